From an optimization exercise on the open Yosys and OpenROAD flow, aimed at small area; shortcuts taken in it are not production practice. At most, simulation tests tie the RTL to the original design; equivalence was not proved. Order is by start time. A run may have started before the one above it ended, and the first run may already hold edits. The series may have gaps, and a smaller design here may also do less where the tests do not look. Function not checked in runs 1 to 4 and 12: the RTL went through the layout flow alone. No driver is modelled on the clock port, so clocking that relies on it looks cheaper here than on a real chip. Power is estimated from default activity; no workload was simulated.

==> flow/design.v <==
`timescale 1ns / 1ps
`default_nettype none
module dmi_jtag (
    input  logic i_clk,
    input  logic i_tms,
    input  logic i_td,
    output logic o_td
);
    localparam logic [3:0] EXIT2_DR = 4'h0, EXIT1_DR = 4'h1, SHIFT_DR = 4'h2,
        PAUSE_DR = 4'h3, SELECT_IR = 4'h4, UPDATE_DR = 4'h5, CAPTURE_DR = 4'h6,
        SELECT_DR = 4'h7, EXIT2_IR = 4'h8, EXIT1_IR = 4'h9, SHIFT_IR = 4'hA,
        PAUSE_IR = 4'hB, RUN_IDLE = 4'hC, UPDATE_IR = 4'hD, CAPTURE_IR = 4'hE,
        TEST_RESET = 4'hF;
    logic [3:0] state, next_state;
    logic [31:0] sr;       
    logic [40:0] dmi;      
    logic sel_s;           
    logic sel_b;           
    logic err;             
    logic tdo;
    always_comb begin
        case (state)
            TEST_RESET: next_state = i_tms ? TEST_RESET : RUN_IDLE;
            RUN_IDLE:   next_state = i_tms ? SELECT_DR  : RUN_IDLE;
            SELECT_DR:  next_state = i_tms ? SELECT_IR  : CAPTURE_DR;
            CAPTURE_DR: next_state = i_tms ? EXIT1_DR   : SHIFT_DR;
            SHIFT_DR:   next_state = i_tms ? EXIT1_DR   : SHIFT_DR;
            EXIT1_DR:   next_state = i_tms ? UPDATE_DR  : PAUSE_DR;
            PAUSE_DR:   next_state = i_tms ? EXIT2_DR   : PAUSE_DR;
            EXIT2_DR:   next_state = i_tms ? UPDATE_DR  : SHIFT_DR;
            UPDATE_DR:  next_state = i_tms ? SELECT_DR  : RUN_IDLE;
            SELECT_IR:  next_state = i_tms ? TEST_RESET : CAPTURE_IR;
            CAPTURE_IR: next_state = i_tms ? EXIT1_IR   : SHIFT_IR;
            SHIFT_IR:   next_state = i_tms ? EXIT1_IR   : SHIFT_IR;
            EXIT1_IR:   next_state = i_tms ? UPDATE_IR  : PAUSE_IR;
            PAUSE_IR:   next_state = i_tms ? EXIT2_IR   : PAUSE_IR;
            EXIT2_IR:   next_state = i_tms ? UPDATE_IR  : SHIFT_IR;
            default:    next_state = i_tms ? SELECT_DR  : RUN_IDLE;  
        endcase
    end
    always_ff @(posedge i_clk)
        state <= next_state;
    wire tlr   = (state == TEST_RESET);
    wire cap_dr = (state == CAPTURE_DR);
    wire cap_ir = (state == CAPTURE_IR);
    wire sh_dr = (state == SHIFT_DR);
    wire sh_ir = (state == SHIFT_IR);
    wire upd_dr = (state == UPDATE_DR);
    wire upd_ir = (state == UPDATE_IR);
    wire sel_id    = sel_s & sel_b;
    wire sel_dtmcs = sel_s & ~sel_b;
    wire sel_dmi   = ~sel_s & sel_b;
    wire s_sh   = sh_dr | sh_ir;
    wire s_hold = ~(s_sh | cap_dr | cap_ir);
    wire ld_id  = cap_dr & sel_b;                  
    wire [31:0] ld;
    genvar gi;
    generate
        for (gi = 0; gi < 32; gi = gi + 1) begin : g_ld
            if (gi == 0 || gi == 2)
                assign ld[gi] = ld_id | cap_ir;
            else if (gi == 10)
                assign ld[gi] = cap_dr & (sel_b | err);
            else if (gi == 18 || gi == 22 || gi == 23 || gi == 24 || gi == 28)
                assign ld[gi] = cap_dr;
            else
                assign ld[gi] = ld_id;
        end
    endgenerate
    wire [31:0] s_in = {i_td, sr[31:6], sh_ir ? i_td : sr[5], sr[4:1]};
    always_ff @(posedge i_clk)
        sr <= ld | ({32{s_sh}} & s_in) | ({32{s_hold}} & sr);
    wire d_sh   = sh_dr & sel_dmi;
    wire d_hold = ~(tlr | d_sh);
    always_ff @(posedge i_clk)
        dmi <= ({41{d_sh}} & {i_td, dmi[40:1]}) | ({41{d_hold}} & dmi);
    wire ir_id    = (sr[4:0] == 5'h01);
    wire ir_dtmcs = (sr[4:0] == 5'h10);
    wire ir_dmi   = (sr[4:0] == 5'h11);
    always_ff @(negedge i_clk) begin
        if (tlr) begin
            sel_s <= 1'b1;
            sel_b <= 1'b1;
        end else if (upd_ir) begin
            sel_s <= ir_id | ir_dtmcs;
            sel_b <= ir_id | ir_dmi;
        end
    end
    always_ff @(negedge i_clk) begin
        if (tlr)
            err <= 1'b0;
        else if (upd_dr) begin
            if (sel_dtmcs && (sr[15] || sr[14]))
                err <= 1'b0;
            else if (sel_dmi)
                err <= 1'b1;
        end
    end
    always_ff @(negedge i_clk)
        tdo <= ((sh_ir | (sh_dr & sel_s)) & sr[0]) | (sh_dr & sel_dmi & dmi[0]);
    assign o_td = tdo;
endmodule
==> flow/run.sh <==
#!/bin/bash
# synth_recipe.tcl (not shown) runs the flow's synth.tcl, then flattens the netlist and writes it again
# the make line also repeats each setting of config.mk as NAME=value (left out here)
make -C /OpenROAD-flow-scripts/flow DESIGN_CONFIG=/design/flow/config.mk WORK_HOME=/design/flow/orfs CLKGATE_MAP_FILE= SYNTH_SCRIPT=/design/flow/synth_recipe.tcl finish
==> flow/config.mk <==
export PLATFORM = sky130hd
export DESIGN_NAME = dmi_jtag
export DESIGN_NICKNAME = dmi_jtag
export VERILOG_FILES = /design/flow/design.v
export SDC_FILE = /design/flow/constraint.sdc
export NUM_CORES = 4
export LEC_CHECK = 0
export CAP_MARGIN = 20
export CORE_MARGIN = 2
export CORE_UTILIZATION = 40
export SLEW_MARGIN = 20
==> flow/constraint.sdc <==
create_clock -name core_clock -period 8.0 [get_ports {i_clk}]
set_input_delay 1.6000 -clock core_clock [delete_from_list [all_inputs] [get_ports {i_clk}]]
set_output_delay 1.6000 -clock core_clock [all_outputs]
set_load 0.01 [all_outputs]
==> impl_metrics.csv, run 1 <==
group,metric,value,unit
status,outcome,"timing/DRC/antenna clean",
drt,wire_per_inst,11.0,µm
die,die_area,8860,µm²
synth,synthCells,369,
global_routing,grt_usage,0.128,
cells_and_area,areaGrowthSynthToFinish,7.35,%
synth,ys_seq_area_frac,0.499,
placement,hpwlAfterDp,3120,µm
synth,synthesis.area,3250,µm²
cells_and_area,regArea,1620,µm²
clocking,cts-resized-gates,0,
drt,drc,0,
clocking,cts_buffer_depth,2,
synth,ys.flop_type,"dfxtp_1",
clocking,cts_setup_buffers,0,
clocking,htree_levels,3,
min_path,hp-class,"flip-flop to flip-flop",
run,maxCapViolCount,0,
worst_setup_path,criticalPathCategory,"flip-flop to output port",
synth,synth_edf_count,0,
die,initial_core_util,0.416,
placement,gp_congestion,0.688,
synth,avgSynthCellArea,8.81,µm²
timing,maxSlewHeadroom,0.354,
synth,synth_top_area_frac,0.499,
clocking,cts_num_sinks,81,
drt,vias,2248,
worst_setup_path,cpMaxStageDelayCell,"clkdlybuf4s50_1",
power,power_leakage,1.54,nW
timing,hold_viol,0,
timing,skew,36.5,ps
power,power_density,364,nW/µm²
synth,synth-seq-cells,81,
die,die_w,94.1,µm
synth,ys_types,34,
die,core-area,7810,µm²
cells_and_area,finalNonFillerCells,469,
placement,place_ws,1580,ps
global_routing,grt_pass1_wl,9060,µm
die,die_y,94.1,µm
cells_and_area,nFillCells,768,
cells_and_area,finalNetCount,365,
global_routing,grt_max_degree,45,
worst_setup_path,worstPathCellList,"clkdlybuf4s50_1",
cells_and_area,diodes,0,
clocking,root_buffer,"clkbuf_8",
worst_setup_path,cp-end-kind,"output port",
die,pin_count,4,
cells_and_area,multiInputGateArea,1280,µm²
synth,synthArstFlopShare,0,
worst_setup_path,path_buf_inv,1,
power,vdd_drop_max,0.220,mV
timing,fin_ws,1200,ps
synth,synth_area_leader_cell,"dfxtp_1",
synth,yosys-top-cells-area,"dfxtp_1 50%, mux2i_1 13%, nand2_1 6.5%, inv_1 5.2%, a21oi_1 4.6%",
placement,io_buffers,3,
synth,synthesis.nets,372,
cells_and_area,drive_gt1_frac,0.0627,
clocking,clkLatencyLatePin,380,ps
timing,worst_slew_pin_slew,966,ps
worst_setup_path,cpLargestDelayFamily,"buffers and inverters",
clocking,tritoncts,"done",
worst_setup_path,slowest_delay,520,ps
drt,drt_first_pass_iters,4,
timing,rsz0062_at_grt,"no",
clocking,cts_buffers,9,
timing,timing_max_transition_violations_final,0,
clocking,clk_pin_slew,80,ps
drt,wirelength,5160,µm
global_routing,grt_antenna_before_repair,0,
synth,yosysWarnings,1,
clocking,cts_hold_buf,0,
global_routing,grt_overflow_total,0,
timing,setup_tns,0,ps
drt,drt_iter0_drc,153,
worst_setup_path,worstPathArrival,5200,ps
drt,via_per_inst,4.79,
drt,ant_nets,0,
worst_setup_path,critPathMaxFanout,1,
global_routing,first_global_vias,2120,
timing,final-setup-viol-count,0,
die,core.rowCount,32,
placement,dp_cells,450,
worst_setup_path,required,6400,ps
worst_setup_path,worst_setup_path_start_kind,"flip-flop",
-- cell usage after synthesis (2+ instances only) --
cell / n
a211oi_1: 2
clkbuf_1: 2
mux2i_1: 42
nand2b_1: 3
nor2_1: 25
nand3_1: 4
nand2_1: 56
a21oi_1: 30
dfxtp_1: 81
buf_4: 3
o311ai_1: 4
o22ai_1: 2
o21ai_0: 3
inv_1: 45
buf_2: 17
o21ai_1: 28
buf_6: 5
-- registers in the layout, indices dropped and copies added (netlist names) --
name,count
tdo,1
dmi,41
state,4
err,1
sr,32
sel_b,1
sel_s,1
-- kinds of logic after synthesis --
logic type	count (synthesis)	share of synthesized area
AO/OA/AOI/OAI	75	0.130
XOR/XNOR	1	0.00270
buffers and inverters	73	0.106
flip-flops	81	0.499
multiplexers	44	0.136
AND/OR/NAND/NOR	95	0.126
-- power breakdown --
part	leakage, nW	switching [mW]	internal [mW]	total [mW]
combinational	0.740	0.194	0.138	0.333
sequential	0.666	0.0932	0.513	0.606
clock	0.131	0.146	0.186	0.332
total	1.54	0.434	0.837	1.27
-- layer usage --
metal	part of all wire	GRT usage	vias to the layer above
met5	0	0	-
met4	0.022	0.0580	0
met3	0.021	0.0361	9
met2	0.45	0.204	18
met1	0.51	0.162	1038
li1	-	-	1183
-- cell type report --
| cell class | instances | area share |
|---|---|---|
| flip-flops and latches | 81 | 0.465 |
| well taps | 102 | 0.0366 |
| clock inverters | 9 | 0.0265 |
| repair buffers | 6 | 0.0151 |
| clock buffers | 11 | 0.0405 |
| multi-input cells | 215 | 0.368 |
| inverters | 45 | 0.0484 |
-- through the flow --
stage / power, mW / hold WS (ps) / cell area (µm²) / utilization
floorplan: 0.904 / 427 / 3250 / -
global placement: 0.941 / 433 / 3260 / 0.417
detailed placement: 0.954 / 439 / 3260 / 0.417
CTS: 1.28 / 451 / 3490 / 0.447
global route: 1.36 / 469 / 3490 / 0.447
finish: 1.27 / 449 / 3490 / 0.447
-- path summary, 6_finish.rpt --
path | start | end | slack (ps) | cells past startpoint
worst max-delay path | tdo$_DFF_N_ | o_td | 1200 | 1
worst min-delay path | dmi[35]$_DFF_P_ | dmi[34]$_DFF_P_ | 450 | 2
worst max register to register | sel_b$_SDFFE_NP1N_ | dmi[26]$_DFF_P_ | 2130 | 2
worst min register to register | dmi[35]$_DFF_P_ | dmi[34]$_DFF_P_ | 450 | 2
-- cell usage in the layout, fill, tap and decap left out, types with 2 or more instances in the layout --
master / instances
clkdlybuf4s50_1: 3
o311ai_1: 4
nand2_1: 56
a21oi_1: 30
mux2i_1: 42
bufinv_16: 2
buf_4: 3
clkinv_2: 2
nand2b_1: 3
o21ai_0: 3
o21ai_1: 28
a211oi_1: 2
inv_1: 48
dfxtp_1: 81
clkbuf_8: 10
nand3_1: 4
o22ai_1: 2
nor2_1: 25
==> run 2: changes to the inputs <==
--- a/flow/config.mk
+++ b/flow/config.mk
@@ -6,6 +6,10 @@
 export NUM_CORES = 4
 export LEC_CHECK = 0
+export ABC_AREA = 1
 export CAP_MARGIN = 20
 export CORE_MARGIN = 2
 export CORE_UTILIZATION = 40
+export CTS_BUF_LIST = sky130_fd_sc_hd__clkbuf_4
+export CTS_CLUSTER_DIAMETER = 100
+export CTS_CLUSTER_SIZE = 30
 export SLEW_MARGIN = 20
==> run 2 against run 1 <==
Net effect:
- sequential power shrank 7.8%
- setup slack lost 60 ps
- still clean
- count of clock-buffer cells in the layout shrank 2
- power shrank 15%
- synthesized area shrank 5.5%
- register-to-register slack lost 150 ps
- synthesized cell count grew 11%
- critical path type unchanged
- via count grew 7.9%
- sequential share of layout area grew 3.2 points
- routed wire length grew 1.6%
- non-clock buffer count is the same
==> impl_metrics.csv, run 2 <==
group,metric,value,unit
status,outcome,"timing/DRC/antenna clean",
global_routing,grt_antenna_before_repair,0,
die,core-area,7330,µm²
power,p_clk_frac,0.215,
synth,synth_fa_ha_area_frac,0,
min_path,hold_end,"dmi[21]$_DFF_P_",
timing,timing_max_transition_violations_final,0,
worst_setup_path,worstPathArrival,5260,ps
global_routing,grt_overflow_total,0,
power,swShare,0.361,
worst_setup_path,ff2ff_path_depth,6,
timing,setup_tns,0,ps
clocking,cts_num_sinks,81,
drt,drt_iter0_drc,155,
cells_and_area,layout_common_cells,"166 x nand2_1, 81 x dfxtp_1, 79 x nand3_1, 22 x inv_1, 14 x nor2_1",
clocking,cts_hold_buf,0,
global_routing,grt_pass1_wl,9320,µm
power,p_int,0.690,mW
power,power_density,331,nW/µm²
power,power,1.08,mW
cells_and_area,drive_gt1_frac,0.0659,
clocking,cts_buffers,9,
cells_and_area,final_area,3260,µm²
placement,gp_congestion,0.822,
clocking,htree_levels,3,
clocking,clk_pin_slew,120,ps
global_routing,gr-max-usage-layer,"met2",
worst_setup_path,path_buf_inv,1,
synth,ys_types,21,
worst_setup_path,ff2ff_setup_slack,1980,ps
worst_setup_path,reg2reg_to,"dmi[15]$_DFF_P_",
worst_setup_path,criticalPathCategory,"flip-flop to output port",
global_routing,first_global_vias,2175,
die,die_y,91.6,µm
power,p_sw,0.389,mW
synth,synthesis.nets,411,
worst_setup_path,critPathMaxFanout,1,
synth,synth-xor-area-share,0.00285,
drt,wirelength,5240,µm
synth,synthMuxAreaShare,0,
synth,synth.most_common_cell,"nand2_1",
die,die_w,91.6,µm
synth,synth_top_area_frac,0.528,
clocking,clkLatencyLatePin,430,ps
die,pin_count,4,
timing,final-setup-viol-count,0,
placement,io_buffers,3,
worst_setup_path,worst_setup_path_start_kind,"flip-flop",
min_path,worstHoldStart,"dmi[22]$_DFF_P_",
drt,wire_per_inst,10.3,µm
synth,synth_compound_area_frac,0.0285,
clocking,tritoncts,"done",
synth,synth.top_cells.by_count,"166 x nand2_1, 81 x dfxtp_1, 79 x nand3_1",
synth,avgSynthCellArea,7.52,µm²
min_path,hp-class,"flip-flop to flip-flop",
global_routing,grt_usage,0.136,
cells_and_area,largest-register,"dmi",
drt,vias,2426,
timing,rsz0062_at_grt,"no",
synth,yosys-top-cells-area,"dfxtp_1 53%, nand2_1 20%, nand3_1 13%, inv_1 2.3%, nor2_1 1.7%",
synth,synthCells,408,
cells_and_area,diodes,0,
drt,drc,0,
global_routing,use_met3,0.0340,
timing,worst_slew_pin_slew,629,ps
drt,ant_nets,0,
cells_and_area,nFillCells,759,
cells_and_area,top_regs,"dmi x41, sr x32, state x4",
synth,yosysWarnings,1,
worst_setup_path,worstPathCellList,"clkdlybuf4s50_1",
cells_and_area,layout_commonest_cell,"nand2_1",
cells_and_area,finalNetCount,410,
die,die_area,8390,µm²
die,core.rowCount,31,
clocking,cts_buffer_depth,2,
cells_and_area,final_util,0.445,
global_routing,use_met1,0.174,
synth,synth-seq-cells,81,
placement,hpwlAfterDp,3180,µm
timing,maxSlewHeadroom,0.580,
worst_setup_path,required,6400,ps
global_routing,use_met2,0.213,
worst_setup_path,cpMaxStageDelayCell,"clkdlybuf4s50_1",
power,seqPwrFrac,0.518,
synth,synth-simple-area-share,0.374,
timing,whs,456,ps
drt,drt_first_pass_iters,4,
die,initial_core_util,0.419,
synth,synth_top_family_by_area,"simple AND/OR/NAND/NOR gates",
synth,ys_seq_area_frac,0.528,
timing,skew,32.7,ps
placement,dpl_cell_area,3130,µm²
drt,via_per_inst,4.77,
synth,ys.flop_type,"dfxtp_1",
cells_and_area,largest_reg_flops,41,
global_routing,grt_max_degree,44,
run,maxCapViolCount,0,
synth,synth_edf_count,0,
synth,synth_area_leader_cell,"dfxtp_1",
power,p_comb_frac,0.267,
worst_setup_path,slowest_delay,530,ps
worst_setup_path,r2r_start,"sel_b$_SDFFE_NP1N_",
power,power_leakage,1.59,nW
min_path,hold_depth,2,
power,vdd_drop_max,0.195,mV
synth,synthArstFlopShare,0,
timing,hold_viol,0,
synth,synthesis.area,3070,µm²
cells_and_area,areaGrowthSynthToFinish,6.32,%
worst_setup_path,cp-end-kind,"output port",
worst_setup_path,cpLargestDelayFamily,"buffers and inverters",
clocking,cts-resized-gates,0,
clocking,cts_setup_buffers,0,
clocking,root_buffer,"clkbuf_4",
## run 2: changes by cell type after synthesis, moves of 7 or more
cell	previous run	this run
mux2i_1	42	0
inv_1	45	19
nand2_1	56	166
nor2_1	25	14
buf_2	17	10
a21oi_1	30	3
nand3_1	4	79
o21ai_1	28	2
## run 2: cell type report
class                   count  area [µm²]  share of cell area
clock inverters             9        71.3              0.0219
well taps                  99         124              0.0380
clock buffers               9        67.6              0.0207
flip-flops and latches     81        1620               0.497
multi-input cells         283        1240               0.381
repair buffers              6        52.6              0.0161
inverters                  22        82.6              0.0253
## run 2: worst max path at each step
stage                 from  endpoint  depth (start not counted)
2_1_floorplan  tdo$_DFF_N_      o_td                          0
3_3_place_gp   tdo$_DFF_N_      o_td                          1
3_5_place_dp   tdo$_DFF_N_      o_td                          1
4_1_cts        tdo$_DFF_N_      o_td                          1
5_1_grt        tdo$_DFF_N_      o_td                          1
6_report       tdo$_DFF_N_      o_td                          1
## run 2: metal layers
layer  share of wire  vias up  routed length, µm
li1                -     1292                  -
met1            0.52     1103               2750
met2            0.44       24               2290
met3           0.025        7                130
met4           0.015        0                 78
met5               0        -                  0
## run 2: cells by family after synthesis
kind of cell,count (synthesis)
AO/OA/AOI/OAI,15
flip-flops,81
AND/OR/NAND/NOR,267
XOR/XNOR,1
buffers and inverters,44
## run 2: per-stage QoR
| stage | cells | setup WS (ps) |
|---|---|---|
| after detailed placement | 492 | 1580 |
| after global routing | 509 | 1090 |
| after CTS | 509 | 1110 |
| after floorplan | 408 | 2070 |
| final | 509 | 1140 |
| after global placement | 492 | 1580 |
## run 2: power by group through the flow
stage	registers, mW	logic (mW)	clock network [mW]
finish	0.559	0.288	0.232
global route	0.571	0.334	0.257
CTS	0.559	0.293	0.242
detailed placement	0.567	0.291	0.00389
global placement	0.567	0.288	0.00389
floorplan	0.548	0.251	0.00389
==> run 3: changes to the inputs <==
--- a/flow/design.v
+++ b/flow/design.v
@@ -41,9 +41,7 @@
     always_ff @(posedge i_clk)
         state <= next_state;
-    wire tlr   = (state == TEST_RESET);
-    wire cap_dr = (state == CAPTURE_DR);
-    wire cap_ir = (state == CAPTURE_IR);
-    wire sh_dr = (state == SHIFT_DR);
-    wire sh_ir = (state == SHIFT_IR);
+    wire tlr    = (state == TEST_RESET);
+    wire sh_dr  = (state == SHIFT_DR);
+    wire sh_ir  = (state == SHIFT_IR);
     wire upd_dr = (state == UPDATE_DR);
     wire upd_ir = (state == UPDATE_IR);
@@ -51,31 +49,38 @@
     wire sel_dtmcs = sel_s & ~sel_b;
     wire sel_dmi   = ~sel_s & sel_b;
-    wire s_sh   = sh_dr | sh_ir;
-    wire s_hold = ~(s_sh | cap_dr | cap_ir);
-    wire ld_id  = cap_dr & sel_b;                  
-    wire [31:0] ld;
-    genvar gi;
-    generate
-        for (gi = 0; gi < 32; gi = gi + 1) begin : g_ld
-            if (gi == 0 || gi == 2)
-                assign ld[gi] = ld_id | cap_ir;
-            else if (gi == 10)
-                assign ld[gi] = cap_dr & (sel_b | err);
-            else if (gi == 18 || gi == 22 || gi == 23 || gi == 24 || gi == 28)
-                assign ld[gi] = cap_dr;
-            else
-                assign ld[gi] = ld_id;
-        end
-    endgenerate
-    wire [31:0] s_in = {i_td, sr[31:6], sh_ir ? i_td : sr[5], sr[4:1]};
+    wire n_sh_dr  = (next_state == SHIFT_DR);
+    wire n_sh_ir  = (next_state == SHIFT_IR);
+    wire n_cap_dr = (next_state == CAPTURE_DR);
+    wire n_cap_ir = (next_state == CAPTURE_IR);
+    logic s_sh, s_hold, s_inv, ld_ir, ld_dt, ld_err, d_sh, d_hold;
+    always_ff @(posedge i_clk) begin
+        s_sh   <= n_sh_dr | n_sh_ir;
+        s_hold <= ~(n_sh_dr | n_sh_ir | n_cap_dr | n_cap_ir);
+        s_inv  <= n_sh_dr & sel_id;
+        ld_ir  <= n_cap_ir;
+        ld_dt  <= n_cap_dr & sel_dtmcs;
+        ld_err <= n_cap_dr & sel_dtmcs & err;
+        d_sh   <= n_sh_dr & sel_dmi;
+        d_hold <= ~((next_state == TEST_RESET) | (n_sh_dr & sel_dmi));
+    end
+    logic [31:0] ld;
+    always_comb begin
+        ld = '0;
+        ld[27] = ld_ir;
+        ld[29] = ld_ir;
+        ld[10] = ld_err;
+        ld[18] = ld_dt;
+        ld[22] = ld_dt;
+        ld[23] = ld_dt;
+        ld[24] = ld_dt;
+        ld[28] = ld_dt;
+    end
     always_ff @(posedge i_clk)
-        sr <= ld | ({32{s_sh}} & s_in) | ({32{s_hold}} & sr);
-    wire d_sh   = sh_dr & sel_dmi;
-    wire d_hold = ~(tlr | d_sh);
+        sr <= ld | ({32{s_sh}} & {i_td ^ s_inv, sr[31:1]}) | ({32{s_hold}} & sr);
     always_ff @(posedge i_clk)
         dmi <= ({41{d_sh}} & {i_td, dmi[40:1]}) | ({41{d_hold}} & dmi);
-    wire ir_id    = (sr[4:0] == 5'h01);
-    wire ir_dtmcs = (sr[4:0] == 5'h10);
-    wire ir_dmi   = (sr[4:0] == 5'h11);
+    wire ir_id    = (sr[31:27] == 5'h01);
+    wire ir_dtmcs = (sr[31:27] == 5'h10);
+    wire ir_dmi   = (sr[31:27] == 5'h11);
     always_ff @(negedge i_clk) begin
         if (tlr) begin
@@ -98,5 +103,7 @@
     end
     always_ff @(negedge i_clk)
-        tdo <= ((sh_ir | (sh_dr & sel_s)) & sr[0]) | (sh_dr & sel_dmi & dmi[0]);
+        tdo <= (sh_ir & sr[27]) |
+               (sh_dr & sel_s & (sr[0] ^ sel_b)) |
+               (sh_dr & sel_dmi & dmi[0]);
     assign o_td = tdo;
 endmodule
==> flow/config.mk (replaced) <==
export PLATFORM = sky130hd
export DESIGN_NAME = dmi_jtag
export DESIGN_NICKNAME = dmi_jtag
export VERILOG_FILES = /design/flow/design.v
export SDC_FILE = /design/flow/constraint.sdc
export NUM_CORES = 4
export LEC_CHECK = 0
export ABC_AREA = 0
export CAP_MARGIN = 20
export CORE_MARGIN = 2
export CORE_UTILIZATION = 40
export CTS_BUF_LIST = sky130_fd_sc_hd__clkbuf_8
export CTS_CLUSTER_DIAMETER = 500
export CTS_CLUSTER_SIZE = 100
export SLEW_MARGIN = 20
==> run 3 against run 2 <==
Net effect:
- hold slack worse by 36 ps
- sequential share of layout area is 6.2 points higher
- clock skew is 21 ps higher
==> impl_metrics.csv, run 3 <==
group,metric,value,unit
status,outcome,"timing/DRC/antenna clean",
min_path,hold_end,"sr[10]$_DFF_P_",
worst_setup_path,required,6400,ps
placement,dpl_cell_area,2980,µm²
worst_setup_path,worstPathArrival,5220,ps
synth,synth_area_leader_cell,"dfxtp_1",
worst_setup_path,worst_setup_path_start_kind,"flip-flop",
synth,synth.top_cells.by_count,"89 x dfxtp_1, 65 x a22o_1, 21 x clkbuf_1",
worst_setup_path,ff2ff_path_depth,3,
synth,synthesis.nets,247,
cells_and_area,finalNetCount,244,
placement,hpwlAfterDp,2480,µm
worst_setup_path,ff2ff_setup_slack,2580,ps
worst_setup_path,cpLargestDelayFamily,"buffers and inverters",
synth,avgSynthCellArea,11.9,µm²
synth,synth.most_common_cell,"dfxtp_1",
drt,drc,0,
worst_setup_path,critPathMaxFanout,1,
placement,io_buffers,3,
global_routing,first_global_vias,1691,
min_path,hp-class,"flip-flop to flip-flop",
clocking,cts_hold_buf,0,
drt,vias,1826,
worst_setup_path,cpMaxStageDelayCell,"clkdlybuf4s50_1",
cells_and_area,final_area,3190,µm²
drt,drt_first_pass_iters,4,
placement,place_ws,1590,ps
clocking,cts_setup_buffers,0,
power,p_sw,0.330,mW
worst_setup_path,reg2reg_to,"ld_err$_DFF_P_",
synth,yosys-top-cells-area,"dfxtp_1 62%, a22o_1 20%, a221o_1 2.8%, clkbuf_1 2.7%, a21oi_1 1.2%",
cells_and_area,diodes,0,
worst_setup_path,slowest_delay,530,ps
cells_and_area,largest-register,"dmi",
min_path,worstHoldStart,"ld_err$_DFF_P_",
drt,wirelength,4480,µm
placement,gp_congestion,0.683,
global_routing,grt_overflow_total,0,
cells_and_area,layout_common_cells,"89 x dfxtp_1, 65 x a22o_1, 10 x clkbuf_8, 8 x inv_1, 8 x a221o_1",
drt,drt_iter0_drc,137,
cells_and_area,largest_reg_flops,41,
die,initial_core_util,0.406,
drt,via_per_inst,5.29,
global_routing,grt_pass1_wl,7930,µm
timing,setup_tns,0,ps
die,die_y,89.1,µm
die,core-area,7140,µm²
synth,synthArstFlopShare,0,
min_path,hold_depth,1,
global_routing,grt_max_degree,42,
global_routing,grt_antenna_before_repair,0,
synth,synth_top_area_frac,0.616,
power,power_leakage,1.24,nW
clocking,clkLatencyLatePin,390,ps
clocking,cts_buffer_depth,2,
power,seqPwrFrac,0.574,
synth,ys_seq_area_frac,0.616,
clocking,cts_buffers,9,
power,swShare,0.306,
timing,final-setup-viol-count,0,
clocking,tritoncts,"done",
power,p_clk_frac,0.282,
drt,ant_nets,0,
synth,ys.flop_type,"dfxtp_1",
synth,synth-seq-cells,89,
global_routing,grt_usage,0.127,
timing,hold_viol,0,
cells_and_area,finalNonFillerCells,345,
clocking,cts_num_sinks,89,
die,die_area,7930,µm²
run,maxCapViolCount,0,
synth,synthCells,244,
power,vdd_drop_max,0.173,mV
placement,dp_cells,326,
worst_setup_path,criticalPathCategory,"flip-flop to output port",
timing,fin_ws,1180,ps
timing,timing_max_transition_violations_final,0,
timing,maxSlewHeadroom,0.294,
timing,worst_slew_pin_slew,1060,ps
cells_and_area,drive_gt1_frac,0.0854,
die,pin_count,4,
synth,yosysWarnings,1,
worst_setup_path,r2r_start,"sel_s$_SDFFE_NP1N_",
timing,skew,53.4,ps
power,p_comb_frac,0.143,
synth,synth_edf_count,0,
drt,wire_per_inst,13.0,µm
worst_setup_path,path_buf_inv,1,
synth,synthesis.area,2890,µm²
cells_and_area,top_regs,"dmi x41, sr x32, state x4",
synth,ys_types,38,
clocking,cts-resized-gates,0,
power,p_int,0.747,mW
die,core.rowCount,31,
timing,rsz0062_at_grt,"no",
die,die_w,89.1,µm
cells_and_area,areaGrowthSynthToFinish,10.1,%
worst_setup_path,worstPathCellList,"clkdlybuf4s50_1",
worst_setup_path,cp-end-kind,"output port",
clocking,htree_levels,3,
cells_and_area,layout_commonest_cell,"dfxtp_1",
clocking,root_buffer,"clkbuf_8",
power,power_density,338,nW/µm²
clocking,clk_pin_slew,80,ps
==> run 3: how the worst max path moves through the flow <==
stage,start,endpoint,slack [ps],cells after the start
2_1_floorplan,tdo$_DFF_N_,o_td,2070,0
3_3_place_gp,tdo$_DFF_N_,o_td,1580,1
3_5_place_dp,tdo$_DFF_N_,o_td,1590,1
4_1_cts,tdo$_DFF_N_,o_td,1160,1
5_1_grt,tdo$_DFF_N_,o_td,1130,1
6_report,tdo$_DFF_N_,o_td,1180,1
==> run 3: metrics by stage <==
step | power, mW | utilization | hold slack (ps)
2_1_floorplan | 0.745 | - | 400
3_3_place_gp | 0.781 | 0.417 | 412
3_5_place_dp | 0.785 | 0.417 | 412
4_1_cts | 1.09 | 0.446 | 426
5_1_grt | 1.15 | 0.446 | 455
6_report | 1.08 | 0.446 | 420
==> run 3: cell families after synthesis <==
kind of cell	share of synthesized area
buffers and inverters	0.0354
flip-flops	0.616
AND/OR/NAND/NOR	0.0597
XOR/XNOR	0.00605
AO/OA/AOI/OAI	0.283
==> run 3: power groups by stage <==
| stage | clock network [mW] | logic (mW) | registers, mW |
|---|---|---|---|
| finish | 0.304 | 0.154 | 0.618 |
| CTS | 0.315 | 0.156 | 0.617 |
| global placement | 0.00389 | 0.152 | 0.626 |
| detailed placement | 0.00389 | 0.154 | 0.627 |
| global route | 0.333 | 0.179 | 0.635 |
| floorplan | 0.00389 | 0.183 | 0.558 |
==> run 3: per-layer routing <==
layer	vias up	global-route usage	wire, µm
met5	-	0	0
met4	0	0.0692	57
met3	6	0.0332	94
met2	18	0.161	1780
met1	880	0.191	2550
li1	922	-	-
==> run 3: area by class of cell <==
cell class	count	area, µm²
Multi-Input combinational cell	128	1010
Fill cell	685	3950
Timing Repair Buffer	5	45.0
Clock inverter	10	72.6
Clock buffer	10	138
Inverter	4	15.0
Tap cell	99	124
Sequential cell	89	1780
==> run 4: changes to the inputs <==
--- a/flow/design.v
+++ b/flow/design.v
@@ -15,6 +15,5 @@
     logic [31:0] sr;       
     logic [40:0] dmi;      
-    logic sel_s;           
-    logic sel_b;           
+    logic ia, ib;          
     logic err;             
     logic tdo;
@@ -42,25 +41,21 @@
         state <= next_state;
     wire tlr    = (state == TEST_RESET);
+    wire cap_dr = (state == CAPTURE_DR);
+    wire cap_ir = (state == CAPTURE_IR);
     wire sh_dr  = (state == SHIFT_DR);
     wire sh_ir  = (state == SHIFT_IR);
     wire upd_dr = (state == UPDATE_DR);
     wire upd_ir = (state == UPDATE_IR);
-    wire sel_id    = sel_s & sel_b;
-    wire sel_dtmcs = sel_s & ~sel_b;
-    wire sel_dmi   = ~sel_s & sel_b;
-    wire n_sh_dr  = (next_state == SHIFT_DR);
-    wire n_sh_ir  = (next_state == SHIFT_IR);
-    wire n_cap_dr = (next_state == CAPTURE_DR);
-    wire n_cap_ir = (next_state == CAPTURE_IR);
-    logic s_sh, s_hold, s_inv, ld_ir, ld_dt, ld_err, d_sh, d_hold;
-    always_ff @(posedge i_clk) begin
-        s_sh   <= n_sh_dr | n_sh_ir;
-        s_hold <= ~(n_sh_dr | n_sh_ir | n_cap_dr | n_cap_ir);
-        s_inv  <= n_sh_dr & sel_id;
-        ld_ir  <= n_cap_ir;
-        ld_dt  <= n_cap_dr & sel_dtmcs;
-        ld_err <= n_cap_dr & sel_dtmcs & err;
-        d_sh   <= n_sh_dr & sel_dmi;
-        d_hold <= ~((next_state == TEST_RESET) | (n_sh_dr & sel_dmi));
+    wire sel_id    = ia & ~ib;
+    wire sel_dtmcs = ~ia & ib;
+    wire sel_dmi   = ia & ib;
+    logic s_sh, s_hold, ld_ir, ld_dt, d_sh, d_hold;
+    always_ff @(negedge i_clk) begin
+        s_sh   <= sh_dr | sh_ir;
+        s_hold <= ~(sh_dr | sh_ir | cap_dr | cap_ir);
+        ld_ir  <= cap_ir;
+        ld_dt  <= cap_dr & sel_dtmcs;
+        d_sh   <= sh_dr & sel_dmi;
+        d_hold <= ~(tlr | (sh_dr & sel_dmi));
     end
     logic [31:0] ld;
@@ -69,5 +64,5 @@
         ld[27] = ld_ir;
         ld[29] = ld_ir;
-        ld[10] = ld_err;
+        ld[10] = ld_dt & err;
         ld[18] = ld_dt;
         ld[22] = ld_dt;
@@ -76,18 +71,17 @@
         ld[28] = ld_dt;
     end
+    wire s_in = i_td ^ (sel_id & sh_dr);
     always_ff @(posedge i_clk)
-        sr <= ld | ({32{s_sh}} & {i_td ^ s_inv, sr[31:1]}) | ({32{s_hold}} & sr);
+        sr <= ld | ({32{s_sh}} & {s_in, sr[31:1]}) | ({32{s_hold}} & sr);
     always_ff @(posedge i_clk)
         dmi <= ({41{d_sh}} & {i_td, dmi[40:1]}) | ({41{d_hold}} & dmi);
-    wire ir_id    = (sr[31:27] == 5'h01);
-    wire ir_dtmcs = (sr[31:27] == 5'h10);
-    wire ir_dmi   = (sr[31:27] == 5'h11);
+    wire ir_z = ~(sr[28] | sr[29] | sr[30]);
     always_ff @(negedge i_clk) begin
         if (tlr) begin
-            sel_s <= 1'b1;
-            sel_b <= 1'b1;
+            ia <= 1'b1;
+            ib <= 1'b0;
         end else if (upd_ir) begin
-            sel_s <= ir_id | ir_dtmcs;
-            sel_b <= ir_id | ir_dmi;
+            ia <= ir_z & sr[27];
+            ib <= ir_z & sr[31];
         end
     end
@@ -104,5 +98,6 @@
     always_ff @(negedge i_clk)
         tdo <= (sh_ir & sr[27]) |
-               (sh_dr & sel_s & (sr[0] ^ sel_b)) |
+               (sh_dr & sel_id & ~sr[0]) |
+               (sh_dr & sel_dtmcs & sr[0]) |
                (sh_dr & sel_dmi & dmi[0]);
     assign o_td = tdo;
--- a/flow/config.mk
+++ b/flow/config.mk
@@ -11,5 +11,3 @@
 export CORE_UTILIZATION = 40
 export CTS_BUF_LIST = sky130_fd_sc_hd__clkbuf_8
-export CTS_CLUSTER_DIAMETER = 500
-export CTS_CLUSTER_SIZE = 100
 export SLEW_MARGIN = 20
==> run 4 against run 3 <==
Net effect:
- still clean
- non-clock buffer count is 1 higher
- register-to-register slack better by 40 ps
- count of clock-buffer cells in the layout is 1 lower
- utilization is 0.97 points higher
- power is 4.3% lower
- setup slack worse by 10 ps
- global-route usage is 0.29 points lower
- routed wire length is 3.2% lower
- die area is 2.3% lower
- sequential cell count is 2 lower
- final area is 2.2% lower
- final cell count is 2.3% lower
- highest routed layer unchanged
==> impl_metrics.csv, run 4 <==
group,metric,value,unit
worst_setup_path,required,6400,ps
min_path,hp-class,"flip-flop to flip-flop",
worst_setup_path,cp-endpoint,"o_td",
synth,synth-seq-cells,87,
clocking,cts_num_sinks,87,
die,die_w,88.0,µm
placement,gp_congestion,0.758,
timing,worst_slew_pin_slew,1050,ps
power,seqPwrFrac,0.560,
clocking,tritoncts,"done",
clocking,cts_setup_buffers,0,
die,initial_core_util,0.414,
clocking,clk_pin_slew,80,ps
global_routing,first_global_vias,1635,
cells_and_area,finalNetCount,239,
worst_setup_path,startpoint,"tdo$_DFF_N_",
synth,synth_edf_count,0,
timing,hold_viol,0,
drt,drt_first_pass_iters,4,
worst_setup_path,ff2ff_setup_slack,2620,ps
drt,wirelength,4340,µm
drt,vias,1763,
power,power_density,331,nW/µm²
power,p_clk_frac,0.304,
clocking,htree_levels,3,
placement,dpl_cell_area,2880,µm²
die,die_y,88.0,µm
worst_setup_path,cpLargestDelayFamily,"buffers and inverters",
synth,synth.top_cells.by_count,"87 x dfxtp_1, 65 x a22o_1, 17 x clkbuf_1",
clocking,root_buffer,"clkbuf_8",
drt,ant_nets,0,
timing,whs,474,ps
run,maxCapViolCount,0,
die,core.rowCount,30,
worst_setup_path,crit_cells,1,
cells_and_area,final_area,3120,µm²
die,core-area,6830,µm²
synth,yosysWarnings,1,
placement,hpwlAfterDp,2530,µm
clocking,cts_hold_buf,0,
power,swShare,0.313,
synth,synthesis.area,2830,µm²
timing,skew,56.4,ps
worst_setup_path,r2r_start,"s_hold$_DFF_N_",
synth,ys_types,35,
worst_setup_path,worstPathCellList,"clkdlybuf4s50_1",
synth,synth_area_leader_cell,"dfxtp_1",
timing,maxSlewHeadroom,0.301,
synth,yosys-top-cells-area,"dfxtp_1 62%, a22o_1 20%, a221o_1 2.5%, clkbuf_1 2.3%, clkbuf_8 0.97%",
clocking,cts-resized-gates,0,
synth,synthCells,231,
cells_and_area,nFillCells,649,
worst_setup_path,cpMaxStageDelayCell,"clkdlybuf4s50_1",
drt,wire_per_inst,12.9,µm
power,power,1.03,mW
drt,via_per_inst,5.23,
cells_and_area,largest-register,"dmi",
drt,drc,0,
drt,drt_iter0_drc,90,
cells_and_area,diodes,0,
global_routing,grt_pass1_wl,7390,µm
die,pin_count,4,
cells_and_area,multiInputGateArea,951,µm²
clocking,clkLatencyLatePin,400,ps
synth,avgSynthCellArea,12.2,µm²
synth,ys_seq_area_frac,0.616,
power,p_comb_frac,0.136,
power,p_int,0.708,mW
synth,synthArstFlopShare,0,
cells_and_area,drive_gt1_frac,0.0996,
global_routing,grt_overflow_total,0,
synth,synth.most_common_cell,"dfxtp_1",
status,outcome,"timing/DRC/antenna clean",
cells_and_area,areaGrowthSynthToFinish,10.3,%
power,power_leakage,1.25,nW
placement,place_ws,1590,ps
synth,ys.flop_type,"dfxtp_1",
power,p_sw,0.322,mW
synth,synth_top_area_frac,0.616,
worst_setup_path,critPathMaxFanout,1,
power,vdd_drop_max,0.211,mV
placement,dp_cells,311,
worst_setup_path,path_buf_inv,1,
clocking,cts_buffer_depth,2,
worst_setup_path,slowest_delay,530,ps
global_routing,grt_antenna_before_repair,0,
worst_setup_path,ff2ff_path_depth,1,
synth,synthesis.nets,234,
die,die_area,7750,µm²
clocking,cts_buffers,9,
cells_and_area,final_util,0.456,
cells_and_area,layout_commonest_cell,"dfxtp_1",
cells_and_area,layout_common_cells,"87 x dfxtp_1, 65 x a22o_1, 14 x inv_1, 9 x clkbuf_8, 7 x a221o_1",
worst_setup_path,cp-end-kind,"output port",
timing,setup_tns,0,ps
placement,io_buffers,3,
cells_and_area,finalNonFillerCells,337,
cells_and_area,top_regs,"dmi x41, sr x32, state x4",
timing,fin_ws,1170,ps
worst_setup_path,criticalPathCategory,"flip-flop to output port",
timing,rsz0062_at_grt,"no",
worst_setup_path,worstPathArrival,5230,ps
global_routing,grt_usage,0.124,
worst_setup_path,worst_setup_path_start_kind,"flip-flop",
timing,timing_max_transition_violations_final,0,
worst_setup_path,reg2reg_to,"sr[29]$_DFF_P_",
cells_and_area,largest_reg_flops,41,
global_routing,grt_max_degree,42,
cells_and_area,regArea,1740,µm²
timing,final-setup-viol-count,0,
## run 4: cell count changes in the layout (fill, tap and decap cells not counted), sizes merged, moves of 2 or more
cell	before	now
nor3b	0	2
xor2	2	0
o21bai	2	0
a31oi	3	0
inv	9	17
nor3	3	1
nand4b	0	2
mux2	0	2
a21oi	7	4
o22ai	0	2
dfxtp	89	87
## run 4: final cells by class
type	count	area share
repair buffers	6	0.0193
flip-flops and latches	87	0.559
clock inverters	17	0.0333
well taps	96	0.0386
clock buffers	9	0.0398
inverters	4	0.00482
multi-input cells	118	0.305
## run 4: power by group through the flow
stage	combinational, mW	sequential [mW]	clock [mW]
global route	0.160	0.590	0.343
global placement	0.120	0.600	0.00846
finish	0.141	0.577	0.313
CTS	0.121	0.590	0.323
detailed placement	0.121	0.597	0.00846
floorplan	0.181	0.523	0.00846
## run 4: worst min-delay path by stage
stage	from	end	cells after the start
floorplan	sr[10]$_DFF_P_	sr[10]$_DFF_P_	2
global placement	dmi[35]$_DFF_P_	dmi[35]$_DFF_P_	1
detailed placement	dmi[22]$_DFF_P_	dmi[22]$_DFF_P_	1
CTS	dmi[35]$_DFF_P_	dmi[35]$_DFF_P_	1
global route	dmi[33]$_DFF_P_	dmi[33]$_DFF_P_	1
finish	dmi[7]$_DFF_P_	dmi[7]$_DFF_P_	1
## run 4: kinds of logic (layout without fill, tap and decap cells)
group	count (synthesis)	in the layout	synth area share
AOI/OAI and AO/OA	87	87	0.262
DFF	87	87	0.616
muxes	3	3	0.0115
and+or+nand+nor	28	28	0.0629
buffers and inverters	26	36	0.0469
## run 4: routing by layer
layer,up-vias,track usage,share of wire
met5,-,0,0
met4,0,0.0537,0.016
met3,7,0.0537,0.033
met2,24,0.187,0.43
met1,846,0.154,0.52
li1,886,-,-
==> run 5: changes to the inputs <==
--- a/flow/design.v
+++ b/flow/design.v
@@ -50,10 +50,10 @@
     wire sel_dtmcs = ~ia & ib;
     wire sel_dmi   = ia & ib;
-    logic s_sh, s_hold, ld_ir, ld_dt, d_sh, d_hold;
+    logic s_sh, d_sh, d_hold;
+    wire s_hold = ~(state[1] & ~state[0]);    
+    wire ld_ir = cap_ir;
+    wire ld_dt = cap_dr & sel_dtmcs;
     always_ff @(negedge i_clk) begin
         s_sh   <= sh_dr | sh_ir;
-        s_hold <= ~(sh_dr | sh_ir | cap_dr | cap_ir);
-        ld_ir  <= cap_ir;
-        ld_dt  <= cap_dr & sel_dtmcs;
         d_sh   <= sh_dr & sel_dmi;
         d_hold <= ~(tlr | (sh_dr & sel_dmi));
==> run 5 against run 4 <==
Net effect:
- still clean on timing, DRC and antenna
- routed wire length down 3.8%
- power shrank 5.5%
- hold slack better by 0.63 ps
- register-to-register slack got worse by 320 ps
- via count shrank 1.1%
- critical endpoint unchanged
- largest cell class unchanged
- largest power group unchanged
- highest routed layer unchanged
==> impl_metrics.csv, run 5 <==
group,metric,value,unit
worst_setup_path,criticalPathCategory,"flip-flop to output port",
clocking,cts_buffers,9,
status,outcome,"timing/DRC/antenna clean",
timing,skew,41.9,ps
die,die_y,86.7,µm
die,core-area,6720,µm²
placement,dp_cells,298,
clocking,cts-resized-gates,0,
timing,rsz0062_at_grt,"no",
synth,synthArstFlopShare,0,
run,maxCapViolCount,0,
cells_and_area,finalNonFillerCells,320,
cells_and_area,top_regs,"dmi x41, sr x32, state x4",
cells_and_area,largest_reg_flops,41,
power,p_clk_frac,0.304,
timing,hold_viol,0,
worst_setup_path,ff2ff_setup_slack,2300,ps
global_routing,use_met3,0.0619,
worst_setup_path,crit_cells,1,
die,initial_core_util,0.408,
power,vdd_drop_max,0.173,mV
min_path,hp-class,"flip-flop to flip-flop",
drt,vias,1743,
worst_setup_path,slowest_delay,520,ps
synth,yosysWarnings,1,
timing,worst_slew_pin_slew,1030,ps
cells_and_area,drive_gt1_frac,0.100,
clocking,tritoncts,"done",
synth,synth-seq-cells,84,
power,p_comb_frac,0.146,
worst_setup_path,reg2reg_to,"sr[31]$_DFF_P_",
worst_setup_path,worstPathArrival,5210,ps
global_routing,use_met1,0.158,
global_routing,use_met2,0.173,
worst_setup_path,cpLargestDelayFamily,"buffers and inverters",
cells_and_area,layout_commonest_cell,"dfxtp_1",
synth,synthCells,234,
placement,dpl_cell_area,2800,µm²
global_routing,grt_usage,0.123,
synth,synthesis.area,2740,µm²
drt,wire_per_inst,13.0,µm
synth,yosys-top-cells-area,"dfxtp_1 61%, a22o_1 21%, clkbuf_1 2.7%, a221o_1 2.2%, nand2_1 1.6%",
power,p_int,0.668,mW
timing,final-setup-viol-count,0,
die,die_w,86.7,µm
worst_setup_path,startpoint,"tdo$_DFF_N_",
power,seqPwrFrac,0.550,
worst_setup_path,r2r_start,"s_sh$_DFF_N_",
cells_and_area,diodes,0,
drt,drc,0,
cells_and_area,areaGrowthSynthToFinish,10.2,%
timing,timing_max_transition_violations_final,0,
worst_setup_path,cp-end-kind,"output port",
clocking,root_buffer,"clkbuf_8",
cells_and_area,nFillCells,623,
drt,drt_iter0_drc,56,
worst_setup_path,cp-endpoint,"o_td",
cells_and_area,largest-register,"dmi",
timing,setup_tns,0,ps
drt,ant_nets,0,
global_routing,first_global_vias,1640,
timing,maxSlewHeadroom,0.310,
power,power_density,323,nW/µm²
placement,hpwlAfterDp,2360,µm
synth,synth.most_common_cell,"dfxtp_1",
clocking,cts_hold_buf,0,
synth,synth_edf_count,0,
synth,synth.top_cells.by_count,"84 x dfxtp_1, 65 x a22o_1, 20 x clkbuf_1",
worst_setup_path,critPathMaxFanout,1,
clocking,clk_pin_slew,80,ps
clocking,clkLatencyLatePin,390,ps
synth,synth_area_leader_cell,"dfxtp_1",
drt,drt_first_pass_iters,4,
power,power,0.974,mW
clocking,cts_setup_buffers,0,
global_routing,grt_overflow_total,0,
worst_setup_path,required,6400,ps
clocking,cts_num_sinks,84,
synth,ys_seq_area_frac,0.614,
die,pin_count,4,
synth,synthesis.nets,237,
power,p_sw,0.306,mW
global_routing,grt_max_degree,42,
power,swShare,0.314,
die,die_area,7520,µm²
min_path,worstHoldStart,"dmi[10]$_DFF_P_",
global_routing,gr-max-usage-layer,"met2",
drt,via_per_inst,5.45,
placement,gp_congestion,0.737,
synth,ys_types,31,
cells_and_area,finalNetCount,238,
cells_and_area,final_area,3020,µm²
synth,synth_top_area_frac,0.614,
drt,wirelength,4170,µm
die,core.rowCount,30,
power,power_leakage,1.18,nW
synth,ys.flop_type,"dfxtp_1",
synth,avgSynthCellArea,11.7,µm²
worst_setup_path,ff2ff_path_depth,2,
worst_setup_path,worst_setup_path_start_kind,"flip-flop",
worst_setup_path,worstPathCellList,"clkdlybuf4s50_1",
clocking,cts_buffer_depth,2,
global_routing,grt_antenna_before_repair,0,
worst_setup_path,path_buf_inv,1,
cells_and_area,layout_common_cells,"84 x dfxtp_1, 65 x a22o_1, 12 x nand2_1, 11 x clkbuf_8, 10 x inv_1",
placement,io_buffers,3,
global_routing,grt_pass1_wl,7210,µm
clocking,htree_levels,3,
worst_setup_path,cpMaxStageDelayCell,"clkdlybuf4s50_1",
[run 5: worst min-delay path by stage]
stage,to,slack [ps],depth (start not counted)
global placement,dmi[39]$_DFF_P_,450,1
global route,dmi[24]$_DFF_P_,490,1
CTS,dmi[10]$_DFF_P_,480,1
finish,dmi[10]$_DFF_P_,470,1
detailed placement,dmi[27]$_DFF_P_,460,1
floorplan,dmi[0]$_DFF_P_,440,1
[run 5: layout make-up]
cell class / count / area, µm² / area share
flip-flops and latches: 84 / 1680 / 0.557
multi-input cells: 124 / 952 / 0.316
clock buffers: 11 / 151 / 0.0502
well taps: 80 / 100 / 0.0332
clock inverters: 12 / 68.8 / 0.0228
repair buffers: 6 / 52.6 / 0.0174
inverters: 3 / 11.3 / 0.00373
[run 5: cell families (layout without fill, tap and decap cells)]
logic type	count (synthesis)	after routing	share of synthesized area
AND/OR/NAND/NOR	37	37	0.0749
buffers and inverters	26	32	0.0384
flip-flops	84	84	0.614
multiplexers	2	2	0.00822
AO/OA/AOI/OAI	85	85	0.265
[run 5: worst register-to-register path, cell delays in order (launching register included)]
cell and delay [ps]:
dfxtp_1 990, or4b_1 510, nand4_1 110
[run 5: power by group through the flow]
stage	combinational [mW]	sequential (mW)	clock [mW]
2_1_floorplan	0.160	0.498	0.00618
3_3_place_gp	0.141	0.544	0.00618
3_5_place_dp	0.143	0.544	0.00618
4_1_cts	0.144	0.536	0.308
5_1_grt	0.161	0.547	0.327
6_report	0.142	0.536	0.296
[run 5: stage by stage]
stage               hold slack (ps)  worst slack [ps]  utilization
floorplan                       440              2070            -
global placement                454              1590        0.417
detailed placement              455              1590        0.417
CTS                             479              1180        0.449
global route                    489              1150        0.449
finish                          474              1190        0.449
[run 5: routing by layer]
metal,up-vias,routed length (µm),part of all wire
met4,0,75,0.018
met3,6,142,0.034
met5,-,0,0
met1,827,2230,0.53
li1,892,-,-
met2,18,1730,0.41
==> run 6: changes to the inputs <==
==> flow/flow/run.sh (new file) <==
#!/bin/bash
# The standard layout, with two changes to clock tree synthesis: no
# dummy loads, and clock buffers downsized afterwards (flow/post_cts.tcl).
set -euo pipefail
here=$(pwd)
cat >> config.mk <<EOC
export CTS_ARGS = -sink_clustering_enable -repair_clock_nets -dont_use_dummy_load -buf_list sky130_fd_sc_hd__clkbuf_8
export POST_CTS_TCL = $here/flow/post_cts.tcl
EOC
bash standard.sh > standard.log 2>&1
==> flow/flow/post_cts.tcl (new file) <==
set slew_target 0.108
set sizes {sky130_fd_sc_hd__clkbuf_1 sky130_fd_sc_hd__clkbuf_2 sky130_fd_sc_hd__clkbuf_4 sky130_fd_sc_hd__clkbuf_8 sky130_fd_sc_hd__clkbuf_16}

proc worst_clk_slew {} {
  set mx 0.0
  foreach pin [get_pins -hierarchical */CLK] {
    foreach p {slew_max_rise slew_max_fall} {
      set s [get_property $pin $p]
      if { $s > $mx } { set mx $s }
    }
  }
  return $mx
}

estimate_parasitics -placement
puts "clock resize: worst clock pin slew before [worst_clk_slew]"
set bufs {}
foreach inst [get_cells *] {
  set ref [get_property $inst ref_name]
  if { [string match "sky130_fd_sc_hd__clkbuf_*" $ref] } { lappend bufs [get_full_name $inst] }
}
set bufs [lsort -decreasing $bufs]
foreach b $bufs {
  set orig [get_property [get_cells $b] ref_name]
  foreach m $sizes {
    if { $m eq $orig } { break }
    replace_cell [get_cells $b] $m
    estimate_parasitics -placement
    if { [worst_clk_slew] <= $slew_target } {
      break
    }
    replace_cell [get_cells $b] $orig
  }
  puts "clock resize: $b $orig -> [get_property [get_cells $b] ref_name]"
}
estimate_parasitics -placement
puts "clock resize: worst clock pin slew after [worst_clk_slew]"
detailed_placement
estimate_parasitics -placement
==> flow/standard.sh (new file) <==
#!/bin/bash
# synth_recipe.tcl (not shown) runs the flow's synth.tcl, then flattens the netlist and writes it again
# the make line also repeats each setting of config.mk as NAME=value (left out here)
make -C /OpenROAD-flow-scripts/flow DESIGN_CONFIG=/design/flow/config.mk WORK_HOME=/design/flow/orfs CLKGATE_MAP_FILE= SYNTH_SCRIPT=/design/flow/synth_recipe.tcl "${@:-finish}"
--- a/flow/config.mk
+++ b/flow/config.mk
@@ -12,2 +12,4 @@
 export CTS_BUF_LIST = sky130_fd_sc_hd__clkbuf_8
 export SLEW_MARGIN = 20
+export CTS_ARGS = -sink_clustering_enable -repair_clock_nets -dont_use_dummy_load -buf_list sky130_fd_sc_hd__clkbuf_8
+export POST_CTS_TCL = /design/flow/flow/post_cts.tcl
removed: flow/run.sh
==> run 6 against run 5 <==
Net effect:
- largest power group unchanged
- clock power is 35% lower
- register-to-register slack improved by 20 ps
- still clean on timing, DRC and antenna
- clock skew fell by 15 ps
==> impl_metrics.csv, run 6 <==
group,metric,value,unit
status,outcome,"timing/DRC/antenna clean",
global_routing,grt_antenna_before_repair,0,
timing,fin_ws,1090,ps
cells_and_area,largest_reg_flops,41,
synth,yosysWarnings,1,
synth,synthCells,234,
synth,synthesis.nets,237,
worst_setup_path,cpLargestDelayFamily,"buffers and inverters",
placement,gp_congestion,0.737,
worst_setup_path,worstPathArrival,5310,ps
worst_setup_path,path_buf_inv,1,
cells_and_area,areaGrowthSynthToFinish,6.03,%
timing,whs,474,ps
drt,wl_met2,1710,µm
drt,top_layer,"met4",
timing,final-setup-viol-count,0,
clocking,clk_pin_slew,90,ps
worst_setup_path,worstPathCellList,"clkdlybuf4s50_1",
die,die_y,86.7,µm
die,die_area,7520,µm²
die,pin_count,4,
global_routing,grt_overflow_total,0,
synth,synthArstFlopShare,0,
synth,ys_seq_area_frac,0.614,
global_routing,grt_usage,0.120,
placement,place_ws,1590,ps
synth,synth_edf_count,0,
worst_setup_path,cpMaxStageDelayCell,"clkdlybuf4s50_1",
drt,wirelength,4080,µm
synth,synth.most_common_cell,"dfxtp_1",
cells_and_area,finalNetCount,238,
synth,synth_top_area_frac,0.614,
cells_and_area,final_util,0.432,
clocking,clkLatencyLatePin,500,ps
min_path,hp-class,"flip-flop to flip-flop",
worst_setup_path,criticalPathCategory,"flip-flop to output port",
worst_setup_path,worst_setup_path_start_kind,"flip-flop",
worst_setup_path,cp-end-kind,"output port",
power,p_sw,0.273,mW
drt,wire_per_inst,13.0,µm
power,p_int,0.596,mW
run,maxCapViolCount,0,
timing,maxSlewHeadroom,0.287,
cells_and_area,layout_commonest_cell,"dfxtp_1",
synth,avgSynthCellArea,11.7,µm²
power,power_density,299,nW/µm²
synth,synth.top_cells.by_count,"84 x dfxtp_1, 65 x a22o_1, 20 x clkbuf_1",
die,core-area,6720,µm²
timing,timing_max_transition_violations_final,0,
power,p_comb_frac,0.163,
die,die_w,86.7,µm
die,initial_core_util,0.408,
power,swShare,0.314,
synth,ys.flop_type,"dfxtp_1",
drt,drt_first_pass_iters,4,
timing,skew,27.1,ps
worst_setup_path,required,6400,ps
min_path,hold_end,"sr[3]$_DFF_P_",
cells_and_area,diodes,0,
worst_setup_path,slowest_delay,520,ps
drt,wl_met3,170,µm
drt,drt_iter0_drc,64,
die,core.rowCount,30,
timing,rsz0062_at_grt,"no",
power,seqPwrFrac,0.615,
worst_setup_path,ff2ff_path_depth,2,
synth,yosys-top-cells-area,"dfxtp_1 61%, a22o_1 21%, clkbuf_1 2.7%, a221o_1 2.2%, nand2_1 1.6%",
timing,hold_viol,0,
power,power_leakage,1.13,nW
global_routing,grt_max_degree,42,
cells_and_area,top_regs,"dmi x41, sr x32, state x4",
clocking,tritoncts,"done",
clocking,cts_num_sinks,84,
drt,vias,1723,
worst_setup_path,ff2ff_setup_slack,2320,ps
timing,setup_tns,0,ps
drt,wl_met1,2160,µm
timing,worst_slew_pin_slew,1070,ps
synth,synth_area_leader_cell,"dfxtp_1",
cells_and_area,largest-register,"dmi",
min_path,hold_depth,1,
cells_and_area,layout_common_cells,"84 x dfxtp_1, 65 x a22o_1, 12 x nand2_1, 10 x inv_1",
drt,drc,0,
worst_setup_path,reg2reg_to,"sr[31]$_DFF_P_",
worst_setup_path,critPathMaxFanout,1,
placement,io_buffers,3,
drt,via_per_inst,5.50,
cells_and_area,drive_gt1_frac,0.0687,
global_routing,grt_pass1_wl,7040,µm
synth,synthesis.area,2740,µm²
min_path,worstHoldStart,"sr[4]$_DFF_P_",
drt,ant_nets,0,
synth,synth-seq-cells,84,
power,p_clk_frac,0.222,
placement,hpwlAfterDp,2360,µm
power,vdd_drop_max,0.158,mV
synth,ys_types,31,
global_routing,first_global_vias,1593,
worst_setup_path,r2r_start,"s_sh$_DFF_N_",
[run 6: cell counts after synthesis]
Identical to the previous run, type by type.
[run 6: worst max path at each step]
stage / slack [ps] / to / start / cells past startpoint
after floorplan: 2070 / o_td / tdo$_DFF_N_ / 0
after global placement: 1590 / o_td / tdo$_DFF_N_ / 1
after detailed placement: 1590 / o_td / tdo$_DFF_N_ / 1
after global routing: 1000 / o_td / tdo$_DFF_N_ / 1
final: 1090 / o_td / tdo$_DFF_N_ / 1
[run 6: logic make-up after synthesis]
group	Yosys count	synth area share
multiplexers	2	0.00822
buffers and inverters	26	0.0384
flip-flops	84	0.614
AO/OA/AOI/OAI	85	0.265
AND/OR/NAND/NOR	37	0.0749
[run 6: cell type report]
cell class	count	area [µm²]
clock inverters	7	26.3
fillers	625	3810
clock buffers	9	80.1
flip-flops and latches	84	1680
well taps	80	100
inverters	3	11.3
multi-input cells	124	952
repair buffers	6	52.6
[run 6: power by group through the flow]
stage	logic, mW	clock network [mW]	registers (mW)
after global placement	0.141	0.00618	0.544
after global routing	0.161	0.222	0.547
after detailed placement	0.143	0.00618	0.544
after floorplan	0.160	0.00618	0.498
final	0.142	0.193	0.535
[run 6: through the flow]
step / cell area [µm²] / power, mW / instances
2_1_floorplan: 2740 / 0.665 / 234
3_3_place_gp: 2800 / 0.692 / 298
3_5_place_dp: 2800 / 0.693 / 298
5_1_grt: 2900 / 0.929 / 313
6_report: 2900 / 0.869 / 313
[run 6: layer usage]
| metal | track usage | up-vias |
|---|---|---|
| met5 | 0 | - |
| met4 | 0.0455 | 0 |
| met3 | 0.0648 | 4 |
| met2 | 0.164 | 22 |
| met1 | 0.160 | 818 |
| li1 | - | 879 |
==> run 7: changes to the inputs <==
--- a/flow/flow/run.sh
+++ b/flow/flow/run.sh
@@ -7,4 +7,5 @@
 export CTS_ARGS = -sink_clustering_enable -repair_clock_nets -dont_use_dummy_load -buf_list sky130_fd_sc_hd__clkbuf_8
 export POST_CTS_TCL = $here/flow/post_cts.tcl
+export BUFFER_PORTS_ARGS = -buffer_cell sky130_fd_sc_hd__buf_1
 EOC
 bash standard.sh > standard.log 2>&1
--- a/flow/config.mk
+++ b/flow/config.mk
@@ -7,9 +7,10 @@
 export LEC_CHECK = 0
 export ABC_AREA = 0
-export CAP_MARGIN = 20
+export CAP_MARGIN = 0
 export CORE_MARGIN = 2
 export CORE_UTILIZATION = 40
 export CTS_BUF_LIST = sky130_fd_sc_hd__clkbuf_8
-export SLEW_MARGIN = 20
+export SLEW_MARGIN = 0
 export CTS_ARGS = -sink_clustering_enable -repair_clock_nets -dont_use_dummy_load -buf_list sky130_fd_sc_hd__clkbuf_8
 export POST_CTS_TCL = /design/flow/flow/post_cts.tcl
+export BUFFER_PORTS_ARGS = -buffer_cell sky130_fd_sc_hd__buf_1
==> run 7 against run 6 <==
Net effect:
- first-iteration DRC count is 3.1% higher
- routed wire length is 1.3% higher
- via count is 1.2% lower
- setup slack better by 470 ps
- critical path type unchanged
- critical endpoint unchanged
- largest power group unchanged
==> impl_metrics.csv, run 7 <==
group,metric,value,unit
drt,vias,1702,
timing,maxSlewHeadroom,0.288,
die,die_area,7520,µm²
cells_and_area,largest-register,"dmi",
timing,final-setup-viol-count,0,
synth,yosysWarnings,1,
cells_and_area,largest_reg_flops,41,
worst_setup_path,cpLargestDelayFamily,"flip-flops",
power,power_leakage,1.13,nW
timing,rsz0062_at_grt,"no",
min_path,worstHoldStart,"dmi[28]$_DFF_P_",
synth,synth.most_common_cell,"dfxtp_1",
worst_setup_path,critPathMaxFanout,1,
worst_setup_path,slowest_delay,290,ps
worst_setup_path,worst_setup_path_start_kind,"flip-flop",
cells_and_area,diodes,0,
worst_setup_path,worstPathArrival,4850,ps
global_routing,grt_usage,0.120,
worst_setup_path,cpMaxStageDelayCell,"dfxtp_1",
die,die_w,86.7,µm
timing,fin_ws,1550,ps
placement,io_buffers,3,
worst_setup_path,path_buf_inv,1,
global_routing,first_global_vias,1546,
timing,timing_max_transition_violations_final,0,
cells_and_area,top_regs,"dmi x41, sr x32, state x4",
run,maxCapViolCount,0,
clocking,clkLatencyLatePin,420,ps
timing,setup_tns,0,ps
synth,synth_top_area_frac,0.614,
timing,hold_viol,0,
cells_and_area,layout_common_cells,"84 x dfxtp_1, 65 x a22o_1, 12 x nand2_1, 10 x inv_1",
drt,ant_nets,0,
synth,ys_types,31,
global_routing,grt_overflow_total,0,
synth,ys_seq_area_frac,0.614,
cells_and_area,finalNonFillerCells,313,
worst_setup_path,worstPathCellList,"buf_1",
min_path,hold_depth,1,
cells_and_area,drive_gt1_frac,0.0730,
worst_setup_path,ff2ff_setup_slack,2340,ps
min_path,hp-class,"flip-flop to flip-flop",
drt,wire_per_inst,13.2,µm
synth,synth-seq-cells,84,
drt,drt_first_pass_iters,4,
drt,via_per_inst,5.44,
global_routing,grt_pass1_wl,7130,µm
worst_setup_path,reg2reg_to,"sr[31]$_DFF_P_",
global_routing,grt_max_degree,42,
die,die_y,86.7,µm
cells_and_area,areaGrowthSynthToFinish,5.80,%
clocking,cts_num_sinks,84,
placement,dp_cells,298,
die,initial_core_util,0.408,
die,pin_count,4,
clocking,tritoncts,"done",
placement,hpwlAfterDp,2380,µm
drt,drt_iter0_drc,66,
die,core-area,6720,µm²
placement,gp_congestion,0.737,
drt,wirelength,4140,µm
cells_and_area,finalNetCount,238,
synth,ys.flop_type,"dfxtp_1",
global_routing,grt_antenna_before_repair,0,
worst_setup_path,ff2ff_path_depth,2,
status,outcome,"timing/DRC/antenna clean",
timing,skew,34.0,ps
timing,worst_slew_pin_slew,1070,ps
synth,yosys-top-cells-area,"dfxtp_1 61%, a22o_1 21%, clkbuf_1 2.7%, a221o_1 2.2%, nand2_1 1.6%",
power,vdd_drop_max,0.148,mV
synth,synthesis.area,2740,µm²
placement,place_ws,1970,ps
worst_setup_path,cp-end-kind,"output port",
synth,synth_area_leader_cell,"dfxtp_1",
synth,avgSynthCellArea,11.7,µm²
synth,synthCells,234,
min_path,hold_end,"dmi[27]$_DFF_P_",
power,power_density,305,nW/µm²
synth,synthesis.nets,237,
die,core.rowCount,30,
synth,synth.top_cells.by_count,"84 x dfxtp_1, 65 x a22o_1, 20 x clkbuf_1",
clocking,clk_pin_slew,100,ps
synth,synthArstFlopShare,0,
synth,synth_edf_count,0,
cells_and_area,nFillCells,611,
worst_setup_path,r2r_start,"s_sh$_DFF_N_",
worst_setup_path,required,6400,ps
worst_setup_path,criticalPathCategory,"flip-flop to output port",
cells_and_area,layout_commonest_cell,"dfxtp_1",
drt,drc,0,
-- run 7: power breakdown --
group	leakage [nW]	total (mW)	switching [mW]	internal (mW)
Clock	0.0890	0.206	0.128	0.0781
Sequential	0.680	0.536	0.0707	0.466
Combinational	0.359	0.141	0.0776	0.0635
-- run 7: stage by stage --
step | utilization | hold WS, ps | power, mW | cell area (µm²)
floorplan | - | 440 | 0.665 | 2740
global placement | 0.414 | 453 | 0.689 | 2780
detailed placement | 0.414 | 454 | 0.692 | 2780
global route | 0.431 | 481 | 0.941 | 2900
finish | 0.431 | 467 | 0.883 | 2900
-- run 7: kinds of logic (layout without fill, tap and decap cells) --
family | after synthesis | count (layout) | share of synthesized area
buffers and inverters | 26 | 25 | 0.0384
muxes | 2 | 2 | 0.00822
AOI/OAI and AO/OA | 85 | 85 | 0.265
and+or+nand+nor | 37 | 37 | 0.0749
DFF | 84 | 84 | 0.614
-- run 7: layout make-up --
class | count | area, µm² | share of cell area
clock inverters | 7 | 26.3 | 0.00907
clock buffers | 9 | 92.6 | 0.0320
repair buffers | 6 | 33.8 | 0.0117
well taps | 80 | 100 | 0.0345
inverters | 3 | 11.3 | 0.00389
flip-flops and latches | 84 | 1680 | 0.580
multi-input cells | 124 | 952 | 0.329
-- run 7: layer usage --
metal | vias up | wire length, µm | part of all wire | GRT usage
met4 | 0 | 49 | 0.012 | 0.0511
met2 | 14 | 1720 | 0.42 | 0.162
met1 | 806 | 2240 | 0.54 | 0.166
met3 | 5 | 120 | 0.029 | 0.0514
li1 | 877 | - | - | -
met5 | - | 0 | 0 | 0
-- run 7: worst max path at each step --
stage                           start    to  slack [ps]  depth (start not counted)
final                     tdo$_DFF_N_  o_td        1550                          1
after global routing      tdo$_DFF_N_  o_td        1490                          1
after detailed placement  tdo$_DFF_N_  o_td        1970                          1
after global placement    tdo$_DFF_N_  o_td        1970                          1
after floorplan           tdo$_DFF_N_  o_td        2070                          0
==> run 8: changes to the inputs <==
--- a/flow/config.mk
+++ b/flow/config.mk
@@ -7,9 +7,10 @@
 export LEC_CHECK = 0
 export ABC_AREA = 0
-export CAP_MARGIN = 0
+export CAP_MARGIN = 20
 export CORE_MARGIN = 2
-export CORE_UTILIZATION = 40
+export CORE_UTILIZATION = 65
 export CTS_BUF_LIST = sky130_fd_sc_hd__clkbuf_8
-export SLEW_MARGIN = 0
+export PLACE_DENSITY = 0.75
+export SLEW_MARGIN = 20
 export CTS_ARGS = -sink_clustering_enable -repair_clock_nets -dont_use_dummy_load -buf_list sky130_fd_sc_hd__clkbuf_8
 export POST_CTS_TCL = /design/flow/flow/post_cts.tcl
==> run 8 against run 7 <==
Net effect:
- synthesized cell count is the same
- final area down 1.3%
- sequential cell count stayed put
- highest routed layer unchanged
- largest cell class unchanged
- non-clock buffer count is 1 lower
- clock skew grew 55 ps
- still clean on timing, DRC and antenna
- hold slack barely moved
- utilization rose by 28 points
- largest power group unchanged
- setup slack better by 2.3 ps
==> impl_metrics.csv, run 8 <==
group,metric,value,unit
status,outcome,"timing/DRC/antenna clean",
clocking,clkLatencyLatePin,420,ps
clocking,cts_num_sinks,84,
timing,maxSlewHeadroom,0.288,
timing,worst_slew_pin_slew,1070,ps
global_routing,grt_max_degree,42,
timing,rsz0062_at_grt,"no",
placement,hpwlAfterDp,2620,µm
die,die_w,68.9,µm
drt,wirelength,4400,µm
synth,yosysWarnings,1,
timing,timing_max_transition_violations_final,0,
drt,drt_iter0_drc,113,
worst_setup_path,worstPathArrival,4840,ps
cells_and_area,final_area,2860,µm²
cells_and_area,layout_commonest_cell,"dfxtp_1",
worst_setup_path,slowest_delay,290,ps
synth,synth_top_area_frac,0.614,
worst_setup_path,worst_setup_path_start_kind,"flip-flop",
min_path,hold_depth,1,
die,core.rowCount,23,
global_routing,grt_pass1_wl,7030,µm
run,maxCapViolCount,0,
timing,skew,89.2,ps
worst_setup_path,critPathMaxFanout,1,
drt,via_per_inst,6.29,
cells_and_area,finalNetCount,237,
worst_setup_path,crit_cells,1,
min_path,hp-class,"flip-flop to flip-flop",
cells_and_area,multiInputGateArea,952,µm²
cells_and_area,drive_gt1_frac,0.0733,
synth,yosys-top-cells-area,"dfxtp_1 61%, a22o_1 21%, clkbuf_1 2.7%, a221o_1 2.2%, nand2_1 1.6%",
drt,drc,0,
cells_and_area,top_regs,"dmi x41, sr x32, state x4",
drt,drt_first_pass_iters,4,
cells_and_area,areaGrowthSynthToFinish,4.43,%
worst_setup_path,worstPathCellList,"buf_1",
placement,dpl_cell_area,2740,µm²
die,initial_core_util,0.680,
clocking,tritoncts,"done",
die,pin_count,4,
synth,avgSynthCellArea,11.7,µm²
synth,synthArstFlopShare,0,
worst_setup_path,cp-end-kind,"output port",
global_routing,grt_overflow_total,0,
cells_and_area,largest-register,"dmi",
cells_and_area,largest_reg_flops,41,
synth,ys.flop_type,"dfxtp_1",
global_routing,grt_usage,0.209,
power,vdd_drop_max,0.235,mV
clocking,clk_pin_slew,100,ps
synth,synthesis.area,2740,µm²
worst_setup_path,required,6400,ps
cells_and_area,regArea,1680,µm²
synth,ys_seq_area_frac,0.614,
worst_setup_path,cpMaxStageDelayCell,"dfxtp_1",
drt,ant_nets,0,
worst_setup_path,ff2ff_path_depth,2,
power,power_density,313,nW/µm²
synth,synth_area_leader_cell,"dfxtp_1",
global_routing,first_global_vias,1541,
worst_setup_path,cpLargestDelayFamily,"flip-flops",
worst_setup_path,path_buf_inv,1,
synth,synthCells,234,
timing,final-setup-viol-count,0,
placement,gp_congestion,0.902,
placement,io_buffers,3,
synth,synth.most_common_cell,"dfxtp_1",
cells_and_area,nFillCells,290,
synth,ys_types,31,
worst_setup_path,criticalPathCategory,"flip-flop to output port",
die,die_y,68.9,µm
power,power_leakage,1.13,nW
cells_and_area,layout_common_cells,"83 x dfxtp_1, 65 x a22o_1, 12 x nand2_1, 10 x inv_1",
synth,synth.top_cells.by_count,"84 x dfxtp_1, 65 x a22o_1, 20 x clkbuf_1",
die,core-area,4030,µm²
cells_and_area,diodes,0,
synth,synthesis.nets,237,
synth,synth-seq-cells,84,
global_routing,grt_antenna_before_repair,0,
timing,setup_tns,0,ps
die,die_area,4750,µm²
synth,synth_edf_count,0,
drt,wire_per_inst,15.6,µm
drt,vias,1773,
timing,hold_viol,0,
-- run 8: logic make-up (layout without fill, tap and decap cells) --
group | Yosys count | in the layout | synth area share
compound gates | 85 | 85 | 0.265
flops | 84 | 84 | 0.614
simple gates | 37 | 37 | 0.0749
buf+inv | 26 | 24 | 0.0384
mux | 2 | 2 | 0.00822
-- run 8: layout make-up --
cell class | instances | area share
well taps | 50 | 0.0219
clock inverters | 7 | 0.00919
flip-flops and latches | 84 | 0.588
multi-input cells | 124 | 0.333
repair buffers | 5 | 0.00919
inverters | 3 | 0.00394
clock buffers | 9 | 0.0346
-- run 8: final timing paths --
| check | startpoint | to | slack (ps) |
|---|---|---|---|
| worst min register to register | dmi[13]$_DFF_P_ | dmi[12]$_DFF_P_ | 470 |
| worst max register to register | s_sh$_DFF_N_ | sr[31]$_DFF_P_ | 2260 |
| worst max-delay path | tdo$_DFF_N_ | o_td | 1560 |
| worst min-delay path | dmi[13]$_DFF_P_ | dmi[12]$_DFF_P_ | 470 |
-- run 8: report_power, final --
part,total [mW],switching [mW],leakage [nW],internal (mW)
combinational,0.141,0.0774,0.354,0.0636
sequential,0.538,0.0719,0.681,0.466
clock,0.216,0.132,0.0916,0.0841
total,0.895,0.282,1.13,0.613
-- run 8: metrics by stage --
step | total power, mW | hold slack, ps | setup WS (ps) | instances | util
floorplan | 0.665 | 440 | 2070 | 234 | -
global placement | 0.681 | 453 | 1970 | 267 | 0.680
detailed placement | 0.692 | 455 | 1970 | 267 | 0.680
global route | 0.948 | 489 | 1470 | 282 | 0.710
finish | 0.895 | 466 | 1560 | 282 | 0.710
-- run 8: routing by layer --
metal	part of all wire	global-route usage	up-vias
met2	0.44	0.284	34
met3	0.048	0.107	11
met4	0.018	0.103	0
met1	0.49	0.273	851
met5	0	0	-
li1	-	-	877
==> run 9: changes to the inputs <==
--- a/flow/design.v
+++ b/flow/design.v
@@ -7,9 +7,5 @@
     output logic o_td
 );
-    localparam logic [3:0] EXIT2_DR = 4'h0, EXIT1_DR = 4'h1, SHIFT_DR = 4'h2,
-        PAUSE_DR = 4'h3, SELECT_IR = 4'h4, UPDATE_DR = 4'h5, CAPTURE_DR = 4'h6,
-        SELECT_DR = 4'h7, EXIT2_IR = 4'h8, EXIT1_IR = 4'h9, SHIFT_IR = 4'hA,
-        PAUSE_IR = 4'hB, RUN_IDLE = 4'hC, UPDATE_IR = 4'hD, CAPTURE_IR = 4'hE,
-        TEST_RESET = 4'hF;
+    localparam logic [3:0] EXIT2_DR = 4'h0, EXIT1_DR = 4'h1, SHIFT_DR = 4'h2, PAUSE_DR = 4'h3, SELECT_IR = 4'h7, UPDATE_DR = 4'h4, CAPTURE_DR = 4'h6, SELECT_DR = 4'h5, EXIT2_IR = 4'h8, EXIT1_IR = 4'h9, SHIFT_IR = 4'hA, PAUSE_IR = 4'hB, RUN_IDLE = 4'hC, UPDATE_IR = 4'hD, CAPTURE_IR = 4'hE, TEST_RESET = 4'hF;
     logic [3:0] state, next_state;
     logic [31:0] sr;       
@@ -51,5 +47,5 @@
     wire sel_dmi   = ia & ib;
     logic s_sh, d_sh, d_hold;
-    wire s_hold = ~(state[1] & ~state[0]);    
+    wire s_hold = ~(sh_dr | sh_ir | cap_dr | cap_ir);
     wire ld_ir = cap_ir;
     wire ld_dt = cap_dr & sel_dtmcs;
--- a/flow/flow/post_cts.tcl
+++ b/flow/flow/post_cts.tcl
@@ -1,3 +1,3 @@
-set slew_target 0.108
+set slew_target 0.118
 set sizes {sky130_fd_sc_hd__clkbuf_1 sky130_fd_sc_hd__clkbuf_2 sky130_fd_sc_hd__clkbuf_4 sky130_fd_sc_hd__clkbuf_8 sky130_fd_sc_hd__clkbuf_16}
 
--- a/flow/config.mk
+++ b/flow/config.mk
@@ -7,10 +7,9 @@
 export LEC_CHECK = 0
 export ABC_AREA = 0
-export CAP_MARGIN = 20
+export CAP_MARGIN = 0
 export CORE_MARGIN = 2
-export CORE_UTILIZATION = 65
+export CORE_UTILIZATION = 40
 export CTS_BUF_LIST = sky130_fd_sc_hd__clkbuf_8
-export PLACE_DENSITY = 0.75
-export SLEW_MARGIN = 20
+export SLEW_MARGIN = 0
 export CTS_ARGS = -sink_clustering_enable -repair_clock_nets -dont_use_dummy_load -buf_list sky130_fd_sc_hd__clkbuf_8
 export POST_CTS_TCL = /design/flow/flow/post_cts.tcl
==> run 9 against run 8 <==
Net effect:
- critical path depth stayed put
- largest cell class unchanged
- utilization is 27 points lower
- synthesized cell count decreased by 3.0%
- critical endpoint unchanged
- final area grew 0.13%
- synthesized area fell by 1.1%
- final cell count increased by 8.2%
- sequential share of layout area shrank 0.12 points
- critical path type unchanged
- count of clock-buffer cells in the layout stayed put
- highest routed layer unchanged
- largest power group unchanged
- via count shrank 5.8%
==> impl_metrics.csv, run 9 <==
group,metric,value,unit
synth,synthesis.nets,230,
synth,synthCells,227,
global_routing,grt_overflow_total,0,
drt,ant_nets,0,
power,swShare,0.306,
timing,timing_max_transition_violations_final,0,
drt,wl_met2,1740,µm
synth,synth_edf_count,0,
global_routing,grt_antenna_before_repair,0,
die,initial_core_util,0.419,
synth,ys_types,32,
synth,synthArstFlopShare,0,
cells_and_area,diodes,0,
timing,hold_viol,0,
synth,synth.top_cells.by_count,"84 x dfxtp_1, 65 x a22o_1, 14 x clkbuf_1",
cells_and_area,areaGrowthSynthToFinish,5.78,%
worst_setup_path,criticalPathCategory,"flip-flop to output port",
worst_setup_path,worstPathCellList,"buf_1",
power,p_comb_frac,0.151,
cells_and_area,top_regs,"dmi x41, sr x32, state x4",
worst_setup_path,slowest_delay,290,ps
cells_and_area,layout_common_cells,"84 x dfxtp_1, 65 x a22o_1, 10 x inv_1, 9 x nand2_1",
die,pin_count,4,
cells_and_area,final_util,0.443,
power,vdd_drop_max,0.217,mV
die,core-area,6460,µm²
synth,synth.most_common_cell,"dfxtp_1",
die,core.rowCount,29,
die,die_w,86.3,µm
drt,top_layer,"met4",
worst_setup_path,critPathMaxFanout,1,
synth,ys_seq_area_frac,0.621,
worst_setup_path,ff2ff_setup_slack,2440,ps
power,power,0.844,mW
placement,dpl_cell_area,2760,µm²
timing,worst_slew_pin_slew,1060,ps
drt,drt_iter0_drc,50,
cells_and_area,layout_commonest_cell,"dfxtp_1",
clocking,clkLatencyLatePin,390,ps
power,p_clk_frac,0.237,
worst_setup_path,cpMaxStageDelayCell,"dfxtp_1",
cells_and_area,finalNetCount,233,
power,p_int,0.586,mW
placement,io_buffers,3,
synth,ys.flop_type,"dfxtp_1",
die,die_area,7440,µm²
worst_setup_path,worst_setup_path_start_kind,"flip-flop",
cells_and_area,final_area,2860,µm²
global_routing,grt_usage,0.126,
worst_setup_path,cp-end-kind,"output port",
drt,wl_met1,2270,µm
drt,wl_met3,157,µm
global_routing,grt_pass1_wl,7450,µm
worst_setup_path,cpLargestDelayFamily,"flip-flops",
run,maxCapViolCount,0,
drt,via_per_inst,5.48,
global_routing,grt_max_degree,42,
cells_and_area,nFillCells,608,
worst_setup_path,required,6400,ps
timing,maxSlewHeadroom,0.294,
worst_setup_path,worstPathArrival,4800,ps
global_routing,first_global_vias,1642,
placement,dp_cells,290,
worst_setup_path,path_buf_inv,1,
die,die_y,86.3,µm
clocking,cts_num_sinks,84,
power,power_leakage,1.13,nW
synth,avgSynthCellArea,11.9,µm²
power,power_density,295,nW/µm²
clocking,tritoncts,"done",
cells_and_area,largest_reg_flops,41,
status,outcome,"timing/DRC/antenna clean",
synth,yosysWarnings,1,
synth,synth_area_leader_cell,"dfxtp_1",
placement,gp_congestion,0.731,
timing,rsz0062_at_grt,"no",
timing,skew,70.2,ps
synth,synth_top_area_frac,0.621,
cells_and_area,finalNonFillerCells,305,
drt,wire_per_inst,13.7,µm
power,seqPwrFrac,0.613,
min_path,hp-class,"flip-flop to flip-flop",
timing,final-setup-viol-count,0,
cells_and_area,largest-register,"dmi",
synth,yosys-top-cells-area,"dfxtp_1 62%, a22o_1 21%, clkbuf_1 1.9%, a221o_1 1.8%, nand2_1 1.2%",
synth,synthesis.area,2710,µm²
power,p_sw,0.258,mW
drt,wirelength,4190,µm
clocking,clk_pin_slew,110,ps
drt,vias,1671,
drt,drt_first_pass_iters,4,
timing,setup_tns,0,ps
synth,synth-seq-cells,84,
drt,drc,0,
placement,hpwlAfterDp,2420,µm
cells_and_area,drive_gt1_frac,0.0702,
[run 9: cell types whose count changed after synthesis, moves of 2 or more]
| cell | before | now |
|---|---|---|
| a22oi_1 | 1 | 3 |
| and2_1 | 0 | 2 |
| buf_2 | 0 | 6 |
| clkbuf_1 | 20 | 14 |
| nand2_1 | 12 | 9 |
| nand3_1 | 6 | 1 |
| or3_1 | 0 | 2 |
| or4b_1 | 2 | 0 |
[run 9: metal layers]
metal  global-route usage  vias to the layer above
li1                     -                      862
met1                0.162                      790
met2                0.187                       17
met3               0.0571                        2
met4               0.0483                        0
met5                    0                        -
[run 9: cells by family (layout without fill, tap and decap cells)]
group | Yosys count | in the layout | share of synthesized area
compound gates | 91 | 91 | 0.282
flops | 84 | 84 | 0.621
simple gates | 27 | 27 | 0.0568
buf+inv | 24 | 25 | 0.0360
mux | 1 | 1 | 0.00416
[run 9: path summary, 6_finish.rpt]
| kind | from | cells after the start | to |
|---|---|---|---|
| max | tdo$_DFF_N_ | 1 | o_td |
| min | dmi[36]$_DFF_P_ | 1 | dmi[35]$_DFF_P_ |
| max reg2reg | s_sh$_DFF_N_ | 3 | sr[31]$_DFF_P_ |
| min reg2reg | dmi[36]$_DFF_P_ | 1 | dmi[35]$_DFF_P_ |
[run 9: area by class of cell]
cell class / instances / area (µm²) / area share
inverters: 3 / 11.3 / 0.00393
repair buffers: 6 / 33.8 / 0.0118
multi-input cells: 119 / 928 / 0.324
clock buffers: 9 / 86.3 / 0.0301
flip-flops and latches: 84 / 1680 / 0.587
clock inverters: 7 / 26.3 / 0.00917
well taps: 77 / 96.3 / 0.0336
[run 9: through the flow]
| stage | hold slack, ps | setup slack [ps] |
|---|---|---|
| floorplan | 440 | 2070 |
| global placement | 453 | 1970 |
| detailed placement | 456 | 1970 |
| global route | 483 | 1570 |
| finish | 463 | 1600 |
[run 9: power groups by stage]
| stage | logic [mW] | registers (mW) | clock network [mW] |
|---|---|---|---|
| after floorplan | 0.135 | 0.491 | 0.00618 |
| final | 0.127 | 0.517 | 0.200 |
| after global placement | 0.126 | 0.526 | 0.00618 |
| after global routing | 0.147 | 0.527 | 0.229 |
| after detailed placement | 0.128 | 0.525 | 0.00618 |
==> run 10: changes to the inputs <==
--- a/flow/design.v
+++ b/flow/design.v
@@ -67,5 +67,5 @@
         ld[28] = ld_dt;
     end
-    wire s_in = i_td ^ (sel_id & sh_dr);
+    wire s_in = i_td ^ (sel_id & ~state[3]);   
     always_ff @(posedge i_clk)
         sr <= ld | ({32{s_sh}} & {s_in, sr[31:1]}) | ({32{s_hold}} & sr);
--- a/flow/flow/run.sh
+++ b/flow/flow/run.sh
@@ -1,5 +1,10 @@
 #!/bin/bash
-# The standard layout, with two changes to clock tree synthesis: no
-# dummy loads, and clock buffers downsized afterwards (flow/post_cts.tcl).
+# The standard layout (standard.sh) with these changes:
+# - clock tree synthesis inserts no dummy loads;
+# - after it, flow/post_cts.tcl downsizes the clock buffers (keeping clock
+#   pin slews under 118 ps) and the logic cells (keeping timing met and no
+#   slew/cap/fanout violations), see flow/area_recover.tcl;
+# - ports are buffered with buf_1.
+# All tool output goes to standard.log and ORFS's own logs under orfs/logs.
 set -euo pipefail
 here=$(pwd)
==> flow/flow/area_recover.tcl (new file) <==
# Area recovery: swap each logic cell for the smallest cell of the same
# function (another drive strength) that keeps the design free of max
# slew, capacitance and fanout violations, with setup and hold slack at
# least the margins below (in seconds; placement-estimated parasitics).
set ar_setup_margin 0.8e-9
set ar_hold_margin 0.1e-9

proc ar_ok {} {
  estimate_parasitics -placement
  if { [sta::max_slew_violation_count] > 0 } { return 0 }
  if { [sta::max_capacitance_violation_count] > 0 } { return 0 }
  if { [sta::max_fanout_violation_count] > 0 } { return 0 }
  if { [sta::worst_slack_cmd max] < $::ar_setup_margin } { return 0 }
  if { [sta::worst_slack_cmd min] < $::ar_hold_margin } { return 0 }
  return 1
}

set dont_use {}
if { [info exists ::env(DONT_USE_CELLS)] } { set dont_use $::env(DONT_USE_CELLS) }
set saved 0.0
set ok0 [ar_ok]
puts "area recover: start ok=$ok0 slew [sta::max_slew_violation_count] cap [sta::max_capacitance_violation_count] fanout [sta::max_fanout_violation_count] setup [sta::worst_slack_cmd max] hold [sta::worst_slack_cmd min]"
if { $ok0 } {
  foreach inst [get_cells *] {
    set ref [get_property $inst ref_name]
    if { ![regexp {^(sky130_fd_sc_hd__[a-z0-9]+)_([0-9]+)$} $ref -> base drive] } { continue }
    if { [regexp {clk|df|dl|tap|fill|decap|conb} $base] } { continue }
    set cur_area [get_property [get_lib_cells */$ref] area]
    set cands {}
    foreach lc [get_lib_cells */${base}_*] {
      set n [get_property $lc name]
      if { ![regexp "^${base}_\[0-9\]+\$" $n] } { continue }
      if { [lsearch -exact $dont_use $n] >= 0 } { continue }
      set a [get_property $lc area]
      if { $a < $cur_area - 1e-6 } { lappend cands [list $a $n] }
    }
    foreach c [lsort -real -index 0 $cands] {
      set n [lindex $c 1]
      replace_cell $inst $n
      if { [ar_ok] } {
        set saved [expr { $saved + $cur_area - [lindex $c 0] }]
        puts "area recover: [get_full_name $inst] $ref -> $n"
        break
      }
      replace_cell $inst $ref
    }
  }
  estimate_parasitics -placement
}
puts "area recover: saved $saved um2"
--- a/flow/flow/post_cts.tcl
+++ b/flow/flow/post_cts.tcl
@@ -36,4 +36,5 @@
 estimate_parasitics -placement
 puts "clock resize: worst clock pin slew after [worst_clk_slew]"
+source [file join [file dirname [info script]] area_recover.tcl]
 detailed_placement
 estimate_parasitics -placement
==> run 10 against run 9 <==
Net effect:
- the run now fails in 4_1_cts
- synthesized cell count shrank 1.3%
- synthesized area fell by 0.14%
==> impl_metrics.csv, run 10 <==
group,metric,value,unit
status,outcome,"stopped before the end",
status,lastStage,"4_1_cts",
status,tool.error,"Error: cts.tcl, 90 can't read \"::ar_setup_margin\": no such variable",
die,die_w,86.2,µm
clocking,cts_num_sinks,84,
synth,synth_top_area_frac,0.622,
placement,gp_congestion,0.732,
synth,synthesis.nets,227,
synth,ys.flop_type,"dfxtp_1",
synth,synthesis.area,2700,µm²
die,core.rowCount,29,
placement,io_buffers,3,
synth,synthArstFlopShare,0,
die,die_y,86.2,µm
synth,synth.top_cells.by_count,"84 x dfxtp_1, 66 x a22o_1, 19 x clkbuf_1",
synth,synth-seq-cells,84,
synth,synth.most_common_cell,"dfxtp_1",
synth,ys_types,31,
synth,synth_edf_count,0,
synth,yosysWarnings,1,
synth,yosys-top-cells-area,"dfxtp_1 62%, a22o_1 21%, clkbuf_1 2.6%, a221o_1 2.6%, o21ai_0 0.93%",
synth,synthCells,224,
placement,dp_cells,286,
placement,hpwlAfterDp,2340,µm
die,initial_core_util,0.419,
die,pin_count,4,
synth,ys_seq_area_frac,0.622,
synth,avgSynthCellArea,12.1,µm²
placement,dpl_cell_area,2750,µm²
synth,synth_area_leader_cell,"dfxtp_1",
-- run 10: changes by cell type after synthesis, sizes merged, moves of 2 or more --
cell    before  now
clkbuf      14   19
buf          6    2
nand2        9    5
a221o        5    7
a22oi        3    1
nand2b       1    3
nor3b        0    2
or3          2    0
-- run 10: logic make-up after synthesis --
logic type | Yosys count | share of synthesized area
AO/OA/AOI/OAI | 89 | 0.280
flip-flops | 84 | 0.622
AND/OR/NAND/NOR | 26 | 0.0578
buffers and inverters | 24 | 0.0366
XOR/XNOR | 1 | 0.00324
-- run 10: worst max-delay path by stage --
| stage | from | to | slack (ps) |
|---|---|---|---|
| after detailed placement | tdo$_DFF_N_ | o_td | 1980 |
| after global placement | tdo$_DFF_N_ | o_td | 1970 |
| after floorplan | tdo$_DFF_N_ | o_td | 2070 |
-- run 10: power groups by stage --
stage	Combinational [mW]	Sequential, mW	Clock (mW)
3_3_place_gp	0.126	0.530	0.00618
3_5_place_dp	0.127	0.529	0.00618
2_1_floorplan	0.140	0.492	0.00618
-- run 10: per-stage QoR --
step / hold slack, ps / setup WS [ps] / util / total power, mW
after global placement: 454 / 1970 / 0.425 / 0.662
after floorplan: 439 / 2070 / - / 0.639
after detailed placement: 455 / 1980 / 0.425 / 0.663
==> run 11: changes to the inputs <==
--- a/flow/flow/area_recover.tcl
+++ b/flow/flow/area_recover.tcl
@@ -3,6 +3,6 @@
 # slew, capacitance and fanout violations, with setup and hold slack at
 # least the margins below (in seconds; placement-estimated parasitics).
-set ar_setup_margin 0.8e-9
-set ar_hold_margin 0.1e-9
+set ::ar_setup_margin 0.8e-9
+set ::ar_hold_margin 0.1e-9
 
 proc ar_ok {} {
==> run 11 against run 10 <==
Net effect:
- now clean on timing, DRC and antenna
- synthesized area unchanged
- synthesized cell count unchanged
==> impl_metrics.csv, run 11 <==
group,metric,value,unit
drt,wire_per_inst,13.7,µm
worst_setup_path,required,6400,ps
worst_setup_path,ff2ff_setup_slack,2260,ps
synth,synth_top_area_frac,0.622,
drt,vias,1693,
global_routing,grt_overflow_total,0,
worst_setup_path,worstPathArrival,5010,ps
min_path,worstHoldStart,"dmi[17]$_DFF_P_",
worst_setup_path,cpLargestDelayFamily,"flip-flops",
synth,ys_seq_area_frac,0.622,
synth,synthesis.area,2700,µm²
clocking,clkLatencyLatePin,730,ps
synth,synth.top_cells.by_count,"84 x dfxtp_1, 66 x a22o_1, 19 x clkbuf_1",
worst_setup_path,cpMaxStageDelayCell,"dfxtp_1",
timing,rsz0062_at_grt,"no",
worst_setup_path,reg2reg_to,"err$_SDFFE_NP0P_",
cells_and_area,finalNetCount,229,
die,die_area,7430,µm²
global_routing,grt_max_degree,42,
cells_and_area,largest_reg_flops,41,
die,pin_count,4,
placement,gp_congestion,0.732,
synth,yosysWarnings,1,
worst_setup_path,criticalPathCategory,"flip-flop to output port",
status,outcome,"timing/DRC/antenna clean",
synth,synthCells,224,
worst_setup_path,critPathMaxFanout,1,
power,power,0.828,mW
clocking,clk_pin_slew,110,ps
synth,synth_edf_count,0,
timing,setup_tns,0,ps
synth,synth-seq-cells,84,
global_routing,grt_antenna_before_repair,0,
synth,ys.flop_type,"dfxtp_1",
worst_setup_path,slowest_delay,290,ps
worst_setup_path,ff2ff_path_depth,3,
worst_setup_path,worst_setup_path_start_kind,"flip-flop",
synth,synthesis.nets,227,
power,power_density,293,nW/µm²
synth,synth_area_leader_cell,"dfxtp_1",
timing,hold_viol,0,
placement,io_buffers,3,
clocking,cts_num_sinks,84,
synth,synth.most_common_cell,"dfxtp_1",
drt,drt_iter0_drc,96,
worst_setup_path,cp-end-kind,"output port",
cells_and_area,layout_commonest_cell,"dfxtp_1",
min_path,hold_depth,1,
worst_setup_path,path_buf_inv,1,
clocking,tritoncts,"done",
run,maxCapViolCount,0,
power,power_leakage,1.10,nW
timing,final-setup-viol-count,0,
worst_setup_path,worstPathCellList,"buf_1",
timing,timing_max_transition_violations_final,0,
die,die_w,86.2,µm
cells_and_area,diodes,0,
cells_and_area,drive_gt1_frac,0.0491,
timing,worst_slew_pin_slew,1010,ps
cells_and_area,largest-register,"dmi",
die,die_y,86.2,µm
cells_and_area,areaGrowthSynthToFinish,4.44,%
min_path,hold_end,"dmi[16]$_DFF_P_",
min_path,hp-class,"flip-flop to flip-flop",
drt,wirelength,4110,µm
synth,yosys-top-cells-area,"dfxtp_1 62%, a22o_1 21%, clkbuf_1 2.6%, a221o_1 2.6%, o21ai_0 0.93%",
global_routing,grt_usage,0.124,
die,initial_core_util,0.419,
cells_and_area,top_regs,"dmi x41, sr x32, state x4",
power,vdd_drop_max,0.106,mV
cells_and_area,layout_common_cells,"84 x dfxtp_1, 66 x a22o_1, 9 x inv_1, 7 x a221o_1, 6 x clkbuf_4",
die,core-area,6460,µm²
drt,via_per_inst,5.62,
synth,ys_types,31,
timing,maxSlewHeadroom,0.326,
synth,synthArstFlopShare,0,
global_routing,grt_pass1_wl,7220,µm
synth,avgSynthCellArea,12.1,µm²
worst_setup_path,r2r_start,"state[2]$_DFF_P_",
cells_and_area,nFillCells,612,
drt,drc,0,
timing,skew,169,ps
drt,drt_first_pass_iters,4,
placement,hpwlAfterDp,2340,µm
drt,ant_nets,0,
global_routing,first_global_vias,1561,
die,core.rowCount,29,
## run 11: cell counts after synthesis
Identical to the previous run, type by type.
## run 11: power breakdown
part           switching (mW)  internal (mW)  total, mW
clock network           0.125         0.0627      0.188
registers              0.0604          0.459      0.520
logic                  0.0697         0.0515      0.121
## run 11: stage by stage
stage	hold WS, ps	worst slack [ps]	util	area [µm²]	cells
after global routing	493	1280	0.437	2820	301
after detailed placement	455	1980	0.425	2750	286
final	466	1390	0.437	2820	301
after global placement	454	1970	0.425	2750	286
after floorplan	439	2070	-	2700	224
## run 11: metal layers
metal / up-vias / wire [µm] / global-route usage
met2: 24 / 1690 / 0.181
met1: 804 / 2180 / 0.160
li1: 857 / - / -
met4: 0 / 72 / 0.0511
met3: 8 / 164 / 0.0543
met5: - / 0 / 0
## run 11: how the worst max path moves through the flow
stage | depth (start not counted) | from | end | slack, ps
2_1_floorplan | 0 | tdo$_DFF_N_ | o_td | 2070
3_3_place_gp | 1 | tdo$_DFF_N_ | o_td | 1970
3_5_place_dp | 1 | tdo$_DFF_N_ | o_td | 1980
5_1_grt | 1 | tdo$_DFF_N_ | o_td | 1280
6_report | 1 | tdo$_DFF_N_ | o_td | 1390
## run 11: area by class of cell
type,instances,area [µm²],area share
clock buffers,9,76.3,0.0270
clock inverters,7,26.3,0.00930
inverters,2,7.51,0.00266
multi-input cells,116,910,0.322
flip-flops and latches,84,1680,0.595
well taps,77,96.3,0.0341
repair buffers,6,26.3,0.00930
## run 11: kinds of logic after synthesis
group / after synthesis / share of synthesized area
AO/OA/AOI/OAI: 89 / 0.280
XOR/XNOR: 1 / 0.00324
buffers and inverters: 24 / 0.0366
flip-flops: 84 / 0.622
AND/OR/NAND/NOR: 26 / 0.0578
==> run 12: changes to the inputs <==
--- a/flow/design.v
+++ b/flow/design.v
@@ -7,5 +7,9 @@
     output logic o_td
 );
-    localparam logic [3:0] EXIT2_DR = 4'h0, EXIT1_DR = 4'h1, SHIFT_DR = 4'h2, PAUSE_DR = 4'h3, SELECT_IR = 4'h7, UPDATE_DR = 4'h4, CAPTURE_DR = 4'h6, SELECT_DR = 4'h5, EXIT2_IR = 4'h8, EXIT1_IR = 4'h9, SHIFT_IR = 4'hA, PAUSE_IR = 4'hB, RUN_IDLE = 4'hC, UPDATE_IR = 4'hD, CAPTURE_IR = 4'hE, TEST_RESET = 4'hF;
+    localparam logic [3:0] EXIT2_DR = 4'h0, EXIT1_DR = 4'h1, SHIFT_DR = 4'h2,
+        PAUSE_DR = 4'h3, SELECT_IR = 4'h7, UPDATE_DR = 4'h4, CAPTURE_DR = 4'h6,
+        SELECT_DR = 4'h5, EXIT2_IR = 4'h8, EXIT1_IR = 4'h9, SHIFT_IR = 4'hA,
+        PAUSE_IR = 4'hB, RUN_IDLE = 4'hC, UPDATE_IR = 4'hD, CAPTURE_IR = 4'hE,
+        TEST_RESET = 4'hF;
     logic [3:0] state, next_state;
     logic [31:0] sr;       
@@ -73,5 +77,5 @@
         dmi <= ({41{d_sh}} & {i_td, dmi[40:1]}) | ({41{d_hold}} & dmi);
     wire ir_z = ~(sr[28] | sr[29] | sr[30]);
-    always_ff @(negedge i_clk) begin
+    always_ff @(posedge i_clk) begin
         if (tlr) begin
             ia <= 1'b1;
==> run 12 against run 11 <==
Net effect:
- sequential power is essentially flat
- first-iteration DRC count decreased by 31%
- hold slack better by 4.6 ps
- highest routed layer unchanged
- synthesized area is the same
- critical endpoint unchanged
- largest power group unchanged
- final cell count shrank 0.66%
- largest cell class unchanged
- synthesized cell count stayed put
==> impl_metrics.csv, run 12 <==
group,metric,value,unit
status,outcome,"timing/DRC/antenna clean",
cells_and_area,diodes,0,
drt,drt_first_pass_iters,4,
worst_setup_path,criticalPathCategory,"flip-flop to output port",
synth,ys_seq_area_frac,0.622,
cells_and_area,largest_reg_flops,41,
global_routing,grt_max_degree,42,
synth,synth.most_common_cell,"dfxtp_1",
worst_setup_path,startpoint,"tdo$_DFF_N_",
worst_setup_path,reg2reg_to,"err$_SDFFE_NP0P_",
cells_and_area,final_util,0.437,
power,power_density,293,nW/µm²
clocking,clkLatencyLatePin,420,ps
die,die_w,86.2,µm
placement,dpl_cell_area,2750,µm²
timing,maxSlewHeadroom,0.300,
power,power_leakage,1.09,nW
worst_setup_path,cpLargestDelayFamily,"flip-flops",
worst_setup_path,cpMaxStageDelayCell,"dfxtp_1",
synth,synthCells,224,
drt,drc,0,
cells_and_area,layout_common_cells,"84 x dfxtp_1, 66 x a22o_1, 7 x inv_1, 7 x a221o_1, 7 x clkbuf_4",
cells_and_area,finalNetCount,227,
synth,ys_types,32,
timing,timing_max_transition_violations_final,0,
timing,whs,470,ps
worst_setup_path,cp-end-kind,"output port",
timing,setup_tns,0,ps
clocking,clk_pin_slew,120,ps
timing,final-setup-viol-count,0,
global_routing,grt_pass1_wl,7190,µm
synth,synthesis.nets,227,
synth,synth_area_leader_cell,"dfxtp_1",
die,die_area,7430,µm²
run,maxCapViolCount,0,
clocking,tritoncts,"done",
cells_and_area,nFillCells,616,
cells_and_area,largest-register,"dmi",
synth,synth.top_cells.by_count,"84 x dfxtp_1, 66 x a22o_1, 16 x clkbuf_1",
timing,hold_viol,0,
synth,synthesis.area,2700,µm²
worst_setup_path,path_buf_inv,1,
cells_and_area,layout_commonest_cell,"dfxtp_1",
synth,synth_top_area_frac,0.622,
die,pin_count,4,
worst_setup_path,worstPathCellList,"buf_1",
power,vdd_drop_max,0.130,mV
worst_setup_path,ff2ff_path_depth,3,
global_routing,grt_overflow_total,0,
synth,avgSynthCellArea,12.1,µm²
global_routing,grt_antenna_before_repair,0,
worst_setup_path,slowest_delay,300,ps
die,core-area,6460,µm²
die,die_y,86.2,µm
synth,yosysWarnings,1,
timing,skew,48.6,ps
global_routing,grt_usage,0.121,
synth,ys.flop_type,"dfxtp_1",
worst_setup_path,ff2ff_setup_slack,2430,ps
clocking,cts_num_sinks,84,
synth,synth_edf_count,0,
synth,yosys-top-cells-area,"dfxtp_1 62%, a22o_1 21%, a221o_1 2.6%, clkbuf_1 2.2%, o21ai_0 0.93%",
drt,drt_iter0_drc,66,
synth,synth-seq-cells,84,
cells_and_area,drive_gt1_frac,0.0541,
drt,wirelength,4040,µm
placement,hpwlAfterDp,2380,µm
die,core.rowCount,29,
cells_and_area,finalNonFillerCells,299,
drt,wire_per_inst,13.5,µm
worst_setup_path,crit_cells,1,
cells_and_area,top_regs,"dmi x41, sr x32, state x4",
min_path,hp-class,"flip-flop to flip-flop",
placement,dp_cells,286,
drt,vias,1648,
cells_and_area,final_area,2820,µm²
placement,gp_congestion,0.681,
timing,rsz0062_at_grt,"no",
worst_setup_path,r2r_start,"state[2]$_DFF_P_",
timing,worst_slew_pin_slew,1050,ps
die,initial_core_util,0.419,
worst_setup_path,worstPathArrival,4850,ps
worst_setup_path,required,6400,ps
worst_setup_path,critPathMaxFanout,1,
placement,io_buffers,3,
cells_and_area,areaGrowthSynthToFinish,4.30,%
worst_setup_path,worst_setup_path_start_kind,"flip-flop",
drt,via_per_inst,5.51,
global_routing,first_global_vias,1580,
synth,synthArstFlopShare,0,
drt,ant_nets,0,
worst_setup_path,cp-endpoint,"o_td",
run 12: changes by cell type after synthesis:
cell / previous run / this run
buf_1: 0 / 3
clkbuf_1: 19 / 16
run 12: worst min path at each step:
stage                               start               to  slack, ps  cells after the start
after floorplan            dmi[0]$_DFF_P_   dmi[0]$_DFF_P_        440                      1
after global routing       sr[19]$_DFF_P_   sr[18]$_DFF_P_        490                      1
after global placement    dmi[34]$_DFF_P_  dmi[34]$_DFF_P_        450                      1
final                       sr[9]$_DFF_P_    sr[8]$_DFF_P_        470                      1
after detailed placement  dmi[34]$_DFF_P_  dmi[34]$_DFF_P_        450                      1
run 12: routing by layer:
layer,vias up,GRT usage,part of all wire
met5,-,0,0
met4,0,0.0511,0.017
met3,8,0.0467,0.034
met2,14,0.180,0.43
met1,771,0.159,0.52
li1,855,-,-
run 12: logic make-up (layout without fill, tap and decap cells):
family,Yosys count,after routing,share of synthesized area
DFF,84,84,0.622
AOI/OAI and AO/OA,89,89,0.280
buffers and inverters,24,22,0.0366
and+or+nand+nor,26,26,0.0578
xor gates and xnor gates,1,1,0.00324
run 12: final cells by class:
cell class / instances / area [µm²] / share of cell area
clock inverter: 5 / 18.8 / 0.00665
sequential: 84 / 1680 / 0.596
timing repair buffer: 6 / 26.3 / 0.00932
inverter: 2 / 7.51 / 0.00266
clock buffer: 9 / 80.1 / 0.0284
multi-input combinational: 116 / 910 / 0.323
tap: 77 / 96.3 / 0.0342
run 12: stage by stage:
| stage | setup WS (ps) | total power, mW |
|---|---|---|
| floorplan | 2070 | 0.637 |
| global placement | 1970 | 0.660 |
| detailed placement | 1970 | 0.661 |
| global route | 1510 | 0.882 |
| finish | 1550 | 0.825 |
run 12: report_power, final:
part | total, mW | switching [mW] | internal, mW
combinational | 0.120 | 0.0683 | 0.0514
sequential | 0.520 | 0.0605 | 0.459
clock | 0.186 | 0.119 | 0.0663
total | 0.825 | 0.248 | 0.577
==> run 13: changes to the inputs <==
--- a/flow/design.v
+++ b/flow/design.v
@@ -50,13 +50,12 @@
     wire sel_dtmcs = ~ia & ib;
     wire sel_dmi   = ia & ib;
-    logic s_sh, d_sh, d_hold;
-    wire s_hold = ~(sh_dr | sh_ir | cap_dr | cap_ir);
+    logic s_sh, s_hold, d_sh, d_hold;
+    dmi_jtag_ctrl u_ctrl (
+        .sh_dr(sh_dr), .sh_ir(sh_ir), .cap_dr(cap_dr), .cap_ir(cap_ir),
+        .tlr(tlr), .sel_dmi(sel_dmi),
+        .s_sh(s_sh), .s_hold(s_hold), .d_sh(d_sh), .d_hold(d_hold)
+    );
     wire ld_ir = cap_ir;
     wire ld_dt = cap_dr & sel_dtmcs;
-    always_ff @(negedge i_clk) begin
-        s_sh   <= sh_dr | sh_ir;
-        d_sh   <= sh_dr & sel_dmi;
-        d_hold <= ~(tlr | (sh_dr & sel_dmi));
-    end
     logic [31:0] ld;
     always_comb begin
@@ -103,2 +102,11 @@
     assign o_td = tdo;
 endmodule
+module dmi_jtag_ctrl (
+    input  logic sh_dr, sh_ir, cap_dr, cap_ir, tlr, sel_dmi,
+    output logic s_sh, s_hold, d_sh, d_hold
+);
+    assign s_sh   = sh_dr | sh_ir;
+    assign s_hold = ~(sh_dr | sh_ir | cap_dr | cap_ir);
+    assign d_sh   = sh_dr & sel_dmi;
+    assign d_hold = ~(tlr | (sh_dr & sel_dmi));
+endmodule
--- a/flow/config.mk
+++ b/flow/config.mk
@@ -12,4 +12,6 @@
 export CTS_BUF_LIST = sky130_fd_sc_hd__clkbuf_8
 export SLEW_MARGIN = 0
+export SYNTH_HIERARCHICAL = 1
+export SYNTH_MINIMUM_KEEP_SIZE = 0
 export CTS_ARGS = -sink_clustering_enable -repair_clock_nets -dont_use_dummy_load -buf_list sky130_fd_sc_hd__clkbuf_8
 export POST_CTS_TCL = /design/flow/flow/post_cts.tcl
==> run 13 against run 12 <==
Net effect:
- critical path depth is the same
- combinational power grew 34%
- still clean on timing, DRC and antenna
- setup slack lost 52 ps
- hold slack lost 1.8 ps
==> impl_metrics.csv, run 13 <==
group,metric,value,unit
status,outcome,"timing/DRC/antenna clean",
run,maxCapViolCount,0,
synth,synth_top_family_by_area,"compound AO/OA/AOI/OAI gates",
worst_setup_path,cpLargestDelayFamily,"flip-flops",
global_routing,first_global_vias,1531,
die,core-area,6680,µm²
cells_and_area,final_area,2760,µm²
timing,worst_slew_pin_slew,1260,ps
cells_and_area,areaGrowthSynthToFinish,1.47,%
clocking,cts_num_sinks,81,
cells_and_area,final_util,0.412,
synth,yosysWarnings,7,
synth,synth_top_area_frac,0.597,
synth,synth_area_leader_cell,"dfxtp_1",
synth,yosys-top-cells-area,"dfxtp_1 60%, a22o_1 22%, a221o_1 2.6%, clkbuf_1 1.4%, nor3_4 1.2%",
cells_and_area,largest_reg_flops,41,
worst_setup_path,path_buf_inv,1,
min_path,hp-class,"flip-flop to flip-flop",
timing,rsz0062_at_grt,"no",
die,core.rowCount,30,
global_routing,grt_pass1_wl,7270,µm
power,power,0.828,mW
worst_setup_path,ff2ff_setup_slack,2620,ps
synth,synth_fa_ha_area_frac,0,
global_routing,use_met1,0.167,
drt,via_per_inst,5.65,
synth,synth_compound_area_frac,0.286,
die,die_w,86.4,µm
synth,synth_edf_count,0,
cells_and_area,largest-register,"dmi",
synth,synthMuxAreaShare,0,
drt,wire_per_inst,14.4,µm
cells_and_area,drive_gt1_frac,0.0645,
timing,skew,47.8,ps
timing,timing_max_transition_violations_final,0,
placement,dpl_cell_area,2770,µm²
global_routing,gr-max-usage-layer,"met2",
synth,ys.flop_type,"dfxtp_1",
global_routing,grt_max_degree,42,
timing,setup_tns,0,ps
drt,ant_nets,0,
worst_setup_path,worstPathArrival,4900,ps
drt,vias,1678,
synth,synth-seq-cells,81,
worst_setup_path,worst_setup_path_start_kind,"flip-flop",
synth,synthCells,220,
synth,ys_types,37,
timing,maxSlewHeadroom,0.160,
synth,synthArstFlopShare,0,
clocking,clkLatencyLatePin,490,ps
worst_setup_path,slowest_delay,290,ps
global_routing,use_met3,0.0495,
drt,drt_iter0_drc,89,
synth,synth.most_common_cell,"dfxtp_1",
global_routing,grt_antenna_before_repair,0,
synth,avgSynthCellArea,12.3,µm²
synth,synthesis.nets,223,
cells_and_area,finalNonFillerCells,297,
timing,hold_viol,0,
global_routing,use_met2,0.174,
worst_setup_path,criticalPathCategory,"flip-flop to output port",
clocking,tritoncts,"done",
drt,drc,0,
cells_and_area,nFillCells,655,
synth,synth-xor-area-share,0.00323,
die,pin_count,4,
worst_setup_path,cp-end-kind,"output port",
timing,final-setup-viol-count,0,
cells_and_area,top_regs,"dmi x41, sr x32, state x4",
worst_setup_path,required,6400,ps
synth,synth-simple-area-share,0.0760,
worst_setup_path,worstPathCellList,"buf_1",
placement,hpwlAfterDp,2500,µm
power,power_leakage,1.06,nW
cells_and_area,layout_commonest_cell,"dfxtp_1",
power,power_density,301,nW/µm²
power,vdd_drop_max,0.127,mV
placement,io_buffers,3,
global_routing,grt_usage,0.125,
drt,drt_first_pass_iters,4,
placement,gp_congestion,0.762,
synth,synth.top_cells.by_count,"81 x dfxtp_1, 67 x a22o_1, 10 x clkbuf_1",
clocking,clk_pin_slew,90,ps
worst_setup_path,critPathMaxFanout,1,
drt,wirelength,4270,µm
synth,synthesis.area,2720,µm²
cells_and_area,finalNetCount,222,
cells_and_area,layout_common_cells,"81 x dfxtp_1, 67 x a22o_1, 7 x a221o_1, 6 x nor2_1, 6 x nor3_1",
global_routing,grt_overflow_total,0,
die,initial_core_util,0.406,
cells_and_area,diodes,0,
placement,dp_cells,287,
die,die_area,7460,µm²
synth,ys_seq_area_frac,0.597,
worst_setup_path,cpMaxStageDelayCell,"dfxtp_1",
die,die_y,86.4,µm
==> run 13: layout make-up <==
type,instances,area [µm²],area share
clock buffers,9,81.3,0.0295
well taps,80,100,0.0363
clock inverters,2,7.51,0.00272
flip-flops and latches,81,1620,0.589
multi-input cells,116,910,0.330
inverters,4,15.0,0.00545
repair buffers,5,20.0,0.00727
==> run 13: power breakdown <==
| part | leakage [nW] | internal, mW | switching [mW] | total [mW] |
|---|---|---|---|---|
| clock | 0.0589 | 0.0637 | 0.116 | 0.180 |
| combinational | 0.349 | 0.0567 | 0.105 | 0.161 |
| sequential | 0.655 | 0.443 | 0.0440 | 0.487 |
==> run 13: per-stage QoR <==
step | setup WS (ps) | hold slack [ps]
6_report | 1500 | 469
2_1_floorplan | 2070 | 439
3_3_place_gp | 1970 | 454
5_1_grt | 1420 | 489
3_5_place_dp | 1970 | 458
==> run 13: logic make-up after synthesis <==
logic type,after synthesis
AO/OA/AOI/OAI,90
XOR/XNOR,1
buffers and inverters,23
flip-flops,81
AND/OR/NAND/NOR,25
==> run 13: final timing paths <==
kind / from / to / depth (start not counted)
max: tdo$_DFF_N_ / o_td / 1
min: sr[12]$_DFF_P_ / sr[11]$_DFF_P_ / 1
max reg2reg: state[1]$_DFF_P_ / tdo$_DFF_N_ / 3
min reg2reg: sr[12]$_DFF_P_ / sr[11]$_DFF_P_ / 1
==> run 13: Yosys stat by module (local to each module, per instance) <==
module,times used,cell area (µm²),flip-flops and latches,cells
dmi_jtag_ctrl,1,31.3,0,4
dmi_jtag,1,2680,81,216
==> run 13: layer usage <==
layer | share of wire | wire [µm] | vias to the layer above
met3 | 0.028 | 118 | 5
li1 | - | - | 836
met5 | 0 | 0 | -
met2 | 0.43 | 1850 | 18
met4 | 0.010 | 44 | 0
met1 | 0.53 | 2250 | 819
==> run 14: changes to the inputs <==
--- a/flow/config.mk
+++ b/flow/config.mk
@@ -9,6 +9,7 @@
 export CAP_MARGIN = 0
 export CORE_MARGIN = 2
-export CORE_UTILIZATION = 40
+export CORE_UTILIZATION = 55
 export CTS_BUF_LIST = sky130_fd_sc_hd__clkbuf_8
+export PLACE_DENSITY = 0.65
 export SLEW_MARGIN = 0
 export SYNTH_HIERARCHICAL = 1
==> run 14 against run 13 <==
Net effect:
- first-iteration DRC count grew 30%
- final area shrank 0.73%
- sequential cell count is the same
- register-to-register slack lost 30 ps
- via count is essentially flat
- combinational power is essentially flat
- routed wire length grew 0.30%
- synthesized cell count is the same
- power is essentially flat
- sequential power is essentially flat
- critical path type unchanged
==> impl_metrics.csv, run 14 <==
group,metric,value,unit
timing,whs,458,ps
die,die_w,74.3,µm
synth,synth_top_area_frac,0.597,
timing,timing_max_transition_violations_final,0,
synth,yosysWarnings,7,
drt,ant_nets,0,
power,swShare,0.322,
synth,synth_edf_count,0,
drt,drc,0,
synth,avgSynthCellArea,12.3,µm²
clocking,cts_num_sinks,81,
worst_setup_path,path_buf_inv,1,
run,maxCapViolCount,0,
cells_and_area,top_regs,"dmi x41, sr x32, state x4",
cells_and_area,regArea,1620,µm²
placement,gp_congestion,0.792,
die,pin_count,4,
worst_setup_path,worst_setup_path_start_kind,"flip-flop",
power,p_comb_frac,0.196,
global_routing,first_global_vias,1568,
cells_and_area,areaGrowthSynthToFinish,0.737,%
worst_setup_path,worstPathCellList,"buf_1",
worst_setup_path,r2r_start,"state[1]$_DFF_P_",
drt,drt_iter0_drc,116,
die,die_area,5510,µm²
worst_setup_path,required,6400,ps
worst_setup_path,critPathMaxFanout,1,
synth,synthArstFlopShare,0,
cells_and_area,largest-register,"dmi",
cells_and_area,diodes,0,
status,outcome,"timing/DRC/antenna clean",
timing,hold_viol,0,
synth,yosys-top-cells-area,"dfxtp_1 60%, a22o_1 22%, a221o_1 2.6%, clkbuf_1 1.4%, nor3_4 1.2%",
min_path,hp-class,"flip-flop to flip-flop",
global_routing,grt_max_degree,42,
clocking,tritoncts,"done",
die,core.rowCount,25,
cells_and_area,largest_reg_flops,41,
drt,wire_per_inst,15.1,µm
cells_and_area,final_util,0.575,
cells_and_area,layout_commonest_cell,"dfxtp_1",
synth,synth-seq-cells,81,
timing,rsz0062_at_grt,"no",
synth,ys_types,37,
timing,setup_tns,0,ps
worst_setup_path,slowest_delay,300,ps
worst_setup_path,reg2reg_to,"tdo$_DFF_N_",
cells_and_area,layout_common_cells,"81 x dfxtp_1, 67 x a22o_1, 7 x a221o_1",
synth,ys.flop_type,"dfxtp_1",
worst_setup_path,cp-end-kind,"output port",
min_path,hold_depth,1,
global_routing,grt_overflow_total,0,
global_routing,grt_antenna_before_repair,0,
power,power_leakage,1.06,nW
power,p_sw,0.266,mW
worst_setup_path,cpLargestDelayFamily,"flip-flops",
synth,synth.top_cells.by_count,"81 x dfxtp_1, 67 x a22o_1, 10 x clkbuf_1",
power,p_clk_frac,0.216,
worst_setup_path,criticalPathCategory,"flip-flop to output port",
worst_setup_path,worstPathArrival,4880,ps
timing,skew,70.6,ps
power,seqPwrFrac,0.588,
timing,maxSlewHeadroom,0.151,
global_routing,grt_usage,0.177,
die,core-area,4750,µm²
cells_and_area,multiInputGateArea,910,µm²
drt,via_per_inst,5.91,
timing,final-setup-viol-count,0,
drt,vias,1679,
synth,synthCells,220,
global_routing,grt_pass1_wl,7360,µm
worst_setup_path,ff2ff_setup_slack,2590,ps
worst_setup_path,cpMaxStageDelayCell,"dfxtp_1",
power,vdd_drop_max,0.133,mV
global_routing,use_met3,0.0772,
cells_and_area,nFillCells,440,
clocking,clkLatencyLatePin,440,ps
power,p_int,0.562,mW
timing,worst_slew_pin_slew,1270,ps
die,initial_core_util,0.571,
synth,ys_seq_area_frac,0.597,
placement,io_buffers,3,
global_routing,gr-max-usage-layer,"met2",
min_path,worstHoldStart,"sr[4]$_DFF_P_",
min_path,hold_end,"sr[3]$_DFF_P_",
synth,synth_area_leader_cell,"dfxtp_1",
cells_and_area,finalNetCount,222,
drt,drt_first_pass_iters,4,
drt,wirelength,4280,µm
worst_setup_path,ff2ff_path_depth,3,
synth,synth.most_common_cell,"dfxtp_1",
power,power_density,303,nW/µm²
placement,hpwlAfterDp,2620,µm
synth,synthesis.nets,223,
clocking,clk_pin_slew,110,ps
cells_and_area,drive_gt1_frac,0.0645,
die,die_y,74.3,µm
global_routing,use_met2,0.250,
global_routing,use_met1,0.242,
synth,synthesis.area,2720,µm²
[run 14: cell counts after synthesis]
No cell type changed its count.
[run 14: layer usage]
layer,share of wire,up-vias
li1,-,839
met1,0.49,814
met2,0.46,24
met3,0.042,2
met4,0.0040,0
met5,0,-
[run 14: power groups by stage]
stage | combinational (mW) | clock [mW] | sequential (mW)
2_1_floorplan | 0.177 | 0.00235 | 0.481
3_3_place_gp | 0.184 | 0.00235 | 0.500
3_5_place_dp | 0.193 | 0.00235 | 0.504
5_1_grt | 0.184 | 0.206 | 0.494
6_report | 0.162 | 0.179 | 0.487
[run 14: worst max-delay path by stage]
stage	to	slack, ps	depth (start not counted)	start
floorplan	o_td	2070	0	tdo$_DFF_N_
global placement	o_td	1970	1	tdo$_DFF_N_
detailed placement	o_td	1970	1	tdo$_DFF_N_
global route	o_td	1440	1	tdo$_DFF_N_
finish	o_td	1520	1	tdo$_DFF_N_
[run 14: stage by stage]
stage	setup slack, ps	cells	cell area [µm²]	total power, mW
6_report	1520	284	2740	0.828
5_1_grt	1440	284	2740	0.884
3_5_place_dp	1970	274	2760	0.699
3_3_place_gp	1970	274	2760	0.687
2_1_floorplan	2070	220	2720	0.660
[run 14: kinds of logic after synthesis]
family | Yosys count | share of synthesized area
DFF | 81 | 0.597
xor gates and xnor gates | 1 | 0.00323
buffers and inverters | 23 | 0.0373
AOI/OAI and AO/OA | 90 | 0.286
and+or+nand+nor | 25 | 0.0760
[run 14: cell type report]
type	count	share of cell area
tap	67	0.0306
multi-input combinational	116	0.333
sequential	81	0.593
inverter	4	0.00549
clock buffer	9	0.0284
timing repair buffer	5	0.00732
clock inverter	2	0.00274
[run 14: modules after synthesis, one instance, submodules excluded]
| module | cells | flops+latches | times used |
|---|---|---|---|
| dmi_jtag | 216 | 81 | 1 |
| dmi_jtag_ctrl | 4 | 0 | 1 |
==> run 15: changes to the inputs <==
--- a/flow/config.mk
+++ b/flow/config.mk
@@ -9,7 +9,7 @@
 export CAP_MARGIN = 0
 export CORE_MARGIN = 2
-export CORE_UTILIZATION = 55
+export CORE_UTILIZATION = 70
 export CTS_BUF_LIST = sky130_fd_sc_hd__clkbuf_8
-export PLACE_DENSITY = 0.65
+export PLACE_DENSITY = 0.8
 export SLEW_MARGIN = 0
 export SYNTH_HIERARCHICAL = 1
==> run 15 against run 14 <==
Net effect:
- synthesized cell count unchanged
- critical path depth unchanged
- global-route usage up 5.0 points
- clock skew down 40 ps
- largest power group unchanged
- still clean on timing, DRC and antenna
- final cell count down 6.7%
- register-to-register slack worse by 80 ps
==> impl_metrics.csv, run 15 <==
group,metric,value,unit
worst_setup_path,slowest_delay,300,ps
power,power_leakage,1.06,nW
worst_setup_path,cpMaxStageDelayCell,"dfxtp_1",
placement,io_buffers,3,
drt,ant_nets,0,
worst_setup_path,crit_cells,1,
drt,top_layer,"met4",
cells_and_area,final_area,2710,µm²
worst_setup_path,path_buf_inv,1,
synth,ys_types,37,
drt,drt_first_pass_iters,4,
timing,fin_ws,1510,ps
die,die_area,4390,µm²
timing,rsz0062_at_grt,"no",
worst_setup_path,r2r_start,"state[1]$_DFF_P_",
global_routing,grt_overflow_total,0,
die,die_y,66.3,µm
cells_and_area,areaGrowthSynthToFinish,-0.184,%
clocking,clkLatencyLatePin,470,ps
timing,hold_viol,0,
timing,timing_max_transition_violations_final,0,
cells_and_area,diodes,0,
cells_and_area,top_regs,"dmi x41, sr x32, state x4",
worst_setup_path,worst_setup_path_start_kind,"flip-flop",
cells_and_area,nFillCells,265,
drt,wire_per_inst,16.0,µm
global_routing,grt_antenna_before_repair,0,
min_path,hp-class,"flip-flop to flip-flop",
synth,synth.most_common_cell,"dfxtp_1",
synth,synth_edf_count,0,
worst_setup_path,cpLargestDelayFamily,"flip-flops",
die,pin_count,4,
die,initial_core_util,0.736,
drt,wl_met1,2210,µm
worst_setup_path,criticalPathCategory,"flip-flop to output port",
cells_and_area,final_util,0.735,
die,core-area,3690,µm²
synth,ys.flop_type,"dfxtp_1",
placement,dpl_cell_area,2730,µm²
synth,avgSynthCellArea,12.3,µm²
synth,synth_top_area_frac,0.597,
synth,synthesis.nets,223,
timing,skew,31.1,ps
synth,synth_area_leader_cell,"dfxtp_1",
status,outcome,"timing/DRC/antenna clean",
global_routing,grt_usage,0.227,
synth,synthArstFlopShare,0,
drt,wl_met2,1820,µm
power,vdd_drop_max,0.196,mV
power,power_density,305,nW/µm²
cells_and_area,drive_gt1_frac,0.0599,
placement,hpwlAfterDp,2650,µm
synth,synth-seq-cells,81,
global_routing,grt_pass1_wl,7490,µm
synth,synthCells,220,
synth,synthesis.area,2720,µm²
drt,drt_iter0_drc,100,
worst_setup_path,required,6400,ps
placement,gp_congestion,0.854,
synth,ys_seq_area_frac,0.597,
global_routing,grt_max_degree,42,
global_routing,first_global_vias,1616,
synth,yosysWarnings,7,
timing,final-setup-viol-count,0,
run,maxCapViolCount,0,
clocking,cts_num_sinks,81,
worst_setup_path,worstPathCellList,"buf_1",
die,core.rowCount,22,
worst_setup_path,cp-endpoint,"o_td",
clocking,tritoncts,"done",
placement,place_ws,1970,ps
worst_setup_path,worstPathArrival,4890,ps
die,die_w,66.3,µm
cells_and_area,largest-register,"dmi",
cells_and_area,layout_commonest_cell,"dfxtp_1",
synth,synth.top_cells.by_count,"81 x dfxtp_1, 67 x a22o_1, 10 x clkbuf_1",
worst_setup_path,startpoint,"tdo$_DFF_N_",
drt,wirelength,4230,µm
timing,setup_tns,0,ps
cells_and_area,finalNetCount,222,
timing,maxSlewHeadroom,0.126,
cells_and_area,layout_common_cells,"81 x dfxtp_1, 67 x a22o_1, 7 x a221o_1",
worst_setup_path,critPathMaxFanout,1,
worst_setup_path,cp-end-kind,"output port",
drt,vias,1688,
worst_setup_path,ff2ff_setup_slack,2510,ps
worst_setup_path,ff2ff_path_depth,3,
synth,yosys-top-cells-area,"dfxtp_1 60%, a22o_1 22%, a221o_1 2.6%, clkbuf_1 1.4%, nor3_4 1.2%",
worst_setup_path,reg2reg_to,"tdo$_DFF_N_",
drt,drc,0,
clocking,clk_pin_slew,80,ps
timing,worst_slew_pin_slew,1310,ps
cells_and_area,largest_reg_flops,41,
drt,wl_met3,150,µm
drt,via_per_inst,6.37,
[run 15: changes by cell type in the layout (fill, tap and decap cells not counted)]
cell and change:
and2_1 +1, and2_2 -1
[run 15: through the flow]
| step | hold slack, ps | std cells | power [mW] |
|---|---|---|---|
| 3_3_place_gp | 453 | 255 | 0.687 |
| 3_5_place_dp | 454 | 255 | 0.700 |
| 5_1_grt | 494 | 265 | 0.875 |
| 6_report | 476 | 265 | 0.825 |
| 2_1_floorplan | 439 | 220 | 0.660 |
[run 15: where the power goes]
part	internal, mW	total [mW]	switching, mW
Sequential	0.443	0.489	0.0459
Clock	0.0609	0.172	0.111
Combinational	0.0569	0.165	0.108
Total	0.561	0.825	0.264
[run 15: cells by family (layout without fill, tap and decap cells)]
group	Yosys count	count (layout)	synth area share
buffers and inverters	23	20	0.0373
flip-flops	81	81	0.597
AO/OA/AOI/OAI	90	90	0.286
AND/OR/NAND/NOR	25	25	0.0760
XOR/XNOR	1	1	0.00323
[run 15: how the worst min path moves through the flow]
| stage | start | to | slack (ps) | cells past startpoint |
|---|---|---|---|---|
| 6_report | dmi[33]$_DFF_P_ | dmi[33]$_DFF_P_ | 480 | 1 |
| 5_1_grt | dmi[1]$_DFF_P_ | dmi[0]$_DFF_P_ | 490 | 1 |
| 3_5_place_dp | sr[5]$_DFF_P_ | sr[5]$_DFF_P_ | 450 | 1 |
| 3_3_place_gp | dmi[4]$_DFF_P_ | dmi[4]$_DFF_P_ | 450 | 1 |
| 2_1_floorplan | dmi[0]$_DFF_P_ | dmi[0]$_DFF_P_ | 440 | 1 |
[run 15: layer usage]
layer  track usage  vias to the layer above
met1         0.303                      826
met3        0.0733                        4
met4         0.102                        0
met2         0.335                       26
met5             0                        -
li1              -                      832
[run 15: area by class of cell]
cell class	count	area, µm²	area share
Clock buffer	9	77.6	0.0286
Clock inverter	2	7.51	0.00277
Inverter	4	15.0	0.00554
Multi-Input combinational cell	116	908	0.335
Sequential cell	81	1620	0.598
Tap cell	48	60.1	0.0222
Timing Repair Buffer	5	20.0	0.00739
[run 15: modules after synthesis, one instance, submodules excluded]
module         flip-flops and latches  cells
dmi_jtag                           81    216
dmi_jtag_ctrl                       0      4
==> run 16: changes to the inputs <==
--- a/flow/config.mk
+++ b/flow/config.mk
@@ -9,7 +9,7 @@
 export CAP_MARGIN = 0
 export CORE_MARGIN = 2
-export CORE_UTILIZATION = 70
+export CORE_UTILIZATION = 85
 export CTS_BUF_LIST = sky130_fd_sc_hd__clkbuf_8
-export PLACE_DENSITY = 0.8
+export PLACE_DENSITY = 0.92
 export SLEW_MARGIN = 0
 export SYNTH_HIERARCHICAL = 1
==> run 16 against run 15 <==
Net effect:
- setup slack lost 85 ps
- power increased by 3.7%
- register-to-register slack worse by 40 ps
- still clean on timing, DRC and antenna
- clock skew is 7.2 ps higher
- count of clock-buffer cells in the layout did not move
- routed wire length increased by 50%
- sequential cell count did not move
- largest cell class unchanged
- non-clock buffer count stayed put
==> impl_metrics.csv, run 16 <==
group,metric,value,unit
synth,synth_area_leader_cell,"dfxtp_1",
worst_setup_path,worstPathArrival,4980,ps
min_path,worstHoldStart,"dmi[22]$_DFF_P_",
worst_setup_path,critPathMaxFanout,1,
min_path,hold_depth,1,
placement,hpwlAfterDp,3360,µm
clocking,tritoncts,"done",
die,die_w,60.5,µm
worst_setup_path,reg2reg_to,"tdo$_DFF_N_",
clocking,cts_num_sinks,81,
worst_setup_path,cp-end-kind,"output port",
clocking,clkLatencyLatePin,520,ps
timing,final-setup-viol-count,0,
synth,synthesis.nets,223,
worst_setup_path,required,6400,ps
cells_and_area,layout_commonest_cell,"dfxtp_1",
synth,avgSynthCellArea,12.3,µm²
global_routing,grt_max_degree,42,
cells_and_area,top_regs,"dmi x41, sr x32, state x4",
global_routing,grt_overflow_total,0,
timing,rsz0062_at_grt,"no",
die,pin_count,4,
power,vdd_drop_max,0.241,mV
die,core-area,3050,µm²
drt,drt_first_pass_iters,7,
synth,synth.top_cells.by_count,"81 x dfxtp_1, 67 x a22o_1, 10 x clkbuf_1",
timing,setup_tns,0,ps
die,die_y,60.5,µm
power,power_density,317,nW/µm²
placement,gp_congestion,0.831,
worst_setup_path,worstPathCellList,"buf_1",
worst_setup_path,criticalPathCategory,"flip-flop to output port",
synth,yosys-top-cells-area,"dfxtp_1 60%, a22o_1 22%, a221o_1 2.6%, clkbuf_1 1.4%, nor3_4 1.2%",
run,maxCapViolCount,0,
drt,drt_iter0_drc,253,
cells_and_area,layout_common_cells,"81 x dfxtp_1, 67 x a22o_1, 7 x a221o_1, 7 x clkbuf_4",
power,power_leakage,1.06,nW
placement,io_buffers,3,
die,initial_core_util,0.889,
synth,synth_top_area_frac,0.597,
worst_setup_path,r2r_start,"state[1]$_DFF_P_",
synth,synthArstFlopShare,0,
clocking,clk_pin_slew,120,ps
global_routing,grt_pass1_wl,9660,µm
drt,wirelength,6330,µm
global_routing,first_global_vias,1831,
placement,place_ws,1950,ps
die,core.rowCount,20,
drt,via_per_inst,7.49,
worst_setup_path,path_buf_inv,1,
timing,fin_ws,1420,ps
timing,skew,38.3,ps
global_routing,grt_usage,0.385,
timing,hold_viol,0,
timing,maxSlewHeadroom,0.0775,
synth,ys_types,37,
worst_setup_path,slowest_delay,310,ps
synth,synth-seq-cells,81,
drt,vias,1956,
synth,ys_seq_area_frac,0.597,
cells_and_area,largest-register,"dmi",
status,outcome,"timing/DRC/antenna clean",
synth,synthCells,220,
drt,drc,0,
die,die_area,3660,µm²
timing,timing_max_transition_violations_final,0,
synth,yosysWarnings,7,
cells_and_area,largest_reg_flops,41,
drt,wire_per_inst,24.3,µm
cells_and_area,drive_gt1_frac,0.0599,
min_path,hold_end,"dmi[21]$_DFF_P_",
drt,ant_nets,0,
cells_and_area,finalNetCount,222,
synth,ys.flop_type,"dfxtp_1",
worst_setup_path,cpLargestDelayFamily,"flip-flops",
synth,synth.most_common_cell,"dfxtp_1",
worst_setup_path,worst_setup_path_start_kind,"flip-flop",
global_routing,grt_antenna_before_repair,0,
worst_setup_path,cpMaxStageDelayCell,"dfxtp_1",
worst_setup_path,ff2ff_path_depth,3,
cells_and_area,areaGrowthSynthToFinish,-0.599,%
synth,synthesis.area,2720,µm²
min_path,hp-class,"flip-flop to flip-flop",
timing,worst_slew_pin_slew,1380,ps
synth,synth_edf_count,0,
cells_and_area,diodes,0,
worst_setup_path,ff2ff_setup_slack,2470,ps
run 16: changes by cell type in the layout (fill, tap and decap cells not counted):
cell      delta
clkbuf_4     +1
clkbuf_8     -1
run 16: cell families (layout without fill, tap and decap cells):
kind of cell	count (synthesis)	after routing	synth area share
AO/OA/AOI/OAI	90	90	0.286
flip-flops	81	81	0.597
AND/OR/NAND/NOR	25	25	0.0760
buffers and inverters	23	20	0.0373
XOR/XNOR	1	1	0.00323
run 16: how the worst max path moves through the flow:
stage | from | endpoint | slack (ps) | cells after the start
detailed placement | tdo$_DFF_N_ | o_td | 1950 | 1
floorplan | tdo$_DFF_N_ | o_td | 2070 | 0
finish | tdo$_DFF_N_ | o_td | 1420 | 1
global placement | tdo$_DFF_N_ | o_td | 1970 | 1
global route | tdo$_DFF_N_ | o_td | 1380 | 1
run 16: power by group:
| group | total (mW) | switching (mW) | internal (mW) | leakage (nW) |
|---|---|---|---|---|
| logic | 0.177 | 0.119 | 0.0571 | 0.348 |
| clock network | 0.182 | 0.127 | 0.0556 | 0.0542 |
| registers | 0.497 | 0.0540 | 0.443 | 0.655 |
run 16: area by class of cell:
class / instances / area [µm²]
Clock inverter: 2 / 7.51
Inverter: 4 / 15.0
Multi-Input combinational cell: 116 / 908
Clock buffer: 9 / 71.3
Tap cell: 44 / 55.1
Sequential cell: 81 / 1620
Fill cell: 140 / 354
Timing Repair Buffer: 5 / 20.0
run 16: modules after synthesis, one instance, submodules excluded:
module         times used  cells inside  flops+latches
dmi_jtag_ctrl           1             4              0
dmi_jtag                1           216             81
run 16: stage by stage:
stage          utilization  area, µm²  hold WS, ps  std cells  total power, mW
2_1_floorplan            -       2720          439        220            0.660
3_3_place_gp         0.893       2730          453        251            0.683
3_5_place_dp         0.893       2730          454        251            0.707
5_1_grt              0.884       2700          498        261            0.883
6_report             0.884       2700          465        261            0.856
run 16: layer usage:
metal | routed length, µm | vias to the layer above | global-route usage
met5 | 0 | - | 0
met4 | 385 | 0 | 0.255
met3 | 443 | 45 | 0.117
met2 | 2990 | 128 | 0.604
met1 | 2510 | 949 | 0.458
li1 | - | 834 | -
==> run 17: changes to the inputs <==
--- a/flow/flow/area_recover.tcl
+++ b/flow/flow/area_recover.tcl
@@ -24,4 +24,6 @@
   foreach inst [get_cells *] {
     set ref [get_property $inst ref_name]
+    # clock tree buffers are sized by post_cts.tcl
+    if { [string match "clkbuf_*" [get_full_name $inst]] } { continue }
     if { ![regexp {^(sky130_fd_sc_hd__[a-z0-9]+)_([0-9]+)$} $ref -> base drive] } { continue }
     if { [regexp {clk|df|dl|tap|fill|decap|conb} $base] } { continue }
--- a/flow/flow/post_cts.tcl
+++ b/flow/flow/post_cts.tcl
@@ -1,4 +1,4 @@
 set slew_target 0.118
-set sizes {sky130_fd_sc_hd__clkbuf_1 sky130_fd_sc_hd__clkbuf_2 sky130_fd_sc_hd__clkbuf_4 sky130_fd_sc_hd__clkbuf_8 sky130_fd_sc_hd__clkbuf_16}
+set sizes {sky130_fd_sc_hd__clkbuf_1 sky130_fd_sc_hd__clkbuf_2 sky130_fd_sc_hd__clkbuf_4 sky130_fd_sc_hd__buf_4 sky130_fd_sc_hd__buf_6 sky130_fd_sc_hd__clkbuf_8 sky130_fd_sc_hd__clkbuf_16}
 
 proc worst_clk_slew {} {
@@ -18,5 +18,5 @@
 foreach inst [get_cells *] {
   set ref [get_property $inst ref_name]
-  if { [string match "sky130_fd_sc_hd__clkbuf_*" $ref] } { lappend bufs [get_full_name $inst] }
+  if { [string match "clkbuf_*" [get_full_name $inst]] } { lappend bufs [get_full_name $inst] }
 }
 set bufs [lsort -decreasing $bufs]
--- a/flow/config.mk
+++ b/flow/config.mk
@@ -9,7 +9,7 @@
 export CAP_MARGIN = 0
 export CORE_MARGIN = 2
-export CORE_UTILIZATION = 85
+export CORE_UTILIZATION = 70
 export CTS_BUF_LIST = sky130_fd_sc_hd__clkbuf_8
-export PLACE_DENSITY = 0.92
+export PLACE_DENSITY = 0.8
 export SLEW_MARGIN = 0
 export SYNTH_HIERARCHICAL = 1
==> run 17 against run 16 <==
Net effect:
- global-route usage is 16 points lower
- critical path depth stayed put
- synthesized cell count is the same
- utilization is 15 points lower
- largest power group unchanged
==> impl_metrics.csv, run 17 <==
group,metric,value,unit
worst_setup_path,cpLargestDelayFamily,"flip-flops",
timing,final-setup-viol-count,0,
synth,synth_compound_area_frac,0.286,
min_path,hold_depth,1,
synth,yosysWarnings,7,
global_routing,grt_usage,0.227,
cells_and_area,layout_commonest_cell,"dfxtp_1",
drt,wire_per_inst,15.9,µm
synth,synth_edf_count,0,
clocking,clk_pin_slew,110,ps
timing,setup_tns,0,ps
cells_and_area,final_area,2700,µm²
worst_setup_path,ff2ff_path_depth,3,
placement,place_ws,1970,ps
power,swShare,0.323,
die,initial_core_util,0.736,
synth,synthesis.area,2720,µm²
synth,synth_fa_ha_area_frac,0,
synth,ys_types,37,
power,power_density,302,nW/µm²
power,p_comb_frac,0.203,
global_routing,grt_overflow_total,0,
status,outcome,"timing/DRC/antenna clean",
placement,hpwlAfterDp,2650,µm
drt,vias,1693,
synth,synth-xor-area-share,0.00323,
cells_and_area,nFillCells,268,
global_routing,grt_max_degree,42,
power,p_sw,0.263,mW
worst_setup_path,crit_cells,1,
drt,via_per_inst,6.39,
cells_and_area,drive_gt1_frac,0.0599,
synth,synth-seq-cells,81,
synth,synthArstFlopShare,0,
worst_setup_path,worstPathCellList,"buf_1",
clocking,clkLatencyLatePin,450,ps
drt,wirelength,4230,µm
min_path,hp-class,"flip-flop to flip-flop",
power,p_clk_frac,0.198,
synth,synth-simple-area-share,0.0760,
synth,synth_top_family_by_area,"compound AO/OA/AOI/OAI gates",
synth,synthMuxAreaShare,0,
power,vdd_drop_max,0.196,mV
timing,whs,480,ps
worst_setup_path,critPathMaxFanout,1,
worst_setup_path,path_buf_inv,1,
die,die_y,66.3,µm
power,power_leakage,1.06,nW
timing,maxSlewHeadroom,0.121,
synth,yosys-top-cells-area,"dfxtp_1 60%, a22o_1 22%, a221o_1 2.6%, clkbuf_1 1.4%, nor3_4 1.2%",
drt,ant_nets,0,
timing,rsz0062_at_grt,"no",
run,maxCapViolCount,0,
synth,synthCells,220,
cells_and_area,diodes,0,
cells_and_area,final_util,0.731,
synth,synth.most_common_cell,"dfxtp_1",
worst_setup_path,required,6400,ps
die,pin_count,4,
placement,dp_cells,255,
drt,drt_first_pass_iters,4,
clocking,tritoncts,"done",
power,p_int,0.552,mW
global_routing,grt_pass1_wl,7490,µm
die,core-area,3690,µm²
synth,synth.top_cells.by_count,"81 x dfxtp_1, 67 x a22o_1, 10 x clkbuf_1",
worst_setup_path,criticalPathCategory,"flip-flop to output port",
clocking,cts_num_sinks,81,
die,die_w,66.3,µm
worst_setup_path,slowest_delay,300,ps
die,core.rowCount,22,
timing,fin_ws,1520,ps
cells_and_area,layout_common_cells,"81 x dfxtp_1, 67 x a22o_1, 7 x a221o_1",
timing,timing_max_transition_violations_final,0,
cells_and_area,finalNonFillerCells,265,
synth,avgSynthCellArea,12.3,µm²
placement,io_buffers,3,
worst_setup_path,worstPathArrival,4880,ps
power,seqPwrFrac,0.599,
timing,hold_viol,0,
global_routing,first_global_vias,1616,
synth,synthesis.nets,223,
global_routing,grt_antenna_before_repair,0,
worst_setup_path,cpMaxStageDelayCell,"dfxtp_1",
synth,ys.flop_type,"dfxtp_1",
synth,ys_seq_area_frac,0.597,
worst_setup_path,worst_setup_path_start_kind,"flip-flop",
worst_setup_path,cp-end-kind,"output port",
placement,dpl_cell_area,2730,µm²
die,die_area,4390,µm²
cells_and_area,finalNetCount,222,
cells_and_area,largest_reg_flops,41,
synth,synth_top_area_frac,0.597,
timing,skew,27.6,ps
placement,gp_congestion,0.854,
cells_and_area,areaGrowthSynthToFinish,-0.645,%
cells_and_area,largest-register,"dmi",
drt,drc,0,
drt,drt_iter0_drc,99,
synth,synth_area_leader_cell,"dfxtp_1",
power,power,0.815,mW
timing,worst_slew_pin_slew,1320,ps
cells_and_area,top_regs,"dmi x41, sr x32, state x4",
run 17: cell counts after synthesis:
Identical to the previous run, type by type.
run 17: layout make-up:
class	count	area, µm²	share of cell area
clock inverter	2	7.51	0.00278
multi-input combinational	116	908	0.337
tap	48	60.1	0.0223
clock buffer	9	65.1	0.0241
inverter	4	15.0	0.00557
sequential	81	1620	0.601
timing repair buffer	5	20.0	0.00742
run 17: worst paths after layout:
check / slack (ps) / endpoint / startpoint
max: 1520 / o_td / tdo$_DFF_N_
min: 480 / dmi[12]$_DFF_P_ / dmi[13]$_DFF_P_
max reg2reg: 2520 / tdo$_DFF_N_ / state[1]$_DFF_P_
min reg2reg: 480 / dmi[12]$_DFF_P_ / dmi[13]$_DFF_P_
run 17: routing by layer:
layer  vias to the layer above  GRT usage  wire length [µm]
li1                        832          -                 -
met1                       829      0.303              2220
met2                        28      0.335              1820
met3                         4     0.0733               140
met4                         0      0.102                46
met5                         -          0                 0
run 17: kinds of logic (layout without fill, tap and decap cells):
logic type	after synthesis	after routing
xor+xnor	1	1
flops	81	81
buf+inv	23	20
simple gates	25	25
compound gates	90	90
run 17: modules after synthesis (local to each module, per instance):
module	copies in the design	area, µm²	cells
dmi_jtag	1	2680	216
dmi_jtag_ctrl	1	31.3	4
run 17: power groups by stage:
| stage | sequential [mW] | combinational, mW | clock [mW] |
|---|---|---|---|
| floorplan | 0.481 | 0.177 | 0.00235 |
| global placement | 0.500 | 0.184 | 0.00235 |
| detailed placement | 0.504 | 0.193 | 0.00235 |
| global route | 0.495 | 0.186 | 0.184 |
| finish | 0.489 | 0.165 | 0.161 |
